What follows belongs to an exercise in optimizing a design on an open flow for small area and a short achievable clock period; a production flow would make more cautious choices. Only simulation tests tie the RTL to the original design; equivalence was not proved. Order is by start time. A run may have started before the one above it ended, and the first run may already hold edits. The series may have gaps, and a smaller design here may also do less where the tests do not look. Power and IR drop assume default switching activity.

[flow/config.mk]
export PLATFORM = sky130hd
export DESIGN_NAME = processor_arm
export DESIGN_NICKNAME = processor_arm
export VERILOG_FILES = /design/flow/design.v
export SDC_FILE = /design/flow/constraint.sdc
export NUM_CORES = 4
export LEC_CHECK = 0
export CAP_MARGIN = 20
export CORE_MARGIN = 2
export CORE_UTILIZATION = 40
export SLEW_MARGIN = 20
[flow/constraint.sdc]
create_clock -name core_clock -period 10.0 [get_ports {CLOCK_50}]
set_input_delay 2.0000 -clock core_clock [delete_from_list [all_inputs] [get_ports {CLOCK_50}]]
set_output_delay 2.0000 -clock core_clock [all_outputs]
set_load 0.01 [all_outputs]
[flow/design.v]
module adder #(parameter N = 64)
					(input logic [N-1:0] a, b,
					output logic [N-1:0] y);
	assign y = a + b;
endmodule
module alu (input logic [63:0] a, input logic [63:0] b, input logic [3:0] ALUControl,
				output logic [63:0] result, output logic zero);
	always_comb begin
		casez(ALUControl)
			4'b0000: result = a & b;
			4'b0001: result = a | b;
			4'b0010: result = a + b;
			4'b0110: result = a - b;
			4'b0111: result = b;
			default : result = 64'b1;
		endcase
		zero = result === '0 ? '1 : '0;
	end
endmodule
module aludec (input  logic [10:0] funct,  
					input  logic [1:0]  aluop,  
					output logic [3:0] alucontrol);  				
	always_comb
		if (aluop == 2'b00) alucontrol = 4'b0010;			 
		else if (aluop == 2'b01) alucontrol = 4'b0111; 	 
		else if((aluop == 2'b10)  & (funct == 11'b10001011000)) alucontrol = 4'b0010;	 
		else if((aluop == 2'b10)  & (funct == 11'b11001011000)) alucontrol = 4'b0110;	 
		else if((aluop == 2'b10)  & (funct == 11'b10001010000)) alucontrol = 4'b0000;	 
		else if((aluop == 2'b10)  & (funct == 11'b10101010000)) alucontrol = 4'b0001;	 
		else if((aluop == 2'b10)  & (funct == 11'b10010001000 || funct == 11'b10010001001)) alucontrol = 4'b0010;  
		else if((aluop == 2'b10)  & (funct == 11'b11010001000 || funct == 11'b11010001001)) alucontrol = 4'b0110;  
		else alucontrol = 4'b0000;
endmodule
module maindec(
    input logic [10:0] Op,
    output logic Reg2Loc, 
    output logic ALUSrc, 
    output logic MemtoReg, 
    output logic RegWrite, 
    output logic MemRead, 
    output logic MemWrite, 
    output logic Branch,
    output logic [1:0] ALUOp
);
    always_comb begin
        casez (Op)
            11'b111_1100_0010: {Reg2Loc, ALUSrc, MemtoReg, RegWrite, MemRead, MemWrite, Branch, ALUOp} = 9'b011110000; 
            11'b111_1100_0000: {Reg2Loc, ALUSrc, MemtoReg, RegWrite, MemRead, MemWrite, Branch, ALUOp} = 9'b110001000;
            11'b101_1010_0???: {Reg2Loc, ALUSrc, MemtoReg, RegWrite, MemRead, MemWrite, Branch, ALUOp} = 9'b100000101;
            11'b100_0101_1000, 
            11'b110_0101_1000, 
            11'b100_0101_0000, 
            11'b101_0101_0000: {Reg2Loc, ALUSrc, MemtoReg, RegWrite, MemRead, MemWrite, Branch, ALUOp} = 9'b000100010;
				11'b100_1000_100?,
				11'b110_1000_100?: {Reg2Loc, ALUSrc, MemtoReg, RegWrite, MemRead, MemWrite, Branch, ALUOp} = 9'b010100010;
            default: {Reg2Loc, ALUSrc, MemtoReg, RegWrite, MemRead, MemWrite, Branch, ALUOp} = 9'b000000000;
        endcase
    end
endmodule
module controller(input logic [10:0] instr,
						output logic [3:0] AluControl,						
						output logic reg2loc, regWrite, AluSrc, Branch,
											memtoReg, memRead, memWrite);
	logic [1:0] AluOp_s;
	maindec 	decPpal 	(.Op(instr), 
							.Reg2Loc(reg2loc), 
							.ALUSrc(AluSrc), 
							.MemtoReg(memtoReg), 
							.RegWrite(regWrite), 
							.MemRead(memRead), 
							.MemWrite(memWrite), 
							.Branch(Branch), 
							.ALUOp(AluOp_s));	
	aludec 	decAlu 	(.funct(instr), 
							.aluop(AluOp_s), 
							.alucontrol(AluControl));
endmodule
module flopr #(parameter N = 64) (input logic clk,
					input logic reset,
					input logic [N-1:0] d,
					output logic [N-1:0] q);
			always_ff @(posedge clk, posedge reset)
				if (reset) q <= 4'b0;
				else q <= d;
endmodule
module mux2 #(parameter N = 64)
				(input logic [N-1:0] d0, d1,
				input logic s,
				output logic [N-1:0] y);
	assign y = s ? d1 : d0;
endmodule
module sl2 #(parameter N = 64)
				(input logic [N-1:0] a,					
				output logic [N-1:0] y);
	assign y[0] = 1'b0;
	assign y[1] = 1'b0;
	assign y[63:2] = a[61:0];
endmodule
module signext(input logic [31:0] a, output logic [63:0] y);
	always_comb
		casez(a[31:21])
			11'b11111000010,  
			11'b11111000000:  
				y = {{55{a[20]}}, a[20:12]};  
			11'b10110100???:  
				y = {{45{a[23]}}, a[23:5]};  
			11'b100_1000_100?, 11'b110_1000_100?:  
				y = {{52{a[21]}}, a[21:10]};  
			default: y = 0;
		endcase
endmodule
module regfile(input logic clk, input logic we3, input logic [4:0] ra1,
					input logic [4:0] ra2, input logic [4:0] wa3, input logic [63:0] wd3,
					output logic [63:0] rd1, output logic [63:0] rd2);
	logic [63:0] registers [0:30];
	always @(*) begin
	  rd1 <= (ra1 == 5'd31) ? 64'd0 : registers[ra1];
	  rd2 <= (ra2 == 5'd31) ? 64'd0 : registers[ra2];
	end
	always_ff @(posedge clk) begin
	  if (we3 == 1 && wa3 != 5'd31) begin
			registers[wa3] <= wd3;
	  end
	end
endmodule
module fetch #(parameter N = 64)(input logic PCSrc_F,clk,reset,
					input logic [N-1:0] PCBranch_F,
					output logic [N-1:0] imem_addr_F);
	logic [N-1:0] add_out;
	logic [N-1:0] mux2_out;
	mux2 #(N) mux(add_out, PCBranch_F, PCSrc_F, mux2_out);
	flopr #(N) pc(clk, reset, mux2_out, imem_addr_F);
	adder #(N) add(imem_addr_F, N'('d4), add_out);
endmodule
module decode #(parameter N = 64)
					(input logic regWrite_D, reg2loc_D, clk,
					input logic [N-1:0] writeData3_D,
					input logic [31:0] instr_D,
					output logic [N-1:0] signImm_D, readData1_D, readData2_D, 
					input logic [4:0] wa3_D);  
	logic [4:0] ra2;			
	mux2 	#(5) 	ra2mux	(.d0(instr_D[20:16]), .d1(instr_D[4:0]), .s(reg2loc_D), .y(ra2));
	regfile 		registers(.clk(clk), .we3(regWrite_D), .ra1(instr_D[9:5]), .ra2(ra2), .wa3(wa3_D), 
								 .wd3(writeData3_D), .rd1(readData1_D), .rd2(readData2_D));
	signext 		ext		(.a(instr_D), .y(signImm_D));	
endmodule
module execute #(parameter N = 64)  
(
					input logic AluSrc,
					input logic [3:0] AluControl,
					input logic [N-1:0] PC_E, signImm_E, readData1_E, readData2_E,
					output logic [N-1:0] PCBranch_E, aluResult_E, writeData_E,
					output logic zero_E
	);
	logic [N-1:0] MUX_out;
	logic [N-1:0] sl2_out;
	sl2 sl2(signImm_E,sl2_out);
	mux2 mux(readData2_E, signImm_E, AluSrc, MUX_out);
	adder adder(PC_E,sl2_out,PCBranch_E);
	alu alu(readData1_E,MUX_out,AluControl,aluResult_E, zero_E);
	assign writeData_E = readData2_E;
endmodule
module memory 	(input logic Branch_M, zero_M,					
					output logic PCSrc_M);
	assign PCSrc_M = Branch_M & zero_M;
endmodule
module writeback #(parameter N = 64)
					(input logic [N-1:0] aluResult_W, DM_readData_W,
					input logic memtoReg,
					output logic [N-1:0] writeData3_W);					
	mux2 #(64) MtoRmux (.d0(aluResult_W), .d1(DM_readData_W), .s(memtoReg), .y(writeData3_W));
endmodule
module datapath #(parameter N = 64)
					(input logic reset, clk,
					input logic reg2loc,									
					input logic AluSrc,
					input logic [3:0] AluControl,
					input logic	Branch,
					input logic memRead,
					input logic memWrite,
					input logic regWrite,	
					input logic memtoReg,									
					input logic [31:0] IM_readData,
					input logic [N-1:0] DM_readData,
					output logic [N-1:0] IM_addr, DM_addr, DM_writeData,
					output logic DM_writeEnable, DM_readEnable );					
	logic PCSrc;
	logic [N-1:0] PCBranch_E, aluResult_E, writeData_E, writeData3; 
	logic [N-1:0] signImm_D, readData1_D, readData2_D;
	logic zero_E;
	logic [95:0] qIF_ID;
	logic [270:0] qID_EX;
	logic [202:0] qEX_MEM;
	logic [134:0] qMEM_WB;
	fetch 	#(64) 	FETCH 	(.PCSrc_F(PCSrc),
										.clk(clk),
										.reset(reset),
										.PCBranch_F(qEX_MEM[197:134]),
										.imem_addr_F(IM_addr));								
	flopr 	#(96)		IF_ID 	(.clk(clk),
										.reset(reset), 
										.d({IM_addr, IM_readData}),
										.q(qIF_ID));
	decode 	#(64) 	DECODE 	(.regWrite_D(qMEM_WB[134]),
										.reg2loc_D(reg2loc), 
										.clk(clk),
										.writeData3_D(writeData3),
										.instr_D(qIF_ID[31:0]), 
										.signImm_D(signImm_D), 
										.readData1_D(readData1_D),
										.readData2_D(readData2_D),
										.wa3_D(qMEM_WB[4:0]));				
	flopr 	#(271)	ID_EX 	(.clk(clk),
										.reset(reset), 
										.d({AluSrc, AluControl, Branch, memRead, memWrite, regWrite, memtoReg,	
											qIF_ID[95:32], signImm_D, readData1_D, readData2_D, qIF_ID[4:0]}),
										.q(qID_EX));	
	execute 	#(64) 	EXECUTE 	(.AluSrc(qID_EX[270]),
										.AluControl(qID_EX[269:266]),
										.PC_E(qID_EX[260:197]), 
										.signImm_E(qID_EX[196:133]), 
										.readData1_E(qID_EX[132:69]), 
										.readData2_E(qID_EX[68:5]), 
										.PCBranch_E(PCBranch_E), 
										.aluResult_E(aluResult_E), 
										.writeData_E(writeData_E), 
										.zero_E(zero_E));											
	flopr 	#(203)	EX_MEM 	(.clk(clk),
										.reset(reset), 
										.d({qID_EX[265:261], PCBranch_E, zero_E, aluResult_E, writeData_E, qID_EX[4:0]}),
										.q(qEX_MEM));	
	memory				MEMORY	(.Branch_M(qEX_MEM[202]), 
										.zero_M(qEX_MEM[133]), 
										.PCSrc_M(PCSrc));
	assign DM_writeData = qEX_MEM[68:5];
	assign DM_addr = qEX_MEM[132:69];
	assign DM_writeEnable = qEX_MEM[200];
	assign DM_readEnable = qEX_MEM[201];
	flopr 	#(135)	MEM_WB 	(.clk(clk),
										.reset(reset), 
										.d({qEX_MEM[199:198], qEX_MEM[132:69],	DM_readData, qEX_MEM[4:0]}),
										.q(qMEM_WB));
	writeback #(64) 	WRITEBACK (.aluResult_W(qMEM_WB[132:69]), 
										.DM_readData_W(qMEM_WB[68:5]), 
										.memtoReg(qMEM_WB[133]), 
										.writeData3_W(writeData3));		
endmodule
module processor_arm #(parameter N = 64)
							(input logic CLOCK_50, reset,
							output logic [N-1:0] IM_addr,
							input  logic [31:0] IM_readData,
							output logic [N-1:0] DM_writeData, DM_addr,
							output logic DM_writeEnable, DM_readEnable,
							input  logic [N-1:0] DM_readData);
	logic [31:0] q;
	logic [3:0] AluControl;
	logic reg2loc, regWrite, AluSrc, Branch, memtoReg, memRead, memWrite;
	logic [10:0] instr;
	assign q = IM_readData;
	controller 		c 			(.instr(instr), 
									.AluControl(AluControl), 
									.reg2loc(reg2loc), 
									.regWrite(regWrite), 
									.AluSrc(AluSrc), 
									.Branch(Branch),
									.memtoReg(memtoReg), 
									.memRead(memRead), 
									.memWrite(memWrite));
	datapath #(64) dp 		(.reset(reset), 
									.clk(CLOCK_50), 
									.reg2loc(reg2loc), 
									.AluSrc(AluSrc), 
									.AluControl(AluControl), 
									.Branch(Branch), 
									.memRead(memRead),
									.memWrite(memWrite), 
									.regWrite(regWrite), 
									.memtoReg(memtoReg), 
									.IM_readData(q), 
									.DM_readData(DM_readData), 
									.IM_addr(IM_addr), 
									.DM_addr(DM_addr), 
									.DM_writeData(DM_writeData), 
									.DM_writeEnable(DM_writeEnable), 
									.DM_readEnable(DM_readEnable));				
	flopr #(11)		IF_ID_TOP(.clk(CLOCK_50),
									.reset(reset), 
									.d(q[31:21]), 
									.q(instr));
endmodule
[flow/run.sh]
#!/bin/bash
# synth_recipe.tcl (not shown) runs the flow's synth.tcl, then flattens the netlist and writes it again
# the make line also repeats each setting of config.mk as NAME=value (left out here)
make -C /OpenROAD-flow-scripts/flow DESIGN_CONFIG=/design/flow/config.mk WORK_HOME=/design/flow/orfs CLKGATE_MAP_FILE= SYNTH_SCRIPT=/design/flow/synth_recipe.tcl finish
==> run summary, run 1 <==
Yosys
The post-synthesis cell type count is 89. The proportion of register bits with asynchronous set or reset after synthesis is a little over a quarter. The portion of the post-synthesis area used by sequential elements is about 60%.

The synthesized instance count is 10,100. In this run, synthesis inferred about 2,000 flip-flops with an integrated enable. The dominant synthesized flop cell is sky130_fd_sc_hd__edfxtp_1.

In this run the cell area of the synthesized design comes to around 0.13 mm2. Synthesis inferred around 2,700 register bits. A synthesized cell averages 12.6 um2.

The Yosys step of the flow raised 11 warnings.

Clocking
The TritonCTS clock tree is yes. The post-CTS clock slew at the launch and capture registers of the worst setup and hold paths is about 60 ps. The clock tree buffer depth is 4. The clock root buffer master is sky130_fd_sc_hd__clkbuf_16. The clock latency of the later-clocked register in the worst-skew pair is just over 900 ps. The sink count of the clock tree is between 2,000 and 3,000. TritonCTS created between 300 and 400 clock buffers. The H-tree level count is 5. Post-CTS timing repair inserted 0 buffers for setup. The cts-stage hold buffer count is 0. Gates resized during post-CTS repair numbered 0.

Timing
The number of setup violations in the final report is 0. The final cycle utilization of the critical path is a little over 90%. The shortest clock period the worst path allows after layout is a little over 9000 ps. The final-layout worst hold slack is roughly 340 ps. For the pin with the worst max-slew slack, the measured transition is 1130 ps. Static timing analysis puts the maximum clock frequency at 0.107 GHz. The clock arrives with ~57 ps of skew. The count of final max-slew check failures came to 0. Setup repair after global routing left no endpoint under its margin.

The final-report hold violation count is 0. The remaining max-slew budget at the tightest pin is between 20 and 25%.

Final layout
The number of filler cells placed in the layout is approximately 28,000. The final instance count without filler cells is 14,500. In the layout the commonest cells are sky130_fd_sc_hd__nand2_1, sky130_fd_sc_hd__edfxtp_1, sky130_fd_sc_hd__dfrtp_1. The leading cell type in the layout, fill and taps excluded is sky130_fd_sc_hd__nand2_1. The relative area change from synthesis to final layout is 13.2%.

The number of nets in the final layout is roughly 10,000. The fraction of final layout cells with drive strength greater than 1 is around 14%.

Floorplan
For this configuration, the core starts out at a cell density of between 40 and 50%. The top-level port count is between 200 and 300. The core region is 0.318 mm2. The die is about 570 um tall. The floorplan has 207 rows. The die span in x is about 570 um.

The die footprint is 0.324 mm2.

Power and ir drop
The relative contribution of combinational cells to total power is ~15%. The worst-case IR drop observed on VDD is between 150 and 200 uV. The switching fraction of total power is 28.1%. Cell internal power was estimated by the tool at approximately 22 mW.

The switching power summed over all nets is ~8.5 mW. Power spread over the standard cell area amounts to around 210 mW/mm2. The power share of the sequential group is 47.3%. The clock network accounts for between 30% and 40% of the total power. The leakage power is 52.3 nW.

Routing
For this block, the routed nets add up to 446,000 um of wire. The total via count after detailed routing is about 90,000. The pre-antenna-repair detailed-routing pass consisted of 6 iterations.

Using the TritonRoute via totals, the vias-per-cell ratio works out to between 6 and 7. The count of nets left with antenna violations after detail routing is 0. After detailed routing, the average wire length per cell comes to just over 30 um.

After detailed routing, the number of remaining DRC violations is 0. The first routing iteration left around 11,000 violations.

Global route
The initial antenna violation count is 25. The first global-routing pass estimated 633,000 um of wire. The number of global-route vias before repair is 87,700.

The pin count of the biggest net entering global routing is around 150. The overall global routing resource usage is 26.9%. For this run the aggregate overflow at the end of global routing stands at 0.

Critical path
The top fanout value on the critical path is 20. The depth of the most critical reg-to-reg path is 27. The capture point of the worst reg-to-reg path is dp.EX_MEM.q[133]. The worst-case register-to-register setup slack is about 670 ps.

The signal arrival time at the worst endpoint is approximately 10,000 ps. The startpoint of the lowest-slack register-to-register path is dp.ID_EX.q[270]. The critical path start-end classification is flip-flop to flip-flop.

The peak per-stage delay on the critical path is about 640 ps. STA classifies the critical path startpoint as a flip-flop. The kind of capture point of the worst setup path is a flip-flop. The slowest cell on the critical path is sky130_fd_sc_hd__dfrtp_4. For the worst setup path, the data required time is 10,800 ps.

Run status
The run finished with no timing, DRC or antenna violations.

Hold path
The class of the tightest hold or removal check is flip-flop to flip-flop. The path with the worst hold slack has its endpoint at dp.ID_EX.q[236]. The worst min-delay path startpoint is dp.IF_ID.q[71].

The worst hold path depth is 0.

Place
The number of instances in the placed design is 13,900. The total of buffers placed on input and output ports is around 290. Once detailed placement completed, the half-perimeter wirelength came to between 200,000 and 300,000 um.

The weighted congestion at the end of routability-driven global placement is 0.968.

Run
The max capacitance violation total is 0.
## Yosys cell counts (all sizes together), types with 23 or more instances
cell type	instances	share of area, %
nor2b	23	0.11
mux2	83	0.74
mux4	576	10
a22oi	40	0.23
dfrtp	721	14
a211oi	85	0.51
o21bai	28	0.17
nor2	391	1.1
nand4	55	0.27
xor2	94	0.64
clkbuf	613	1.8
nand3	577	2.3
maj3	53	0.42
inv	83	0.24
mux2i	159	1.3
a311oi	386	2.6
a21o	84	0.49
a31oi	155	0.76
a21oi	315	1.2
xnor2	124	0.85
ha	128	1.3
o21ai	264	1.0
nor3	58	0.23
nand2	2265	6.7
and3	218	1.1
buf	242	1.1
edfxtp	1984	47
## sequential cells by signal (all words and copies together) (netlist names)
register                       count
dp.IF_ID.q                        86
dp.DECODE.registers.registers   1984
dp.EX_MEM.q                      202
dp.ID_EX.q                       224
IF_ID_TOP.q                       10
dp.FETCH.pc.q                     64
dp.MEM_WB.q                      135
## logic make-up after synthesis
| family | after synthesis | synth area share [%] |
|---|---|---|
| AOI/OAI and AO/OA | 1522 | 8.17 |
| adders and majority gates | 183 | 1.70 |
| and+or+nand+nor | 3736 | 12.6 |
| xor gates and xnor gates | 218 | 1.49 |
| muxes | 818 | 12.2 |
| DFF | 2705 | 60.7 |
| buffers and inverters | 938 | 3.18 |
## final cells by class
type | instances | area [um2] | area share (%)
inverters | 83 | 315 | 0.218
well taps | 4180 | 5230 | 3.62
clock buffers | 406 | 8470 | 5.86
multi-input cells | 6477 | 46500 | 32.2
flip-flops and latches | 2705 | 77700 | 53.7
repair buffers | 488 | 4770 | 3.30
clock inverters | 145 | 1650 | 1.14
diodes | 7 | 17.5 | 0.0121
## metrics by stage
| step | power [mW] | instance area [um2] | setup TNS (ps) | utilization, % | setup slack, ps |
|---|---|---|---|---|---|
| final | 30.2 | 145000 | 0 | 45.5 | 669 |
| after detailed placement | 18.9 | 134000 | 0 | 42.3 | 736 |
| after floorplan | 16.9 | 128000 | -1352390 | - | -1880 |
| after global placement | 18.9 | 134000 | 0 | 42.3 | 919 |
| after CTS | 30.3 | 145000 | 0 | 45.5 | 644 |
| after global routing | 31.1 | 145000 | 0 | 45.5 | 269 |
## worst max-delay path, delay by kind of cell (launching register included)
family	cells	cell delay [ps]
AOI/OAI and AO/OA	10	2980
xor gates and xnor gates	2	230
adders and majority gates	2	570
buffers and inverters	2	320
DFF	1	640
muxes	1	430
and+or+nand+nor	10	4010
## worst max path at each step
stage | end | startpoint
6_report | dp.EX_MEM.q[133] | dp.ID_EX.q[270]
5_1_grt | dp.EX_MEM.q[133] | dp.ID_EX.q[270]
4_1_cts | dp.EX_MEM.q[133] | dp.ID_EX.q[270]
3_5_place_dp | dp.EX_MEM.q[133] | dp.ID_EX.q[270]
3_3_place_gp | dp.EX_MEM.q[133] | dp.ID_EX.q[270]
2_1_floorplan | IF_ID_TOP.q[0] | reset
## power by group through the flow
stage	logic (mW)	registers, mW	clock network (mW)
after floorplan	2.85	14.0	0
after global placement	4.39	14.5	0
after detailed placement	4.47	14.5	0
after CTS	4.49	14.3	11.5
after global routing	4.85	14.3	12.0
final	4.52	14.3	11.4
## layer usage
layer | part of all wire (%) | GRT usage [%] | up-vias
met4 | 6.4 | 15.3 | 22
met2 | 45 | 40.7 | 5043
met3 | 9.3 | 4.86 | 1039
met1 | 40 | 36.4 | 46100
met5 | 0.033 | 0 | -
li1 | - | - | 37900
==> inputs of run 2 (changes only) <==
==> flow/design.v (replaced) <==
module adder #(parameter N = 64, parameter L = 6)	 
					(input logic [N-1:0] a, b,
					input logic inv,
					output logic [N-1:0] y);
	logic [N-1:0] g [0:L];
	logic [N-1:0] p [0:L];
	always_comb begin
		g[0] = a & b;
		p[0] = a ^ b;
		for (int l = 1; l <= L; l++)
			for (int i = 0; i < N; i++)
				if (i >= (1 << (l - 1))) begin
					g[l][i] = g[l-1][i] | (p[l-1][i] & g[l-1][i - (1 << (l - 1))]);
					p[l][i] = p[l-1][i] & p[l-1][i - (1 << (l - 1))];
				end else begin
					g[l][i] = g[l-1][i];
					p[l][i] = p[l-1][i];
				end
		y = (p[0] ^ {N{inv}}) ^ {g[L][N-2:0], 1'b0};
	end
endmodule
module regfile(input logic clk, input logic we3, input logic [30:0] rs1,
					input logic [30:0] rs2, input logic [4:0] wa3, input logic [63:0] wd3,
					output logic [63:0] rd1, output logic [63:0] rd2);
	logic [30:0][63:0] registers;
	always_comb begin
		rd1 = '0;
		rd2 = '0;
		for (int k = 0; k < 31; k++) begin
			rd1 = rd1 | ({64{rs1[k]}} & registers[k]);
			rd2 = rd2 | ({64{rs2[k]}} & registers[k]);
		end
	end
	always_ff @(posedge clk)
		for (int k = 0; k < 31; k++)
			if (we3 && wa3 == 5'(k)) registers[k] <= wd3;
endmodule
module processor_arm #(parameter N = 64)
							(input logic CLOCK_50, reset,
							output logic [N-1:0] IM_addr,
							input  logic [31:0] IM_readData,
							output logic [N-1:0] DM_writeData, DM_addr,
							output logic DM_writeEnable, DM_readEnable,
							input  logic [N-1:0] DM_readData);
	logic clk;
	assign clk = CLOCK_50;
	logic [63:2] pc_f;
	logic        pcsrc_m;
	logic [63:0] r_m, x_m;
	always_ff @(posedge clk, posedge reset)
		if (reset) pc_f <= '0;
		else       pc_f <= pcsrc_m ? r_m[63:2] : pc_f + 62'd1;
	assign IM_addr = {pc_f, 2'b00};
	logic        ins31_d;
	logic [30:0] ins_lo_d;
	logic [63:2] pc_d;
	logic [31:0] ins_d;
	logic [30:0] rs1_d, rs2_d;
	logic [4:0]  ra1_f, ra2_f;
	logic        reg2loc_f;
	assign reg2loc_f = IM_readData[31:21] == 11'b11111000000 || IM_readData[31:24] == 8'b10110100;
	assign ra1_f     = IM_readData[9:5];
	assign ra2_f     = reg2loc_f ? IM_readData[4:0] : IM_readData[20:16];
	always_ff @(posedge clk, posedge reset)
		if (reset) ins31_d <= 1'b0;
		else       ins31_d <= IM_readData[31];
	always_ff @(posedge clk) begin
		ins_lo_d <= IM_readData[30:0];
		pc_d     <= pc_f;
		for (int k = 0; k < 31; k++) begin
			rs1_d[k] <= ra1_f == 5'(k);
			rs2_d[k] <= ra2_f == 5'(k);
		end
	end
	assign ins_d = {ins31_d, ins_lo_d};
	logic [10:0] op;
	logic is_ldur, is_stur, is_cbz, is_add, is_sub, is_and, is_orr, is_addi, is_subi;
	logic alusrc, sub_d, regwrite_d;
	logic [63:0] rd1, rd2;
	logic [63:0] imm_d, opa_d, opb_d;
	logic        taken_d;
	logic [4:0]  wa_w;
	logic [63:0] wd_w;
	logic        we_w;
	assign op      = ins_d[31:21];
	assign is_ldur = op == 11'b11111000010;
	assign is_stur = op == 11'b11111000000;
	assign is_cbz  = op[10:3] == 8'b10110100;
	assign is_add  = op == 11'b10001011000;
	assign is_sub  = op == 11'b11001011000;
	assign is_and  = op == 11'b10001010000;
	assign is_orr  = op == 11'b10101010000;
	assign is_addi = op[10:1] == 10'b1001000100;
	assign is_subi = op[10:1] == 10'b1101000100;
	assign alusrc     = is_ldur | is_stur | is_addi | is_subi | is_cbz;
	assign sub_d      = is_sub | is_subi;
	assign regwrite_d = (is_ldur | is_add | is_sub | is_and | is_orr | is_addi | is_subi)
	                    & (ins_d[4:0] != 5'd31);
	regfile registers (.clk(clk), .we3(we_w), .rs1(rs1_d), .rs2(rs2_d), .wa3(wa_w),
	                   .wd3(wd_w), .rd1(rd1), .rd2(rd2));
	assign opa_d = (is_cbz ? {pc_d, 2'b00} : rd1) ^ {64{sub_d}};
	always_comb
		if (is_addi | is_subi) imm_d = {{52{ins_d[21]}}, ins_d[21:10]};
		else if (is_cbz)       imm_d = {{43{ins_d[23]}}, ins_d[23:5], 2'b00};
		else                   imm_d = {{55{ins_d[20]}}, ins_d[20:12]};
	assign opb_d = alusrc ? imm_d : rd2;
	assign taken_d = is_cbz & (rd2 == 64'd0);
	logic [63:0] a_e, b_e, d_e;
	logic [4:0]  wa_e;
	logic sub_e, and_e, orr_e;
	logic regwrite_e, memread_e, memwrite_e, taken_e;
	always_ff @(posedge clk, posedge reset)
		if (reset) begin
			regwrite_e <= 1'b0;
			memread_e  <= 1'b0;
			memwrite_e <= 1'b0;
			taken_e    <= 1'b0;
		end else begin
			regwrite_e <= regwrite_d;
			memread_e  <= is_ldur;
			memwrite_e <= is_stur;
			taken_e    <= taken_d;
		end
	always_ff @(posedge clk) begin
		a_e   <= opa_d;
		b_e   <= opb_d;
		d_e   <= rd2;
		wa_e  <= ins_d[4:0];
		sub_e <= sub_d;
		and_e <= is_and;
		orr_e <= is_orr;
	end
	logic [63:0] sum, res_e;
	adder #(64) alu_add (.a(a_e), .b(b_e), .inv(sub_e), .y(sum));
	assign res_e  = and_e ? (a_e & b_e) : orr_e ? (a_e | b_e) : sum;
	logic [4:0]  wa_m;
	logic regwrite_m, memread_m, memwrite_m;
	always_ff @(posedge clk, posedge reset)
		if (reset) begin
			regwrite_m <= 1'b0;
			memread_m  <= 1'b0;
			memwrite_m <= 1'b0;
			pcsrc_m    <= 1'b0;
		end else begin
			regwrite_m <= regwrite_e;
			memread_m  <= memread_e;
			memwrite_m <= memwrite_e;
			pcsrc_m    <= taken_e;
		end
	always_ff @(posedge clk) begin
		r_m  <= res_e;
		x_m  <= d_e;
		wa_m <= wa_e;
	end
	assign DM_addr        = r_m;
	assign DM_writeData   = x_m;
	assign DM_readEnable  = memread_m;
	assign DM_writeEnable = memwrite_m;
	always_ff @(posedge clk, posedge reset)
		if (reset) we_w <= 1'b0;
		else       we_w <= regwrite_m;
	always_ff @(posedge clk) begin
		wd_w <= memread_m ? DM_readData : r_m;
		wa_w <= wa_m;
	end
endmodule
==> flow/flow/run.sh (new file) <==
#!/bin/bash
export SETUP_SLACK_MARGIN=6.6
bash standard.sh > standard.log 2>&1
==> flow/standard.sh (new file) <==
#!/bin/bash
# synth_recipe.tcl (not shown) runs the flow's synth.tcl, then flattens the netlist and writes it again
# the make line also repeats each setting of config.mk as NAME=value (left out here)
make -C /OpenROAD-flow-scripts/flow DESIGN_CONFIG=/design/flow/config.mk WORK_HOME=/design/flow/orfs CLKGATE_MAP_FILE= SYNTH_SCRIPT=/design/flow/synth_recipe.tcl "${@:-finish}"
--- a/flow/config.mk
+++ b/flow/config.mk
@@ -7,5 +7,9 @@
 export LEC_CHECK = 0
 export CAP_MARGIN = 20
+export CELL_PAD_IN_SITES_DETAIL_PLACEMENT = 1
+export CELL_PAD_IN_SITES_GLOBAL_PLACEMENT = 1
 export CORE_MARGIN = 2
-export CORE_UTILIZATION = 40
+export CORE_UTILIZATION = 35
+export CTS_CLUSTER_DIAMETER = 100
+export CTS_CLUSTER_SIZE = 25
 export SLEW_MARGIN = 20
removed: flow/run.sh
==> run 2 against run 1 <==
Global-route usage is 9.2 points higher; first-iteration DRC count is 86% higher; still clean; highest routed layer unchanged; routed wire length is 32% higher; hold slack worse by 20 ps; sequential share of layout area is 6.7 points higher; critical path type unchanged; clock power is 47% lower.
==> run summary, run 2 <==
Critical path
For the worst setup path, the data arrival time is 4540 ps. The critical path starts at rs2_d[22]. The setup path with the least slack is of type flip-flop to flip-flop. At the worst endpoint, the required time is roughly 11,000 ps. The top fanout value on the critical path is 26. The startpoint of the lowest-slack register-to-register path is rs2_d[22]. The kind of capture point of the worst setup path is a flip-flop. The type of origin of the critical path is a flip-flop.

Final layout
The library cell used most frequently in the layout, excluding fill and tap cells, is sky130_fd_sc_hd__edfxtp_1. The register with the most flip-flops in the layout has 1,984 of them. The number of nets in the final layout is around 8,000. The register name with the most flops is registers.registers. Fill cells in the final layout number around 30,000. Cells with a size suffix above 1 make up 15.8% of the layout.

The relative area change from synthesis to final layout is 14.8%. The multi-input combinational cell area is 0.0313 mm2. The library cells used most frequently in the layout, excluding fill and tap cells, are sky130_fd_sc_hd__edfxtp_1, sky130_fd_sc_hd__a22oi_1, sky130_fd_sc_hd__nand3_1. The sequential cell area is about 0.073 mm2.

Global route
The number of global-route vias before repair is 82,200. The initial antenna violation count is around 60. The pin count of the biggest net entering global routing is 69. The overall global routing resource usage is 36.1%.

The wire length of the first global-routing pass is roughly 750,000 um. Global routing finished with a remaining overflow of 0.

Yosys
The proportion of register bits with asynchronous set or reset after synthesis is ~2.8%. Among all cell types in the netlist, the one instantiated most often is sky130_fd_sc_hd__edfxtp_1. The commonest cells after synthesis are sky130_fd_sc_hd__edfxtp_1, sky130_fd_sc_hd__a22oi_1, sky130_fd_sc_hd__dfxtp_1. In the post-synthesis netlist, the biggest area contributors are sky130_fd_sc_hd__edfxtp_1, sky130_fd_sc_hd__dfxtp_1, sky130_fd_sc_hd__a22oi_1, sky130_fd_sc_hd__a22o_1, sky130_fd_sc_hd__a221oi_1. Yosys mapped the design onto between 70 and 80 distinct sky130hd cell types. Sequential elements use 68.8% of the synthesized area. Averaged over all synthesized cells, the footprint is 13.9 um2. The synthesized netlist devotes 1.53% of its cell area to adder and majority cells. Of the post-synthesis cell area, the part taken by muxes is less than 1%. The synthesized design contains 1,984 enable-type register cells. The dominant synthesized flop cell is sky130_fd_sc_hd__edfxtp_1. By area, the combinational part of the netlist is dominated by compound AO/OA/AOI/OAI gates. The Yosys step of the flow raised 5 warnings. Counting every instance in the synthesized netlist gives about 7,600. The synthesized netlist devotes 6.73% of its cell area to simple gates. The synthesized design spends more area on one cell type than any other, namely sky130_fd_sc_hd__edfxtp_1.

The compound-gate portion of the synthesized area is 17.5%. Counting flops and latches in the post-synthesis netlist gives 2,613. The share of synthesized area in the top cell type comes to between 50% and 60%. The cell area after synthesis is around 0.11 mm2. The xor and xnor area share after synthesis is approximately 2.0%.

Power and ir drop
The power density of the placed cells is between 200 and 250 mW/mm2. The total power consumption of the routed design is about 25 mW. The leakage power is about 40 nW. The maximum ir drop on the vdd rail is between 150 and 200 uV.

Hold path
The worst hold path begins at wa_m[0]. The tightest min-delay check is of the flip-flop to flip-flop type.

Floorplan
The placeable core region is between 0.2 and 0.3 mm2. The floorplan step set the die width to about 550 um. From bottom edge to top edge, the die measures about 550 um. After floorplanning, the core was divided into approximately 200 placement rows. The top-level port count is 292. The starting utilization of the core area is about a third. The die covers approximately 0.31 mm2.

Routing
For this block, the initial DRC count from the detailed router was 20,300. The via density per instance is about 7.3. The first detailed-routing pass took 13 iterations.

The detailed router placed 87,600 vias in this run. The residual DRC count is 0. The routed length per instance is slightly below 50 um. The count of nets left with antenna violations after detail routing is 0. The routed wire length is 586,000 um.

Timing
The measured slew at the worst slew-check pin is between 1000 and 1500 ps. Derived from the worst setup path, the maximum achievable clock frequency is between 0.2 and 0.3 GHz. The final-report hold violation count is 0.

The summed negative setup slack over all endpoints is 0 ps. Setup violations remaining at the end of the flow were counted as 0. Dividing the final minimum period by the clock period gives between 30% and 40%. The count of final max-slew check failures is 0. The final clock skew is around 52 ps. Subtracting the final worst setup slack from the clock period gives 3770 ps. Setup repair after global routing could not meet its margin everywhere. Measured against its own limit, the worst slew margin works out to around 13%.

Run
Across the run, the number of max-cap violations was 0.

Clocking
CTS placed an instance of sky130_fd_sc_hd__clkbuf_16 at the clock tree root. TritonCTS built the clock tree. The longest clock path from root to sink contains 3 buffers.

The H-tree level count is 3. The clock latency of the later-clocked register in the worst-skew pair is just under 900 ps. Clock-pin slew was measured on the worst setup and hold paths at 110 ps.

The sink count of the clock tree is 2,613. The number of clock buffers added by TritonCTS is 120.

Place
At the end of routability-driven placement, the weighted congestion stood at roughly 0.94. Detailed placement finished with a half-perimeter wire length of ~330,000 um. The total of buffers placed on input and output ports is a little under 300.

Run status
The flow ran to the end and the layout has no timing, DRC or antenna violations.
==> run 2: cell types whose count changed after synthesis, moves of 219 or more <==
cell	delta
sky130_fd_sc_hd__dfxtp_1	+557
sky130_fd_sc_hd__a311oi_1	-385
sky130_fd_sc_hd__a22o_1	+250
sky130_fd_sc_hd__nand2_1	-1912
sky130_fd_sc_hd__dfrtp_1	-649
sky130_fd_sc_hd__mux4_2	-576
sky130_fd_sc_hd__a22oi_1	+1255
sky130_fd_sc_hd__a21oi_1	-219
sky130_fd_sc_hd__clkbuf_1	-250
sky130_fd_sc_hd__a221oi_1	+244
==> run 2: per-layer routing <==
layer	share of wire [%]	track usage [%]	routed length, um
met2	41	52.3	239000
met5	0.063	0	372
met3	17	15.8	102000
met4	8.0	20.4	46900
met1	34	44.6	198000
==> run 2: kinds of logic after synthesis <==
logic type | Yosys count
AOI/OAI and AO/OA | 2417
xor gates and xnor gates | 243
adders and majority gates | 129
buffers and inverters | 710
DFF | 2613
muxes | 82
other | 1
and+or+nand+nor | 1396
==> run 2: where the power goes <==
part           switching (mW)  total, mW  internal, mW  leakage [nW]
sequential               1.54       15.0          13.5          23.5
clock                    3.70       6.09          2.39          1.75
combinational            2.26       3.50          1.23          14.8
total                    7.50       24.6          17.1          40.0
==> run 2: worst max-delay path, stage by stage, from the launching register on <==
cell                       delay (ps)
sky130_fd_sc_hd__dfxtp_4          380
sky130_fd_sc_hd__buf_12           200
sky130_fd_sc_hd__buf_8            310
sky130_fd_sc_hd__a22o_1           270
sky130_fd_sc_hd__a221oi_1         240
sky130_fd_sc_hd__nand3_1          110
sky130_fd_sc_hd__or4_4            650
sky130_fd_sc_hd__nor4_4           740
sky130_fd_sc_hd__nand3_2          310
sky130_fd_sc_hd__nor4_4           320
==> run 2: final cells by class <==
type                       instances  area share (%)
sequential                      2613            60.4
multi-input combinational       4269            25.9
timing repair buffer             737            6.01
tap                             3958            4.09
clock buffer                     209            2.79
inverter                         155           0.484
clock inverter                    21           0.235
antenna                           58           0.120
==> run 2: per-stage QoR <==
step | area [um2] | setup WS (ps) | cells | hold slack (ps) | util, %
2_1_floorplan | 105000 | 6040 | 7592 | 310 | -
3_3_place_gp | 113000 | 5110 | 11500 | 315 | 37.8
6_report | 121000 | 6230 | 12000 | 318 | 40.3
5_1_grt | 121000 | 6360 | 12000 | 320 | 40.3
4_1_cts | 119000 | 6280 | 11900 | 322 | 39.7
3_5_place_dp | 113000 | 5400 | 11500 | 313 | 37.8
==> run 2: worst paths after layout <==
path                            end  slack (ps)  depth (start not counted)
setup reg to reg            taken_e        6230                          9
hold / removal              wa_w[0]         320                          0
min in group asynchronous   ins31_d        1610                          3
hold reg to reg             wa_w[0]         320                          0
max in group asynchronous  pc_f[45]        7100                          4
setup / recovery            taken_e        6230                          9
==> run 2: what timing repair did <==
item	CTS	global route
hold endpoints to repair	0	0
hold buffers	0	0
setup buffers	137	79
endpoints found under the setup margin	415	254
cloned	0	15
pin swaps	20	24
resized for setup	1232	157
==> inputs of run 3 (changes only) <==
--- a/flow/design.v
+++ b/flow/design.v
@@ -58,7 +58,8 @@
 	logic [30:0] rs1_d, rs2_d;
 	logic [4:0]  ra1_f, ra2_f;
-	logic        reg2loc_f;
+	logic        reg2loc_f, cbz_f;
 	assign reg2loc_f = IM_readData[31:21] == 11'b11111000000 || IM_readData[31:24] == 8'b10110100;
 	assign ra1_f     = IM_readData[9:5];
+	assign cbz_f     = IM_readData[31:24] == 8'b10110100;
 	assign ra2_f     = reg2loc_f ? IM_readData[4:0] : IM_readData[20:16];
 	always_ff @(posedge clk, posedge reset)
@@ -69,5 +70,5 @@
 		pc_d     <= pc_f;
 		for (int k = 0; k < 31; k++) begin
-			rs1_d[k] <= ra1_f == 5'(k);
+			rs1_d[k] <= ra1_f == 5'(k) && !cbz_f;
 			rs2_d[k] <= ra2_f == 5'(k);
 		end
@@ -79,5 +80,4 @@
 	logic [63:0] rd1, rd2;
 	logic [63:0] imm_d, opa_d, opb_d;
-	logic        taken_d;
 	logic [4:0]  wa_w;
 	logic [63:0] wd_w;
@@ -99,5 +99,5 @@
 	regfile registers (.clk(clk), .we3(we_w), .rs1(rs1_d), .rs2(rs2_d), .wa3(wa_w),
 	                   .wd3(wd_w), .rd1(rd1), .rd2(rd2));
-	assign opa_d = (is_cbz ? {pc_d, 2'b00} : rd1) ^ {64{sub_d}};
+	assign opa_d = (rd1 | ({64{is_cbz}} & {pc_d, 2'b00})) ^ {64{sub_d}};
 	always_comb
 		if (is_addi | is_subi) imm_d = {{52{ins_d[21]}}, ins_d[21:10]};
@@ -105,9 +105,8 @@
 		else                   imm_d = {{55{ins_d[20]}}, ins_d[20:12]};
 	assign opb_d = alusrc ? imm_d : rd2;
-	assign taken_d = is_cbz & (rd2 == 64'd0);
 	logic [63:0] a_e, b_e, d_e;
 	logic [4:0]  wa_e;
 	logic sub_e, and_e, orr_e;
-	logic regwrite_e, memread_e, memwrite_e, taken_e;
+	logic regwrite_e, memread_e, memwrite_e, branch_e;
 	always_ff @(posedge clk, posedge reset)
 		if (reset) begin
@@ -115,10 +114,10 @@
 			memread_e  <= 1'b0;
 			memwrite_e <= 1'b0;
-			taken_e    <= 1'b0;
+			branch_e   <= 1'b0;
 		end else begin
 			regwrite_e <= regwrite_d;
 			memread_e  <= is_ldur;
 			memwrite_e <= is_stur;
-			taken_e    <= taken_d;
+			branch_e   <= is_cbz;
 		end
 	always_ff @(posedge clk) begin
@@ -146,5 +145,5 @@
 			memread_m  <= memread_e;
 			memwrite_m <= memwrite_e;
-			pcsrc_m    <= taken_e;
+			pcsrc_m    <= branch_e && d_e == 64'd0;	 
 		end
 	always_ff @(posedge clk) begin
==> run 3 against run 2 <==
Still clean on timing, DRC and antenna; first-iteration DRC count decreased by 8.1%; setup slack improved by 170 ps; critical path depth is 2 lower; cell area shrank 2.3%; largest cell class unchanged.
==> run summary, run 3 <==
Yosys
Synthesis instantiated 74 different standard cells from the library. The mean instance size in the synthesized netlist is between 10 and 15 um2. The number of enable flip-flop cells after synthesis is 1,984. The cell area after synthesis is ~0.11 mm2. The most instantiated library cell after synthesis is sky130_fd_sc_hd__edfxtp_1. Synthesis inferred between 2,000 and 3,000 register bits. The Yosys step of the flow raised 5 warnings.

After synthesis, the cell types taking the most area are sky130_fd_sc_hd__edfxtp_1, sky130_fd_sc_hd__dfxtp_1, sky130_fd_sc_hd__a22oi_1, sky130_fd_sc_hd__a221oi_1, sky130_fd_sc_hd__a22o_1. The portion of the post-synthesis area used by sequential elements is a little under 70%. The most used flip-flop cell after synthesis is sky130_fd_sc_hd__edfxtp_1. The proportion of register bits with asynchronous set or reset after synthesis is 2.76%. The synthesized instance count is approximately 7,400. sky130_fd_sc_hd__edfxtp_1 takes more of the synthesized area than any other cell. By count the netlist is led by sky130_fd_sc_hd__edfxtp_1, sky130_fd_sc_hd__a22oi_1, sky130_fd_sc_hd__dfxtp_1. Of the post-synthesis cell area, the dominant cell type holds 56.7%.

Critical path
The type of origin of the critical path is a flip-flop. The critical path start-end classification is flip-flop to flip-flop. STA classifies the critical path endpoint as a flip-flop. Data on the critical path is required at its endpoint by roughly 11,000 ps. The top fanout value on the critical path is 28. The signal arrival time at the worst endpoint is 4290 ps.

Floorplan
The die is 552 um tall. The placeable core region is between 0.2 and 0.3 mm2. slightly below 300 I/O pins were placed. Row generation in the floorplan step produced approximately 200 rows.

The starting utilization of the core area is 35.1%. The die footprint is just over 0.3 mm2. The die span in x is between 500 and 600 um.

Power and ir drop
The analysis attributes to cell leakage a power of slightly below 40 nW. Cell internal power was estimated by the tool at 16.9 mW. In this run, the combinational gates consume between 10% and 20% of the power.

The maximum ir drop on the vdd rail is around 160 uV. For this design the ratio of total power to cell area is between 200 and 250 mW/mm2. The switching fraction of total power is about 30%. The analysis attributes to net switching a power of roughly 7.4 mW.

The power share of the sequential group is between 60 and 70%. In this run, the clock network consumes between 20% and 30% of the power.

Final layout
Leaving out fill and tap cells, the most frequent cells in the layout are sky130_fd_sc_hd__edfxtp_1, sky130_fd_sc_hd__a22oi_1, sky130_fd_sc_hd__a22o_1. Across the whole layout, storage elements account for roughly 0.073 mm2. The relative area change from synthesis to final layout is 12.5%. The number of filler cells placed in the layout is 30,400. The register with the most flip-flops in the layout has 1,984 of them. The post-route core utilization is between 30% and 40%. The number of nets in the final layout is between 7,000 and 8,000.

The library cell used most frequently in the layout, excluding fill and tap cells, is sky130_fd_sc_hd__edfxtp_1. More flip-flops sit in one register than any other, and that register is registers.registers. Summing all multi-input logic gate instances after layout gives between 0.03 and 0.04 mm2. The fraction of final layout cells with drive strength greater than 1 is between 10 and 15%.

Global route
The first global-routing pass estimated 734,000 um of wire. The number of global-route vias before repair is around 80,000. The total overflow left after global routing is 0. The pin count of the biggest net entering global routing is 71. The overall global routing resource usage is around 36%.

The initial antenna violation count is 52.

Place
Buffers placed on the I/O ports in this run total 289. The total half-perimeter wirelength after legalization and detailed placement is about 320,000 um. The congestion estimate from routability-driven global placement came to 0.950.

Routing
The residual DRC count is 0. The via density per instance is 7.20. The routed length per instance is approximately 48 um. The number of search-and-repair iterations in the first detailed-routing pass is 11.

The routed wire length is roughly 560,000 um. The count of nets left with antenna violations after detail routing is 0. The total via count after detailed routing is approximately 84,000.

The detailed router's first-iteration violation count is 18,700.

Timing
For this run, the top clock speed supported by timing is 0.278 GHz. Setup repair after global routing could not meet its margin everywhere. Headroom to the max-slew limit came out at between 10% and 20%.

At the pin with the least slew margin, the transition time is 1260 ps. The final critical path takes up 36.0% of the cycle. The shortest clock period the worst path allows after layout is 3600 ps. Setup violations remaining at the end of the flow were counted as 0. The final clock skew is 44.8 ps. The count of final max-slew check failures is 0.

The final-report hold violation count was 0. For the final routed database, the setup TNS stands at 0 ps. The final-layout worst hold slack is approximately 340 ps.

Clocking
After clock tree synthesis, the flow added hold-fix buffers numbering 0. The TritonCTS clock tree is yes. CTS saw between 2,000 and 3,000 sinks. The clock reaches the later pin of the worst-skew pair after 870 ps. The H-tree level count is 3. The clock root buffer master is sky130_fd_sc_hd__clkbuf_16. Counting the buffers created by CTS gives 116. The clock passes through at most 3 buffers. After clock tree synthesis, the clock-pin slew on the worst setup and hold paths is 100 ps.

Hold path
The path class of the tightest hold or removal check is flip-flop to flip-flop.

Run
Max-cap violations in this run came to 0.

Run status
The run finished with no timing, DRC or antenna violations.
-- run 3: cell types whose count changed after synthesis, moves of 20 or more --
cell and change:
sky130_fd_sc_hd__a2111oi_0 +23, sky130_fd_sc_hd__a211oi_1 +44, sky130_fd_sc_hd__a221oi_1 +255, sky130_fd_sc_hd__a22o_1 +250
sky130_fd_sc_hd__a22oi_1 -499, sky130_fd_sc_hd__clkbuf_1 +24, sky130_fd_sc_hd__nand3_1 -133, sky130_fd_sc_hd__nand4_1 +45
sky130_fd_sc_hd__o21ai_0 -20, sky130_fd_sc_hd__o22ai_1 -63, sky130_fd_sc_hd__or4_1 -61
-- run 3: power groups by stage --
stage               logic, mW  registers, mW  clock network [mW]
floorplan                1.28           14.5                   0
global placement         2.89           15.1                   0
detailed placement       2.90           15.2                   0
CTS                      3.01           15.0                5.89
global route             3.36           15.1                6.22
finish                   3.24           15.1                5.92
-- run 3: layout make-up --
type	count	share of cell area [%]
antenna	42	0.0890
clock buffer	203	2.75
clock inverter	16	0.171
inverter	156	0.499
multi-input combinational	4094	25.9
sequential	2613	61.8
tap	3958	4.19
timing repair buffer	649	4.61
-- run 3: path summary, 6_finish.rpt --
path,startpoint,end,slack (ps),cells past startpoint
min in group asynchronous,reset,regwrite_m,1590,3
min reg2reg,wa_e[3],wa_m[3],340,0
max reg2reg,rs1_d[12],a_e[43],6400,7
max,rs1_d[12],a_e[43],6400,7
min,wa_e[3],wa_m[3],340,0
max in group asynchronous,reset,pc_f[51],7230,4
-- run 3: through the flow --
step                      instance area, um2  power (mW)  setup slack, ps  instances
final                                 118000        24.2             6400      11700
after global routing                  118000        24.7             6450      11700
after floorplan                       105000        15.8             6040       7418
after global placement                113000        18.0             5520      11300
after CTS                             118000        23.9             6330      11700
after detailed placement              113000        18.1             5480      11300
-- run 3: timing repair --
action | 4_1_cts | 5_1_grt
pin swaps | 14 | 8
resized for setup | 1055 | 54
setup buffers | 112 | 18
endpoints found under the setup margin | 691 | 198
-- run 3: logic make-up (layout without fill, tap and decap cells) --
family,count (synthesis),after routing,synth area share [%]
adder cells (fa/ha/maj),129,129,1.54
flip-flops,2613,2613,69.1
other,1,44,0.00357
multiplexers,71,71,0.755
buffers and inverters,711,1024,2.55
AND/OR/NAND/NOR,1236,1236,5.92
XOR/XNOR,245,245,2.04
AO/OA/AOI/OAI,2411,2411,18.1
-- run 3: per-layer routing --
metal / vias to the layer above / share of wire, % / track usage [%]
met5: - / 0.065 / 0.109
met4: 52 / 6.7 / 19.4
met3: 2198 / 17 / 16.4
met2: 8452 / 41 / 51.3
met1: 43100 / 35 / 44.0
li1: 30700 / - / -
-- run 3: critical path: stages (launching register included) --
cell                       delay (ps)
sky130_fd_sc_hd__dfxtp_4          530
sky130_fd_sc_hd__buf_4            490
sky130_fd_sc_hd__buf_4            530
sky130_fd_sc_hd__a22o_1           350
sky130_fd_sc_hd__a221oi_1         330
sky130_fd_sc_hd__nand4_1          220
sky130_fd_sc_hd__a211oi_1         790
sky130_fd_sc_hd__xor2_1           140
==> inputs of run 4 (changes only) <==
==> flow/flow/run.sh (replaced) <==
#!/bin/bash
export SETUP_SLACK_MARGIN=6.45
bash standard.sh > standard.log 2>&1
==> run 4 against run 3 <==
Fmax decreased by 4.6%; count of clock-buffer cells in the layout down 5; hold slack worse by 7.0 ps; routed wire length down 0.17%; critical path depth unchanged; largest cell class unchanged; highest routed layer unchanged.
==> run summary, run 4 <==
Run status
The run finished with no timing, DRC or antenna violations.

Critical path
By startpoint and endpoint, the worst setup path is classified as flip-flop to flip-flop. The kind of capture point of the worst setup path is a flip-flop. The type of origin of the critical path is a flip-flop. Data on the critical path arrives at its endpoint at between 4000 and 5000 ps. Along the worst path, the maximum fanout reaches 28.

The setup check on the worst reg-to-reg path leaves a slack of 6230 ps. The required arrival time at the worst endpoint is ~11,000 ps.

Yosys
The number of enable flip-flop cells after synthesis is 1,984. Sorting the synthesized cells by area gives the leading types as sky130_fd_sc_hd__edfxtp_1, sky130_fd_sc_hd__dfxtp_1, sky130_fd_sc_hd__a22oi_1, sky130_fd_sc_hd__a221oi_1, sky130_fd_sc_hd__a22o_1. The dominant synthesized flop cell is sky130_fd_sc_hd__edfxtp_1. Of the synthesized area, sequential elements account for 69.1%. The top cell type by area accounts for 56.7% of the synthesized area. The largest area contributor in the synthesized netlist is sky130_fd_sc_hd__edfxtp_1.

The number of warnings printed during yosys synthesis is 5. The synthesized instance count is about 7,400. The most instantiated library cell after synthesis is sky130_fd_sc_hd__edfxtp_1. The cell area after synthesis is ~0.11 mm2. By count the netlist is led by sky130_fd_sc_hd__edfxtp_1, sky130_fd_sc_hd__a22oi_1, sky130_fd_sc_hd__dfxtp_1. The number of synthesized register bits is about 2,600. The proportion of register bits with asynchronous set or reset after synthesis is 2.76%.

The average instance in the mapped netlist occupies 14.2 um2. The post-synthesis cell type count is between 70 and 80.

Floorplan
The height of the chip is 552 um. The starting utilization of the core area is 35.1%. between 200 and 300 I/O pins were placed.

The die footprint is a little over 0.3 mm2. The floorplan step set the die width to 552 um. The initialized floorplan defines 201 standard-cell rows. In this run the standard cell core region covers roughly 0.3 mm2.

Power and ir drop
Of the total power, registers draw about 63%. Dividing total power by cell area gives a power density of between 200 and 250 mW/mm2. In this run the power spent charging and discharging nets is between 7 and 8 mW. Net switching is between 30% and 40% of the power. The internal cell power is between 15 and 20 mW. The clock group share of total power is about a quarter. The relative contribution of combinational cells to total power is around an eighth.

Total power for the finished layout comes to 24.0 mW. The maximum ir drop on the vdd rail is approximately 150 uV. The leakage power is between 30 and 40 nW.

Routing
The routed design has roughly 560,000 um of wire. The number of search-and-repair iterations in the first detailed-routing pass is 10. Once detail routing completed, the nets flagged for antenna violations numbered 0.

The via density per instance is 7.21. The routed length per instance is 48.1 um. For this run, design rule violations remaining after detail routing come to 0. The total via count after detailed routing is about 84,000. The detailed router's first-iteration violation count is between 15,000 and 20,000.

Final layout
The flip-flop count of the largest register, all copies and words added is roughly 2,000. From synthesis to final layout, the design area changed by 12.0%. The filler cells instantiated in the layout total just over 30,000. Once layout is complete, the utilization of the core stands at 39.3%. The register with the most flip-flops in the final layout is registers.registers. After the last flow step, the layout net total stands at between 7,000 and 8,000.

Leaving out fill and tap cells, the most frequent cells in the layout are sky130_fd_sc_hd__edfxtp_1, sky130_fd_sc_hd__a22oi_1, sky130_fd_sc_hd__a22o_1, sky130_fd_sc_hd__a221oi_1, sky130_fd_sc_hd__dfxtp_1. The leading cell type in the layout, fill and taps excluded is sky130_fd_sc_hd__edfxtp_1. The post-route netlist has slightly above 10% of its cells at a drive strength greater than 1. For this run, the number of standard cells in the final layout without fillers is around 12,000.

Timing
After layout, the worst path uses a little under two fifths of the clock period. The final-report hold violation count is 0. Setup violations remaining at the end of the flow were counted as 0. The clock period could shrink to 3770 ps. Based on the critical path, the design can be clocked at up to about 0.27 GHz. In this run the tightest slew margin relative to its limit is 14.9%. The setup slack after layout is around 6200 ps. At the pin with the least slew margin, the transition time is 1270 ps.

The summed negative setup slack over all endpoints is 0 ps. The count of final max-slew check failures is 0. The final clock skew is approximately 37 ps. Setup repair after global routing could not meet its margin everywhere.

Clocking
The clock buffer count from CTS is roughly 120. The clock latency of the later-clocked register in the worst-skew pair is between 800 and 900 ps. The cts-stage hold buffer count is 0. The sink count of the clock tree is around 2,600.

The post-CTS clock slew at the launch and capture registers of the worst setup and hold paths is roughly 100 ps. The clock root buffer master is sky130_fd_sc_hd__clkbuf_16. The H-tree was split into 3 levels. TritonCTS built the clock tree. In this run the deepest clock path goes through 3 buffers.

Global route
The sum of overflow across all layers after global routing is 0. The wire length of the first global-routing pass is 733,000 um. Across every metal layer, demand over resource in global routing totals about 36%.

The number of global-route vias before repair is roughly 80,000. The initial antenna violation count is a little over 60. Entering global routing, the biggest net connects 71 pins.

Place
Once detailed placement completed, the half-perimeter wirelength came to 327,000 um. The worst setup timing slack at the placement stage is roughly 5200 ps. The weighted congestion at the end of routability-driven global placement is approximately 0.94.

During placement, the flow inserted port buffers numbering ~290. The number of instances in the placed design is approximately 11,000.

Hold path
The class of the tightest hold or removal check is flip-flop to flip-flop.

Run
Max-cap violations in this run came to 0.
## run 4: path summary, 6_finish.rpt
| check | startpoint | to | depth (start not counted) |
|---|---|---|---|
| setup / recovery | rs2_d[20] | b_e[54] | 7 |
| hold / removal | wa_e[4] | wa_m[4] | 0 |
| setup reg to reg | rs2_d[20] | b_e[54] | 7 |
| hold reg to reg | wa_e[4] | wa_m[4] | 0 |
| max in group asynchronous | reset | pcsrc_m | 4 |
| min in group asynchronous | reset | we_w | 3 |
## run 4: worst max-delay path: stages, from the launching register on
cell                       delay (ps)
sky130_fd_sc_hd__dfxtp_4          730
sky130_fd_sc_hd__buf_4            740
sky130_fd_sc_hd__buf_4            780
sky130_fd_sc_hd__a221oi_1         210
sky130_fd_sc_hd__nand3_1          190
sky130_fd_sc_hd__or4_1            700
sky130_fd_sc_hd__nand2_1          100
sky130_fd_sc_hd__nand2_1          100
## run 4: cell families (layout without fill, tap and decap cells)
kind of cell	Yosys count	after routing	synth area share [%]
flip-flops	2613	2613	69.1
buffers and inverters	711	947	2.55
other	1	40	0.00357
AO/OA/AOI/OAI	2411	2411	18.1
AND/OR/NAND/NOR	1236	1236	5.92
multiplexers	71	71	0.755
adder cells (fa/ha/maj)	129	129	1.54
XOR/XNOR	245	245	2.04
## run 4: power by group through the flow
stage,clock [mW],combinational (mW),sequential (mW)
after floorplan,0,1.28,14.5
after global placement,0,2.91,15.1
after detailed placement,0,2.92,15.2
after CTS,5.80,2.88,15.0
after global routing,6.13,3.17,15.2
final,5.84,3.05,15.1
## run 4: timing repair
action	CTS	global route
pin swaps	5	4
resized for setup	503	33
buffers inserted	71	4
endpoints found under the setup margin	467	93
## run 4: through the flow
| step | hold WS [ps] | cell area (um2) |
|---|---|---|
| floorplan | 310 | 105000 |
| global placement | 316 | 113000 |
| detailed placement | 313 | 113000 |
| CTS | 340 | 117000 |
| global route | 349 | 118000 |
| finish | 336 | 118000 |
## run 4: final cells by class
type                    instances  area (um2)  area share [%]
clock inverters                12         104          0.0883
diodes                         38        95.1          0.0808
multi-input cells            4094       30400            25.8
inverters                     156         589           0.501
clock buffers                 198        3260            2.77
repair buffers                581        5270            4.48
well taps                    3958        4950            4.21
flip-flops and latches       2613       73000            62.0
## run 4: routing by layer
layer | track usage, % | part of all wire [%] | vias to the layer above
met5 | 0.0156 | 0.074 | -
li1 | - | - | 30500
met2 | 52.1 | 42 | 8463
met4 | 20.9 | 7.2 | 56
met1 | 44.1 | 35 | 42800
met3 | 14.2 | 16 | 2243
==> inputs of run 5 (changes only) <==
--- a/flow/design.v
+++ b/flow/design.v
@@ -147,5 +147,7 @@
 			pcsrc_m    <= branch_e && d_e == 64'd0;	 
 		end
+	logic memsel_m;
 	always_ff @(posedge clk) begin
+		memsel_m <= memread_e;
 		r_m  <= res_e;
 		x_m  <= d_e;
@@ -160,5 +162,5 @@
 		else       we_w <= regwrite_m;
 	always_ff @(posedge clk) begin
-		wd_w <= memread_m ? DM_readData : r_m;
+		wd_w <= memsel_m ? DM_readData : r_m;
 		wa_w <= wa_m;
 	end
==> flow/flow/run.sh (replaced) <==
#!/bin/bash
export SETUP_SLACK_MARGIN=6.8
bash standard.sh > standard.log 2>&1
==> run 5 against run 4 <==
Still clean on timing, DRC and antenna; core utilization grew 0.77 points; routed wire length grew 0.93%; largest power group unchanged; setup slack gained 260 ps.
==> run summary, run 5 <==
Critical path
The kind of capture point of the worst setup path is an output port. The critical path start-end classification is flip-flop to output port. The top fanout value on the critical path is 2. The signal arrival time at the worst endpoint is about 1500 ps. The required arrival time at the worst endpoint is approximately 8000 ps. The slowest stage of the critical path is the sky130_fd_sc_hd__dfrtp_1 cell.

The signal on the critical path passes through buf_12, buf_6. The peak per-stage delay on the critical path is approximately 410 ps. The type of origin of the critical path is a flip-flop.

Power and ir drop
The maximum ir drop on the vdd rail is roughly 160 uV. The leakage power is just under 40 nW. The power density of the placed cells is 203 mW/mm2.

Final layout
The relative area change from synthesis to final layout is 14.2%. Fill cells in the final layout number just over 30,000. Leaving out fill and tap cells, the most frequent cells in the layout are sky130_fd_sc_hd__edfxtp_1, sky130_fd_sc_hd__a22oi_1, sky130_fd_sc_hd__a22o_1.

Cells with a size suffix above 1 make up between 15 and 20% of the layout. The finished cells cover ~0.12 mm2. The final instance count without filler cells is approximately 12,000. The sequential cell area is roughly 0.073 mm2. The register name with the most flops is registers.registers. The number of nets in the final layout is 7,901. The leading cell type in the layout, fill and taps excluded is sky130_fd_sc_hd__edfxtp_1.

The flip-flop count of the largest register, all copies and words added is ~2,000. The multi-input combinational cell area is around 0.031 mm2.

Clocking
The H-tree was split into 3 levels. Clock-pin slew was measured on the worst setup and hold paths at ~110 ps. The clock latency of the later-clocked register in the worst-skew pair is just under 900 ps.

After clock tree synthesis, the flow added hold-fix buffers numbering 0. The tree is rooted in a sky130_fd_sc_hd__clkbuf_16. Clock tree synthesis inserted a total of 115 buffers.

The sink count of the clock tree is approximately 2,600. TritonCTS built the clock tree. Counting along the longest clock path gives a buffer depth of 3.

Timing
The count of final max-slew check failures was 0. Timing would allow up to 0.285 GHz. The remaining max-slew budget at the tightest pin is ~15%. Once routing completed, OpenROAD measured the worst setup slack at about 6500 ps. For the final routed database, the setup TNS stands at 0 ps. The measured slew at the worst slew-check pin is approximately 1300 ps. The final-layout worst hold slack is roughly 350 ps. Clock skew on the completed layout was measured at about 49 ps. Counting I/O delays and the setup requirement, the final critical path takes between 3000 and 4000 ps. The final cycle utilization of the critical path is a little over a third.

The final-report hold violation count is 0. Setup repair after global routing could not meet its margin everywhere. The number of setup violations in the final report is 0.

Floorplan
The height of the chip is roughly 550 um. For this configuration, the core starts out at a cell density of 35.1%. The floorplan step defined a die boundary enclosing around 0.30 mm2. The count of standard-cell rows is around 200. The placeable core region is roughly 0.3 mm2. The die is 552 um wide. During I/O placement, the number of pins put on the boundary was 292.

Routing
For this run, design rule violations remaining after detail routing come to 0. The via density per instance is about 7.2. The routed layout has roughly 85,000 vias.

The routed wire length is between 500,000 and 600,000 um. After detailed routing, the average wire length per cell comes to around 48 um. The count of nets left with antenna violations after detail routing is 0. The pre-antenna-repair detailed-routing pass consisted of 12 iterations. In this run, the number of DRC markers left after iteration 0 of detailed routing was roughly 18,000.

Place
During placement, the flow inserted port buffers numbering a little under 300. The total half-perimeter wirelength after legalization and detailed placement is about 320,000 um. The worst setup timing slack at the placement stage is between 5000 and 6000 ps. The number of instances in the placed design is roughly 11,000. At the end of routability-driven placement, the weighted congestion stood at 0.961. The area of placed instances is 0.113 mm2.

Yosys
The synthesized design spends more area on one cell type than any other, namely sky130_fd_sc_hd__edfxtp_1. In the synthesized netlist, the number of instances is 7,418. The post-synthesis cell type count is 74. The share of the Yosys chip area taken by registers is 69.1%.

The synthesized netlist occupies a cell area of 0.105 mm2. The proportion of register bits with asynchronous set or reset after synthesis is 2.75%. The number of warnings printed during yosys synthesis is 5. The mean instance size in the synthesized netlist is about 14 um2. The most instantiated library cell after synthesis is sky130_fd_sc_hd__edfxtp_1. The number of enable flip-flop cells after synthesis is roughly 2,000.

Ranked by instance count, the synthesized netlist is headed by sky130_fd_sc_hd__edfxtp_1, sky130_fd_sc_hd__a22oi_1, sky130_fd_sc_hd__dfxtp_1. The dominant synthesized flop cell is sky130_fd_sc_hd__edfxtp_1. Of the post-synthesis cell area, the dominant cell type holds a little under three fifths.

By area the synthesized netlist is led by sky130_fd_sc_hd__edfxtp_1, sky130_fd_sc_hd__dfxtp_1, sky130_fd_sc_hd__a22oi_1, sky130_fd_sc_hd__a221oi_1, sky130_fd_sc_hd__a22o_1. Synthesis inferred 2,614 register bits.

Global route
The first global-routing pass estimated 739,000 um of wire. The overall global routing resource usage is a little over a third. The initial antenna violation count is just over 50.

The pin count of the biggest net entering global routing is 73. The number of global-route vias before repair is 81,200. For this run the aggregate overflow at the end of global routing stands at 0.

Run status
The flow ran to the end and the layout has no timing, DRC or antenna violations.

Run
Max-cap violations in this run came to 0.

Hold path
In this run the worst hold path is classified as flip-flop to flip-flop.
-- run 5: changes by cell type after synthesis --
cell,previous run,this run
sky130_fd_sc_hd__dfxtp_1,557,558
-- run 5: power breakdown --
group	internal (mW)	switching, mW
clock	2.20	3.59
combinational	1.34	2.13
sequential	13.5	1.64
total	17.0	7.36
-- run 5: critical path, delay by kind of cell, from the launching register on --
family	cells	cell delay (ps)
DFF	1	410
buffers and inverters	2	250
-- run 5: layer usage --
layer | global-route usage, % | up-vias | share of wire [%]
li1 | - | 30700 | -
met1 | 44.3 | 43200 | 35
met2 | 51.7 | 8599 | 41
met3 | 15.1 | 2361 | 17
met4 | 21.8 | 56 | 7.7
met5 | 0.109 | - | 0.074
-- run 5: cell type report --
class                           count  area share [%]
Sequential cell                  2614            61.0
Multi-Input combinational cell   4096            26.0
Timing Repair Buffer              691            5.58
Tap cell                         3958            4.13
Clock buffer                      197            2.66
Inverter                          156           0.491
Clock inverter                     11          0.0929
Antenna cell                       20          0.0417
-- run 5: stage by stage --
step                power, mW  utilization (%)
finish                   24.4             40.1
CTS                      24.0             39.8
floorplan                15.8                -
global placement         18.0             37.9
global route             24.9             40.1
detailed placement       18.1             37.9
-- run 5: path summary, 6_finish.rpt --
path                                from           to  slack, ps  cells past startpoint
worst min-delay path             wa_e[3]      wa_m[3]        350                      0
worst max register to register  rs2_d[3]      b_e[19]       6570                      7
worst max-delay path            pc_f[54]  IM_addr[54]       6490                      2
worst min register to register   wa_e[3]      wa_m[3]        350                      0
min in group asynchronous          reset   memwrite_m       1580                      2
max in group asynchronous          reset     pc_f[62]       7090                      3
-- run 5: logic make-up after synthesis --
kind of cell	Yosys count	share of synthesized area [%]
adder cells (fa/ha/maj)	129	1.54
AO/OA/AOI/OAI	2411	18.1
flip-flops	2614	69.1
other	1	0.00357
multiplexers	71	0.755
XOR/XNOR	245	2.04
AND/OR/NAND/NOR	1236	5.92
buffers and inverters	711	2.55
-- run 5: timing repair --
action | 4_1_cts | 5_1_grt
buffers inserted | 150 | 31
resized for setup | 1280 | 185
pin swaps | 52 | 54
endpoints found under the setup margin | 1039 | 450
gates cloned | 2 | 0
==> inputs of run 6 (changes only) <==
==> flow/flow/run.sh (replaced) <==
#!/bin/bash
export SETUP_SLACK_MARGIN=7.1
bash standard.sh > standard.log 2>&1
==> run 6 against run 5 <==
Cell count is 0.52% higher; critical endpoint is now IM_addr[63]; combinational power rose by 7.5%; highest routed layer unchanged; largest cell class unchanged; critical path depth down 1; fmax up 0.50%; synthesized area unchanged; still clean; setup slack improved by 17 ps.
==> run summary, run 6 <==
Final layout
The library cell used most frequently in the layout, excluding fill and tap cells, is sky130_fd_sc_hd__edfxtp_1. The relative area change from synthesis to final layout is 15.8%. Ranked by flip-flop count, first place goes to registers.registers.

The number of filler cells placed in the layout is around 30,000. Across the whole layout, storage elements account for 0.0731 mm2. Summing all multi-input logic gate instances after layout gives around 0.032 mm2. At the end of the flow, the number of nets in the layout was 7,936.

The flip-flop count of the largest register, all copies and words added is 1,984. The fraction of final layout cells with drive strength greater than 1 is 17.6%. The top cell types in the final layout, fill and taps aside, are sky130_fd_sc_hd__edfxtp_1, sky130_fd_sc_hd__a22oi_1, sky130_fd_sc_hd__a22o_1.

Run status
The flow ran to the end and the layout has no timing, DRC or antenna violations.

Clocking
For the worst-skew pair, the clock arrives at the later sink with an insertion delay of approximately 900 ps. The clock tree buffer depth is 3. Counting the buffers created by CTS gives 116. The post-CTS clock slew at the launch and capture registers of the worst setup and hold paths is about 100 ps. The TritonCTS clock tree is yes. The H-tree level count is 3. The clock root buffer master is sky130_fd_sc_hd__clkbuf_16. The sink count of the clock tree is around 2,600.

The cts-stage hold buffer count is 0.

Timing
The count of final max-slew check failures is 0. Setup violations remaining at the end of the flow were counted as 0. The final-report hold violation count was 0. The shortest clock period the worst path allows after layout is ~3500 ps. The summed negative setup slack over all endpoints is 0 ps.

Setup repair after global routing could not meet its margin everywhere. At the pin with the least slew margin, the transition time is 1250 ps. The timing-limited maximum frequency is around 0.29 GHz. The final clock skew is 62.7 ps.

The worst pin sits at a relative slew slack of about 16%. The final critical path takes up about a third of the cycle.

Critical path
Counting cells, the worst reg-to-reg path comes to 15. At the worst endpoint, the arrival time is about 1500 ps. The startpoint of the lowest-slack register-to-register path is b_e[1].

The type of origin of the critical path is a flip-flop. The slowest cell on the critical path is sky130_fd_sc_hd__dfrtp_2. The number of buffers and inverters on the critical path is 1. The setup check on the worst reg-to-reg path leaves a slack of 6800 ps.

The critical path start-end classification is flip-flop to output port. For this run, the slowest stage of the critical path takes 510 ps. The endpoint identified for the worst register-to-register timing path is r_m[63]. The kind of capture point of the worst setup path is an output port. Traced cell by cell, the critical path runs through buf_6. The kind of cell with the highest combined delay along the critical path is flip-flops. The top fanout value on the critical path is 3. STA puts the critical path data required time at 8000 ps.

Place
The total half-perimeter wirelength after legalization and detailed placement is between 300,000 and 400,000 um. The total of buffers placed on input and output ports is just under 300. The congestion estimate from routability-driven global placement came to ~0.94.

Hold path
The startpoint identified for the worst hold timing path is wa_m[0]. The min-delay analysis places its worst path in the category flip-flop to flip-flop. The path with the worst hold slack has its endpoint at wa_w[0]. The worst hold path depth is 0.

Floorplan
The core region is ~0.30 mm2. From left edge to right edge, the die measures around 550 um. The floorplan step defined a die boundary enclosing roughly 0.30 mm2. Pin placement for this block handled roughly 300 I/O pins. The count of standard-cell rows is 201. The die is ~550 um tall.

Once the floorplan was initialized, standard cells occupied 35.1% of the core.

Run
The max capacitance violation total is 0.

Power and ir drop
The switching power summed over all nets is between 7 and 8 mW. Net switching is between 30% and 40% of the power. The internal cell power is ~17 mW.

The power density of the placed cells is 203 mW/mm2. The total power consumption of the routed design is about 25 mW. The clock group share of total power is between 20% and 30%.

In this run, the combinational gates consume 15.1% of the power. The maximum ir drop on the vdd rail is 163 uV. Per report_power, the sequential group accounts for 61.2% of the total. The leakage power is 39.9 nW.

Yosys
The Yosys step of the flow raised 5 warnings. The synthesized instance count is ~7,400. The cell area after synthesis is ~0.11 mm2. Yosys mapped a number of flops with a built-in enable equal to 1,984. The proportion of register bits with asynchronous set or reset after synthesis is under 10%. The most instantiated library cell after synthesis is sky130_fd_sc_hd__edfxtp_1.

After synthesis the netlist holds a flip-flop and latch count of 2,614. The dominant synthesized flop cell is sky130_fd_sc_hd__edfxtp_1. The mean instance size in the synthesized netlist is 14.2 um2.

In the synthesized netlist, the cells that appear most often are sky130_fd_sc_hd__edfxtp_1, sky130_fd_sc_hd__a22oi_1, sky130_fd_sc_hd__dfxtp_1. The area share of the leading cell type in the synthesized netlist is a little under three fifths. In this run, distinct cell masters in the synthesized netlist total 74.

Sequential cells were found to cover 69.1% of the synthesized design area. The largest area contributor in the synthesized netlist is sky130_fd_sc_hd__edfxtp_1. Sorting the synthesized cells by area gives the leading types as sky130_fd_sc_hd__edfxtp_1, sky130_fd_sc_hd__dfxtp_1, sky130_fd_sc_hd__a22oi_1, sky130_fd_sc_hd__a221oi_1, sky130_fd_sc_hd__a22o_1.

Global route
The total overflow left after global routing is 0. The initial antenna violation count was 67. The number of global-route vias before repair came to 81,000. For this run, the total global-route usage over all layers was measured as a little over a third.

The pin count of the biggest net entering global routing is 73. The wire length of the first global-routing pass is approximately 750,000 um.

Routing
The first routing iteration left 18,700 violations. The number of search-and-repair iterations in the first detailed-routing pass is 9. For this block, the routed nets add up to between 500,000 and 600,000 um of wire. After detailed routing, the number of remaining DRC violations is 0. The total via count after detailed routing is ~86,000. Dividing the detail-routed via count by the number of cells gives 7.25. The count of nets left with antenna violations once routing finished came out at 0. After detailed routing, the average wire length per cell comes to about 50 um.
## run 6: cell counts after synthesis
No cell type changed its count.
## run 6: layout make-up
cell class	instances	area share (%)
repair buffers	725	6.20
inverters	156	0.484
flip-flops and latches	2614	60.1
multi-input cells	4096	26.3
well taps	3958	4.07
diodes	36	0.0740
clock buffers	205	2.66
clock inverters	14	0.138
## run 6: power groups by stage
| stage | combinational [mW] | clock [mW] | sequential, mW |
|---|---|---|---|
| 5_1_grt | 3.86 | 6.15 | 15.2 |
| 6_report | 3.73 | 5.87 | 15.1 |
| 2_1_floorplan | 1.28 | 0 | 14.5 |
| 4_1_cts | 3.34 | 5.83 | 15.0 |
| 3_5_place_dp | 2.91 | 0 | 15.2 |
| 3_3_place_gp | 2.91 | 0 | 15.1 |
## run 6: worst max-delay path by stage
| stage | startpoint | endpoint | cells past startpoint |
|---|---|---|---|
| CTS | pc_f[63] | IM_addr[63] | 1 |
| detailed placement | IM_readData[23] | rs2_d[23] | 7 |
| floorplan | we_w | registers.registers[1000] | 3 |
| global placement | IM_readData[21] | rs2_d[27] | 7 |
| finish | pc_f[63] | IM_addr[63] | 1 |
| global route | pc_f[60] | IM_addr[60] | 1 |
## run 6: stage by stage
stage | std cells | utilization, % | hold slack, ps | setup WS, ps | instance area [um2]
2_1_floorplan | 7419 | - | 310 | 6040 | 105000
3_3_place_gp | 11300 | 37.9 | 318 | 5550 | 114000
3_5_place_dp | 11300 | 38.0 | 314 | 5530 | 114000
4_1_cts | 11700 | 40.1 | 337 | 6460 | 120000
5_1_grt | 11800 | 40.6 | 339 | 6480 | 122000
6_report | 11800 | 40.7 | 337 | 6500 | 122000
## run 6: metal layers
layer | share of wire (%) | GRT usage [%] | vias up
li1 | - | - | 30800
met1 | 34 | 44.8 | 43500
met2 | 41 | 52.5 | 8773
met3 | 17 | 15.3 | 2382
met4 | 7.7 | 21.4 | 62
met5 | 0.10 | 0 | -
## run 6: what timing repair did
action	4_1_cts	5_1_grt
endpoints found under the hold margin	0	0
resized for setup	1405	287
buffers inserted	168	62
pin swaps	75	91
cloned	4	1
setup endpoints to repair	944	523
## run 6: logic make-up (layout without fill, tap and decap cells)
logic type | count (synthesis) | after routing | share of synthesized area, %
muxes | 71 | 71 | 0.755
other | 1 | 38 | 0.00357
buffers and inverters | 711 | 1100 | 2.55
AOI/OAI and AO/OA | 2411 | 2411 | 18.1
and+or+nand+nor | 1236 | 1238 | 5.92
xor gates and xnor gates | 245 | 245 | 2.04
adders and majority gates | 129 | 129 | 1.54
DFF | 2614 | 2614 | 69.1
==> inputs of run 7 (changes only) <==
==> flow/flow/run.sh (replaced) <==
#!/bin/bash
export SETUP_SLACK_MARGIN=6.8
bash standard.sh > standard.log 2>&1
--- a/flow/config.mk
+++ b/flow/config.mk
@@ -14,2 +14,3 @@
 export CTS_CLUSTER_SIZE = 25
 export SLEW_MARGIN = 20
+export TNS_END_PERCENT = 30
==> run 7 against run 6 <==
Die area unchanged; cell count decreased by 0.55%; critical endpoint is now a_e[40]; synthesized area unchanged; count of clock-buffer cells in the layout increased by 3; combinational power decreased by 9.9%; cell area decreased by 2.0%; hold slack improved by 7.7 ps; synthesized cell count unchanged; first-iteration DRC count increased by 0.14%; global-route usage decreased by 0.51 points; setup slack got worse by 130 ps.
==> run summary, run 7 <==
Hold path
The class of the tightest hold or removal check is flip-flop to flip-flop. The worst hold path was traced through 0 stages.

Yosys
In the synthesized netlist the dominant register cell turns out to be sky130_fd_sc_hd__edfxtp_1. The share of the Yosys chip area taken by registers is slightly below 70%. The number of warnings printed during yosys synthesis is 5.

Synthesis produced ~7,400 cells. The commonest cells after synthesis are sky130_fd_sc_hd__edfxtp_1, sky130_fd_sc_hd__a22oi_1, sky130_fd_sc_hd__dfxtp_1. The synthesized design devotes to its leading area cell type between 50% and 60% of total area.

The largest area contributor in the synthesized netlist is sky130_fd_sc_hd__edfxtp_1. Counting flops with a built-in enable in the synthesized netlist gives roughly 2,000. For this run, asynchronously set or reset flops after synthesis account for 2.75%. Yosys mapped the design onto 74 distinct sky130hd cell types. By area the synthesized netlist is led by sky130_fd_sc_hd__edfxtp_1, sky130_fd_sc_hd__dfxtp_1, sky130_fd_sc_hd__a22oi_1, sky130_fd_sc_hd__a221oi_1, sky130_fd_sc_hd__a22o_1.

The most instantiated library cell after synthesis is sky130_fd_sc_hd__edfxtp_1. The mean instance size in the synthesized netlist is around 14 um2. Synthesis inferred 2,614 register bits.

Summing every instance area after synthesis gives approximately 0.11 mm2.

Clocking
Counting along the longest clock path gives a buffer depth of 3. The H-tree was split into 3 levels. The post-CTS clock slew at the launch and capture registers of the worst setup and hold paths is roughly 100 ps. Clock latency on the worst-skew pair, taken at its later pin, is roughly 840 ps. After clock tree synthesis, the flow added hold-fix buffers numbering 0. In this run, CTS created clock tree buffers numbering approximately 120. CTS saw approximately 2,600 sinks. CTS placed an instance of sky130_fd_sc_hd__clkbuf_16 at the clock tree root. TritonCTS built the clock tree.

Power and ir drop
In this run the power density over the cells is between 200 and 250 mW/mm2. The analysis attributes to cell leakage a power of around 39 nW. The maximum ir drop on the vdd rail is between 150 and 200 uV.

Routing
The number of search-and-repair iterations in the first detailed-routing pass is 10. The detail route stage leaves a number of antenna-violating nets equal to 0. After detailed routing, the average wire length per cell comes to 48.1 um. The via density per instance is between 7 and 8. The residual DRC count is 0. The routed wire length is 565,000 um. The detailed router placed 84,600 vias in this run. The detailed router's first-iteration violation count is approximately 19,000.

Final layout
The number of nets in the final layout is slightly below 8,000. Leaving out fill and tap cells, the most frequent cells in the layout are sky130_fd_sc_hd__edfxtp_1, sky130_fd_sc_hd__a22oi_1, sky130_fd_sc_hd__a22o_1, sky130_fd_sc_hd__a221oi_1, sky130_fd_sc_hd__dfxtp_1. Ranked by flip-flop count, first place goes to registers.registers. The fraction of final layout cells with drive strength greater than 1 is 14.7%. The number of filler cells placed in the layout is between 30,000 and 40,000. From synthesis to final layout, the design area changed by 13.5%.

The leading cell type in the layout, fill and taps excluded is sky130_fd_sc_hd__edfxtp_1. The flip-flop count of the largest register, all copies and words added is between 1,500 and 2,000.

Floorplan
During I/O placement, the number of pins put on the boundary was approximately 290. The die footprint is approximately 0.3 mm2. The total area inside the core boundary comes to between 0.2 and 0.3 mm2.

The count of standard-cell rows is 201. Measured along the x axis, the die boundary spans ~550 um. For this configuration, the core starts out at a cell density of a little over a third.

The height of the chip is between 500 and 600 um.

Critical path
The peak per-stage delay on the critical path is between 900 and 1000 ps. The worst setup path is of the flip-flop to flip-flop kind. The kind of cell with the highest combined delay along the critical path is compound AO/OA/AOI/OAI gates. The type of origin of the critical path is a flip-flop. Along the worst path, the maximum fanout reaches 27. Counting both buffers and inverters, the worst setup path holds a total of 2. The required arrival time at the worst endpoint is 10,670 ps. The signal arrival time at the worst endpoint is 4300 ps.

STA classifies the critical path endpoint as a flip-flop. Among the stages of the critical path, the cell type that occurs most often is sky130_fd_sc_hd__buf_4. The depth of the most critical reg-to-reg path is 7. The critical path goes through buf_4, buf_4, a22o_1, a221oi_1, nand4_1, a211oi_1, xor2_1.

The slowest cell on the critical path is sky130_fd_sc_hd__a211oi_1. The critical path crosses 7 cells after its start point.

Timing
The timing-limited maximum frequency is 0.276 GHz. The summed negative setup slack over all endpoints is 0 ps. The number of setup violations in the final report is 0. The final-report hold violation count is 0. The final cycle utilization of the critical path is 36.3%.

The setup slack after layout is about 6400 ps. Across all hold checks on the routed design, the worst slack comes to between 300 and 400 ps. The smallest clock period supported by the final layout is computed as 3630 ps.

The count of final max-slew check failures was 0. At the pin with the least slew margin, the transition time is 1300 ps. The remaining max-slew budget at the tightest pin is a little over an eighth. The final clock skew is 30.2 ps. Setup repair after global routing could not meet its margin everywhere.

Global route
In the global route stage, overall resource usage came out at 35.7%. The total overflow left after global routing is 0. The number of global-route vias before repair is a little over 80,000. The initial antenna violation count is 49.

Entering global routing, the biggest net connects between 70 and 80 pins. The wire length of the first global-routing pass is around 740,000 um.

Run status
The flow ran to the end and the layout has no timing, DRC or antenna violations.

Place
The weighted congestion at the end of routability-driven global placement is roughly 0.95. The total half-perimeter wirelength after legalization and detailed placement is about 320,000 um. The total of buffers placed on input and output ports is 289. The worst setup timing slack at the placement stage is between 5000 and 6000 ps.

Run
Max-cap violations in this run came to 0.
run 7: cell types whose count changed in the layout (fill, tap and decap cells not counted), moves of 13 or more:
cell,previous run,this run
sky130_fd_sc_hd__buf_6,242,186
sky130_fd_sc_hd__o21ai_0,113,162
sky130_fd_sc_hd__o21ai_1,51,7
sky130_fd_sc_hd__buf_12,56,29
sky130_fd_sc_hd__buf_4,279,304
sky130_fd_sc_hd__dfxtp_1,358,378
sky130_fd_sc_hd__or4_1,34,54
sky130_fd_sc_hd__or4_4,31,11
sky130_fd_sc_hd__buf_8,19,2
sky130_fd_sc_hd__ha_4,24,7
sky130_fd_sc_hd__ha_1,97,113
sky130_fd_sc_hd__dfxtp_2,94,80
sky130_fd_sc_hd__a211oi_4,16,3
run 7: worst paths after layout:
kind                             to  slack [ps]      start
max                         a_e[40]        6370  rs1_d[18]
min                         wa_m[1]         350    wa_e[1]
max reg2reg                 a_e[40]        6370  rs1_d[18]
min reg2reg                 wa_m[1]         350    wa_e[1]
max in group asynchronous  pc_f[53]        7250      reset
min in group asynchronous   ins31_d        1530      reset
run 7: layer usage:
| layer | GRT usage [%] | share of wire (%) |
|---|---|---|
| met3 | 15.5 | 17 |
| met2 | 51.7 | 41 |
| met5 | 0 | 0.050 |
| met4 | 21.1 | 7.8 |
| met1 | 43.9 | 34 |
run 7: layout make-up:
class	instances	area, um2	share of cell area [%]
clock buffer	208	3300	2.77
antenna	47	118	0.0986
multi-input combinational	4095	30800	25.9
timing repair buffer	651	6160	5.16
tap	3958	4950	4.15
inverter	156	588	0.493
clock inverter	10	194	0.163
sequential	2614	73100	61.3
run 7: logic make-up (layout without fill, tap and decap cells):
kind of cell / count (synthesis) / after routing / share of synthesized area (%)
xor+xnor: 245 / 245 / 2.04
other cells: 1 / 49 / 0.00357
buf+inv: 711 / 1025 / 2.55
flops: 2614 / 2614 / 69.1
mux: 71 / 71 / 0.755
fa+ha+maj: 129 / 129 / 1.54
compound gates: 2411 / 2411 / 18.1
simple gates: 1236 / 1237 / 5.92
run 7: metrics by stage:
step                instances  total power [mW]  utilization (%)  area [um2]
finish                  11700              24.4             39.8      119000
global route            11700              24.9             39.8      119000
CTS                     11700              24.1             39.6      118000
detailed placement      11300              18.1             37.9      113000
global placement        11300              18.0             37.8      113000
floorplan                7419              15.8                -      105000
run 7: repair_timing:
action,CTS,global route
cloned,0,1
setup endpoints to repair,891,848
gates resized for setup,1086,183
setup buffers,110,33
pin swaps,20,23
run 7: where the power goes:
part	internal, mW	leakage, nW	switching [mW]
Sequential	13.5	23.5	1.64
Combinational	1.26	13.9	2.10
Clock	2.34	1.66	3.61
==> inputs of run 8 (changes only) <==
--- a/flow/config.mk
+++ b/flow/config.mk
@@ -10,7 +10,6 @@
 export CELL_PAD_IN_SITES_GLOBAL_PLACEMENT = 1
 export CORE_MARGIN = 2
-export CORE_UTILIZATION = 35
+export CORE_UTILIZATION = 40
 export CTS_CLUSTER_DIAMETER = 100
 export CTS_CLUSTER_SIZE = 25
 export SLEW_MARGIN = 20
-export TNS_END_PERCENT = 30
==> run 8 against run 7 <==
Critical endpoint is now IM_addr[41]; sequential share of layout area is essentially flat; synthesized area is the same; setup slack gained 110 ps; cell area is essentially flat; count of clock-buffer cells in the layout shrank 8; largest cell class unchanged; highest routed layer unchanged; via count shrank 0.58%; clock skew grew 15 ps; synthesized cell count is the same; die area shrank 12%.
==> run summary, run 8 <==
Timing
The final cycle utilization of the critical path is between 30% and 40%. The number of setup violations in the final report is 0. The final-report hold violation count is 0. The summed negative setup slack over all endpoints is 0 ps.

The timing-limited maximum frequency is about 0.28 GHz. In this run the tightest slew margin relative to its limit is approximately 15%. After layout, the minimum clock period comes to 3510 ps.

The setup slack after layout is 6490 ps. The count of final max-slew check failures is 0. The measured slew at the worst slew-check pin is roughly 1300 ps.

Setup repair after global routing could not meet its margin everywhere. The final clock skew is about 46 ps.

Routing
The routed wire length is ~560,000 um. The count of nets left with antenna violations after detail routing is 0. The routed length per instance is around 50 um. The via density per instance is 7.45. The detailed router's first-iteration violation count is roughly 18,000. The residual DRC count is 0. The number of search-and-repair iterations in the first detailed-routing pass is 10.

The total via count after detailed routing is between 80,000 and 90,000.

Power and ir drop
The maximum ir drop on the vdd rail is about 170 uV. The switching fraction of total power is a little under a third. The internal cell power is between 15 and 20 mW. The clock group share of total power is 24.4%. Of the total power, combinational logic draws between 10 and 15%. The leakage power is ~39 nW. Sequential cells account for 61.2% of the total power. The power density of the placed cells is ~210 mW/mm2. The analysis attributes to net switching a power of ~7.4 mW.

Critical path
For the worst setup path, the data arrival time is 1510 ps. The peak per-stage delay on the critical path is around 500 ps. The signal on the critical path passes through buf_6.

The depth of the most critical reg-to-reg path is 8. The worst-case register-to-register setup slack is about 6500 ps. The top cell family by delay on the critical path is flip-flops.

In this run the worst path has a maximum fanout of 2. The largest individual stage delay along the critical path comes from the cell sky130_fd_sc_hd__dfrtp_2. The type of origin of the critical path is a flip-flop. The startpoint of the lowest-slack register-to-register path is rs1_d[30]. In this run the critical register-to-register path is captured at a_e[53]. The critical path is of the flip-flop to output port type. The critical path starts at pc_f[41]. The instance count on the critical path is 1. The worst setup path is captured at an output port.

In this run the worst setup path terminates at IM_addr[41]. The number of buffers and inverters on the critical path is 1. At the worst endpoint, the required time is 8000 ps.

Clocking
In this run the deepest clock path goes through 3 buffers. Clock-pin slew was measured on the worst setup and hold paths at about 110 ps. The H-tree generated during clock tree synthesis spans 3 levels. The clock root buffer master is sky130_fd_sc_hd__clkbuf_16. TritonCTS built the clock tree. The clock latency of the later-clocked register in the worst-skew pair is 880 ps.

For this design, the sink count on the clock tree is ~2,600. TritonCTS created approximately 120 clock buffers. Hold repair after CTS inserted 0 buffers.

Global route
The first global-routing pass estimated between 700,000 and 800,000 um of wire. The initial antenna violation count is 51. Entering global routing, the biggest net connects 75 pins.

The number of global-route vias before repair was approximately 80,000. Global routing used slightly above 40% of the available tracks across all layers. Summed over all layers, the global routing overflow is 0.

Final layout
The register with the most flip-flops in the layout has 1,984 of them. Relative to the synthesized area, the layout overhead comes to 13.6%. The library cells used most frequently in the layout, excluding fill and tap cells, are sky130_fd_sc_hd__edfxtp_1, sky130_fd_sc_hd__a22oi_1, sky130_fd_sc_hd__a22o_1. The fraction of final layout cells with drive strength greater than 1 is around 16%. Counting the fill cells in the layout gives 25,900. The register name with the most flops is registers.registers. At the end of the flow, the number of nets in the layout was 7,881. The leading cell type in the layout, fill and taps excluded is sky130_fd_sc_hd__edfxtp_1.

Place
At the placement stage, the worst setup path has a slack of approximately 5600 ps. The total of buffers placed on input and output ports is 289. The congestion estimate from routability-driven global placement came to 0.937. Detailed placement finished with a half-perimeter wire length of around 320,000 um.

Floorplan
The floorplan step set the die height to about 520 um. Measured along the x axis, the die boundary spans 516 um. The top-level port count is roughly 290. The placeable core region is about 0.26 mm2. The die footprint is about 0.27 mm2. The starting utilization of the core area is roughly 40%. The count of standard-cell rows is 188.

Yosys
The number of synthesized register bits is approximately 2,600. In the synthesized netlist the dominant register cell turns out to be sky130_fd_sc_hd__edfxtp_1. The synthesized instance count is roughly 7,400. Sequential elements use 69.1% of the synthesized area. The mean instance size in the synthesized netlist is between 10 and 15 um2. The top cell type by area accounts for a little under three fifths of the synthesized area. The proportion of register bits with asynchronous set or reset after synthesis is about 2.8%. Yosys instantiated no cell more often than sky130_fd_sc_hd__edfxtp_1. Sorting the synthesized cells by area gives the leading types as sky130_fd_sc_hd__edfxtp_1, sky130_fd_sc_hd__dfxtp_1, sky130_fd_sc_hd__a22oi_1, sky130_fd_sc_hd__a221oi_1, sky130_fd_sc_hd__a22o_1. The synthesized design spends more area on one cell type than any other, namely sky130_fd_sc_hd__edfxtp_1. The number of warnings printed during yosys synthesis is 5. The cell area after synthesis is 0.105 mm2. The synthesized netlist contains 74 unique library cells. The commonest cells after synthesis are sky130_fd_sc_hd__edfxtp_1, sky130_fd_sc_hd__a22oi_1, sky130_fd_sc_hd__dfxtp_1.

The number of enable flip-flop cells after synthesis is 1,984.

Hold path
The worst hold path belongs to the class flip-flop to flip-flop.

Run
The max capacitance violation total is 0.

Run status
The run finished with no timing, DRC or antenna violations.
run 8: cell types whose count changed in the layout (fill, tap and decap cells not counted), moves of 5 or more:
cell | before | now
sky130_fd_sc_hd__buf_6 | 186 | 211
sky130_fd_sc_hd__dfxtp_1 | 378 | 368
sky130_fd_sc_hd__diode_2 | 47 | 21
sky130_fd_sc_hd__buf_12 | 29 | 19
sky130_fd_sc_hd__ha_1 | 113 | 97
sky130_fd_sc_hd__inv_6 | 2 | 8
sky130_fd_sc_hd__dfxtp_4 | 100 | 110
sky130_fd_sc_hd__buf_2 | 30 | 23
sky130_fd_sc_hd__a31oi_2 | 6 | 1
sky130_fd_sc_hd__a31oi_4 | 2 | 11
sky130_fd_sc_hd__clkbuf_1 | 88 | 78
sky130_fd_sc_hd__buf_4 | 304 | 314
sky130_fd_sc_hd__ha_2 | 9 | 22
run 8: cells by family after synthesis:
kind of cell / count (synthesis) / share of synthesized area [%]
compound gates: 2411 / 18.1
xor+xnor: 245 / 2.04
fa+ha+maj: 129 / 1.54
buf+inv: 711 / 2.55
flops: 2614 / 69.1
mux: 71 / 0.755
other cells: 1 / 0.00357
simple gates: 1236 / 5.92
run 8: layer usage:
metal  GRT usage (%)  share of wire, %  vias up
met2            56.9                40     8458
met5               0             0.067        -
met1            52.1                36    42800
met4            19.9               6.4       60
li1                -                 -    30700
met3            19.8                18     2069
run 8: how the worst min path moves through the flow:
stage	start	end	slack (ps)	depth (start not counted)
3_5_place_dp	wa_e[3]	wa_m[3]	310	0
4_1_cts	wa_e[0]	wa_m[0]	330	0
5_1_grt	wa_e[0]	wa_m[0]	340	0
3_3_place_gp	wa_e[1]	wa_m[1]	320	0
2_1_floorplan	wa_e[0]	wa_m[0]	310	0
6_report	wa_e[3]	wa_m[3]	330	0
run 8: through the flow:
stage | util (%) | cells | power (mW) | hold WS [ps] | area, um2
final | 45.6 | 11300 | 24.7 | 335 | 119000
after global routing | 45.6 | 11300 | 25.2 | 342 | 119000
after detailed placement | 43.1 | 10900 | 18.1 | 313 | 113000
after global placement | 43.1 | 10900 | 18.0 | 317 | 113000
after CTS | 45.1 | 11200 | 24.2 | 330 | 118000
after floorplan | - | 7419 | 15.8 | 310 | 105000
run 8: power by group through the flow:
stage | Combinational (mW) | Clock [mW] | Sequential, mW
6_report | 3.54 | 6.02 | 15.1
5_1_grt | 3.68 | 6.32 | 15.2
3_3_place_gp | 2.93 | 0 | 15.1
3_5_place_dp | 2.94 | 0 | 15.2
4_1_cts | 3.25 | 5.98 | 15.0
2_1_floorplan | 1.28 | 0 | 14.5
run 8: final cells by class:
| type | count | area (um2) | area share, % |
|---|---|---|---|
| Multi-Input combinational cell | 4094 | 31200 | 26.2 |
| Inverter | 156 | 589 | 0.494 |
| Sequential cell | 2614 | 73100 | 61.3 |
| Clock buffer | 200 | 3320 | 2.79 |
| Antenna cell | 21 | 52.6 | 0.0440 |
| Tap cell | 3515 | 4400 | 3.69 |
| Clock inverter | 21 | 269 | 0.225 |
| Timing Repair Buffer | 669 | 6300 | 5.28 |
run 8: timing repair:
| action | CTS | global route |
|---|---|---|
| pin swaps | 26 | 36 |
| resized for setup | 1216 | 169 |
| setup buffers | 126 | 44 |
| setup endpoints to repair | 817 | 316 |

[static timing again, ports no longer ideal]
How much do the figures lean on ideal ports? The routed layouts below were timed once more, with nothing changed but the port constraints.
Step 1 (the two cells are an assumption about what drives the block):
set clk [get_ports {CLOCK_50}]
set_driving_cell -lib_cell sky130_fd_sc_hd__clkbuf_16 $clk
set_driving_cell -lib_cell sky130_fd_sc_hd__buf_2 [delete_from_list [all_inputs] $clk]
Step 2 adds t to the input delays and takes it off the output delays; t is the mean of the earliest and latest rising clock arrival at the registers after step 1. Input paths then give back, and output paths get back, about the clock's delay inside the block.
Three values: ideal ports, drivers, drivers and shift; two values: the first two.
run | t, ns | slack for setup (ns) | worst hold slack (ns) | clock arrival spread, ns | worst register clock-pin slew, ns
run 1 | 0.994 | 0.669 / 0.669 / 0.669 | 0.337 / 0.337 / 0.337 | 0.067 / 0.067 | 0.07 / 0.07
run 2 | 0.950 | 6.231 / 6.231 / 5.811 | 0.318 / 0.318 / 0.318 | 0.067 / 0.067 | 0.11 / 0.11
run 3 | 0.947 | 6.402 / 6.374 / 5.849 | 0.343 / 0.343 / 0.343 | 0.063 / 0.064 | 0.11 / 0.11
run 4 | 0.943 | 6.227 / 6.227 / 5.711 | 0.336 / 0.336 / 0.336 | 0.039 / 0.039 | 0.12 / 0.12
run 5 | 0.942 | 6.487 / 6.389 / 5.971 | 0.350 / 0.350 / 0.350 | 0.051 / 0.051 | 0.12 / 0.12
run 6 | 0.951 | 6.504 / 6.405 / 6.278 | 0.337 / 0.337 / 0.337 | 0.066 / 0.066 | 0.12 / 0.12
run 7 | 0.951 | 6.373 / 6.373 / 5.763 | 0.345 / 0.345 / 0.345 | 0.045 / 0.046 | 0.12 / 0.12
run 8 | 0.949 | 6.486 / 6.391 / 5.988 | 0.335 / 0.335 / 0.335 | 0.047 / 0.047 | 0.11 / 0.11
After both steps setup and hold are still met in every run listed. For run 7, which loses most, drivers alone change the setup slack by 0.000 ns; drivers and shift together by -0.610 ns.
